Background: an optimization exercise with open tools, aiming at small area. Do not read the settings as production practice. Function was checked by simulation only, so behaviour that the tests miss may differ from the original. Order is by start time. A run may have started before the one above it ended, and the first run may already hold edits. The series may have gaps, and a smaller design here may also do less where the tests do not look. Power and IR drop assume default switching activity.

**run.sh**
```bash
#!/bin/bash
# synth_recipe.tcl (not shown) runs the flow's synth.tcl, then flattens the netlist and writes it again
# the make line also repeats each setting of config.mk as NAME=value (left out here)
make -C /OpenROAD-flow-scripts/flow DESIGN_CONFIG=/design/flow/config.mk WORK_HOME=/design/flow/orfs CLKGATE_MAP_FILE= SYNTH_SCRIPT=/design/flow/synth_recipe.tcl finish
```
**config.mk**
```make
export PLATFORM = sky130hd
export DESIGN_NAME = PICO_MAIN
export DESIGN_NICKNAME = PICO_MAIN
export VERILOG_FILES = /design/flow/design.v
export SDC_FILE = /design/flow/constraint.sdc
export NUM_CORES = 4
export LEC_CHECK = 0
export CAP_MARGIN = 20
export CORE_MARGIN = 2
export CORE_UTILIZATION = 40
export SLEW_MARGIN = 20
```
**constraint.sdc**
```tcl
create_clock -name core_clock -period 10.0 [get_ports {clock}]
set_input_delay 2.0000 -clock core_clock [delete_from_list [all_inputs] [get_ports {clock}]]
set_output_delay 2.0000 -clock core_clock [all_outputs]
set_load 0.01 [all_outputs]
```
**design.v**
```verilog
`timescale 1ns / 1ps
module Frequency_Signal_Detection(
    input JB7, JB8, JB9, clock, reset,
    output [1:0] forward_signal, left_signal, right_signal,
    output LED9, LED12, LED13
    );
    reg LED9_temp, LED12_temp, LED13_temp;
    reg [31:0] counter, delay1, delay2, delay3;
    reg [16:0] forward_counter;
    reg [16:0] left_counter;
    reg [16:0] right_counter;
    reg last_forward, last_left, last_right, latch1, latch2, latch3;
    reg [5:0] signal_temp, last_signal, return_signal, previous_signal;
    parameter   friendly_freq_high = 33,
                friendly_freq_low = 8,
                enemy_freq_high = 90,
                enemy_freq_low = 34,
                clock_max = 5000;      
    always@(posedge clock) begin
        if (reset) begin
            counter <= 0;
            last_forward <= 0;
            last_left <= 0;
            last_right <= 0;
            forward_counter <= 0;
            left_counter <= 0;
            right_counter <= 0;
            signal_temp <= 0;
            previous_signal <= 0;
            last_signal <= 0;
            delay1 <= 0;
            delay2 <= 0;
            delay3 <= 0;
            latch1 <= 0;
            latch2 <= 0;
            latch3 <= 0;
            LED9_temp <= 0;
            LED12_temp <= 0;
            LED13_temp <= 0;
            return_signal <= 0;
        end
        else if (counter == 0) begin      
            counter <= clock_max;    
            if(last_signal[1:0] == 2'b00) begin
                LED13_temp <= 1;
                LED12_temp <= 0;
                LED9_temp <= 0; end
            else if(last_signal[1:0] == 2'b01) begin
                LED9_temp <= 1;
                LED13_temp <= 0;
                LED12_temp <= 0; end
            else if(last_signal[1:0] == 2'b10) begin
                LED12_temp <= 1;
                LED9_temp <= 0;
                LED13_temp <= 0; end
            forward_counter <= 0;    
            left_counter <= 0;       
            right_counter <= 0;      
            last_signal[1:0] <= signal_temp[1:0];
            last_signal[3:2] <= signal_temp[3:2];
            last_signal[5:4] <= signal_temp[5:4];
            previous_signal[1:0] <= last_signal[1:0];
            previous_signal[3:2] <= last_signal[3:2];
            previous_signal[5:4] <= last_signal[5:4];
            if(last_signal[1:0] != 2'b00 && delay1 < 2)
                delay1 <= delay1 + 1;     
            else if(last_signal[1:0] == 2'b00 || previous_signal[3:2] != last_signal[3:2]) begin
                delay1 <= 0;
                latch1 <= 0;
            end
            else if(delay1 >= 2)
                latch1 <= 1;
            if(last_signal[3:2] != 2'b00 && delay2 < 2)
                delay2 <= delay2 + 1;     
            else if(last_signal[3:2] == 2'b00 || previous_signal[3:2] != last_signal[3:2]) begin
                delay2 <= 0;    
                latch2 <= 0;
            end
            else if(delay2 >= 2)
                latch2 <= 1;
            if(last_signal[5:4] != 2'b00 && delay3 < 2)
                delay3 <= delay3 + 1;     
            else if(last_signal[5:4] == 2'b00 || previous_signal[5:4] != last_signal[5:4]) begin
                delay3 <= 0;    
                latch3 <= 0;
            end
            else if(delay3 >= 2)
                latch3 <= 1;
            if(latch1 == 1)
                return_signal[1:0] <= last_signal[1:0];
            else if(latch1 == 0)
                return_signal[1:0] <= 2'b00;
            if(latch2 == 1)
                return_signal[3:2] <= last_signal[3:2];
            else if(latch2 == 0)
                return_signal[3:2] <= 2'b00; 
            if(latch3 == 1)
                return_signal[5:4] <= last_signal[5:4];
            else if(latch3 == 0)
                return_signal[5:4] <= 2'b00;
        end
        else begin
            counter <= counter - 1;  
            if (JB7 != last_forward && last_forward == 0)
                forward_counter <= forward_counter + 1;
            if (JB8 != last_left && last_left == 0)
                left_counter <= left_counter + 1;
            if (JB9 != last_right && last_right == 0)
                right_counter <= right_counter + 1;
            last_forward <= JB7;
            last_left <= JB8;
            last_right <= JB9;
            if (((forward_counter <= friendly_freq_high) && (forward_counter >= friendly_freq_low))) begin
                signal_temp[1:0] <= 2'b01;  
                end
            else if ((forward_counter <= enemy_freq_high && forward_counter >= enemy_freq_low)) begin
                signal_temp[1:0] <= 2'b10;  
                end
            else begin
                signal_temp[1:0] <= 2'b00;  
                end
            if ((left_counter <= friendly_freq_high && left_counter >= friendly_freq_low)) begin   
                signal_temp[5:4] <= 2'b01;
                end
            else if ((left_counter >= enemy_freq_low && left_counter <= enemy_freq_high)) begin
                signal_temp[5:4] <= 2'b10;
                end
            else if ((left_counter < friendly_freq_low || left_counter > enemy_freq_high)) begin
                signal_temp[5:4] <= 2'b00;
                end
        if ((right_counter <= friendly_freq_high && right_counter >= friendly_freq_low)) begin
            signal_temp[3:2] <= 2'b01;
            end
        else if ((right_counter <= enemy_freq_high && right_counter >= enemy_freq_low)) begin
            signal_temp[3:2] <= 2'b10;
            end
        else begin
            signal_temp[3:2] <= 2'b00;
            end
        end
    end
    assign LED9 = LED9_temp;
    assign LED12 = LED12_temp;
    assign LED13 = LED13_temp;
    assign forward_signal[1:0] = return_signal[1:0];
    assign right_signal[1:0] = return_signal[3:2];
    assign left_signal[1:0] = return_signal[5:4];
endmodule
`timescale 1ns / 1ps
module servo_controller(
    input clock, reset,
    input [1:0] forward_signal, left_signal, right_signal,
    output aim_servo, fire_servo, aiming
);
    reg [21:0] counter;
    reg [23:0] fire_counter;
    reg [30:0] delay;
    reg aiming_reg, firing_reg, fired, aiming_temp;
    reg [4:0] how_many_times_has_this_fool_fired, fool_next;
    reg [17:0] aim_control;
    reg [17:0] fire_control;
    reg [17:0] release_next;     
    parameter   aim_left = 5,       
                aim_right = 200,       
                aim_forward = 100,    
                release_rband = 48;  
    always @(posedge clock) begin
      if (reset) begin
        counter <= 0;
        aiming_temp <= 0;
        aiming_reg <= 0;
        firing_reg <= 0;
        fired <= 0;
        fire_counter <= 0;
        release_next <= 0;
        aim_control <= 0;
        fire_control <= 0;
        how_many_times_has_this_fool_fired <= 0;
        fool_next <= 1;
        delay <= 0;
      end
      else begin
        counter <= counter  + 1;
        if (counter == 'd1999)  
            counter <= 0;
        if(counter < ('d70 + aim_control))
            aiming_reg <= 1;
        else
            aiming_reg <= 0;
        if(counter < ('d70 + release_next))
            firing_reg <= 1;
        else
            firing_reg <= 0;
        if (fire_counter > 'd100 && !fired) begin
            delay <= 'd0;
            fire_counter <= 'd0;
            fired <= 1;      
            if(how_many_times_has_this_fool_fired < 'd2 && !fired) begin
                how_many_times_has_this_fool_fired <= how_many_times_has_this_fool_fired + 1;
                release_next <= 36;  
            end
            else if(how_many_times_has_this_fool_fired < 'd4 && how_many_times_has_this_fool_fired >= 'd2 && !fired) begin
                how_many_times_has_this_fool_fired <= how_many_times_has_this_fool_fired + 1;
                release_next <= 70;  
            end
            else if(how_many_times_has_this_fool_fired < 'd6 && how_many_times_has_this_fool_fired >= 'd4 && !fired) begin
                how_many_times_has_this_fool_fired <= how_many_times_has_this_fool_fired + 1;
                release_next <= 120;  
            end 
            else if(how_many_times_has_this_fool_fired >= 'd6 && !fired) begin
                if(how_many_times_has_this_fool_fired == 'd6)
                    how_many_times_has_this_fool_fired <= 'd7;
                else if(how_many_times_has_this_fool_fired == 'd7)
                    how_many_times_has_this_fool_fired <= 0;
                release_next <= 0;
            end
        end 
        if (forward_signal == 2'b10  && !fired && aim_control != aim_forward && delay > 'd400000) begin                  
            fire_control <= release_next;                            
            fire_counter <= fire_counter + 1; end
        else if (left_signal == 2'b10 && !fired && delay > 'd100000) begin           
            aim_control <= aim_left;                                 
            aiming_temp <= 1; end                                    
        else if (right_signal == 2'b10 && !fired && delay > 'd100000) begin          
            aim_control <= aim_right;                                
            aiming_temp <= 1; end                                    
        else if ((forward_signal || left_signal || right_signal) && fired)  
            aiming_temp <= 0;                                        
        else begin       
            if(delay < 'd2000000)
                delay <= delay + 1;
            fired <= 0;  
            aiming_temp <= 0;    
            aim_control <= aim_forward;
            end
      end
    end
 assign aiming = aiming_temp;
 assign aim_servo = aiming_reg;
 assign fire_servo = firing_reg;
endmodule
`timescale 1ns / 1ps
module Pico_PWM(
    input clock,
    input reset, btnC,
    input SW0,SW1,SW2,SW3, compA, compB, JB1, aiming,
    output enableA, enableB
);
    reg temp_PWM;
    reg [20:0] counter;
    reg [20:0] speed;
    reg [32:0] bufferCounter_clock, surge_clock;
    reg [5:0] bufferCounter;
    reg compBuffer, stop;
    always@(posedge clock) begin  
    if (reset) begin
        counter <= 0;
        temp_PWM <= 0;
        compBuffer <= 0;
        bufferCounter <= 4;
        bufferCounter_clock <= 0;
        stop <= 0;
        surge_clock <= 0;
    end
    else begin
    if (btnC) begin
    stop <= 0;
    compBuffer <= 0;
    end
        if(stop == 0) begin
            if (!compA || !compB)
            surge_clock <= surge_clock + 1;
            end
        else begin
        surge_clock <= 0;
        end
        if (surge_clock >= 8000)
        stop <= 1;
       else if ((!compA || !compB) && stop) begin      
            if (bufferCounter == 4 && !compBuffer) begin       
            compBuffer <= 1;              
            bufferCounter <= 0;           
            bufferCounter_clock <= 0;     
            end
            else if (bufferCounter != 4) begin        
                bufferCounter_clock <= bufferCounter_clock + 1;      
                if (bufferCounter_clock >= 4) begin        
                    bufferCounter_clock <= 0;                    
                    bufferCounter <= bufferCounter + 1;          
                end
            end
           else if(bufferCounter == 4 && compBuffer) begin       
                bufferCounter_clock <= 0;        
                bufferCounter <= 0;          
                compBuffer <= 0;         
            end
        end
         if (!compBuffer && !aiming) begin      
            if(reset)
                counter <= 0;
            else if (counter >= 1567)     
                counter <= 0;
            else
                counter <= counter + 1;
            if(counter < speed)
                temp_PWM <= 1;
            if (counter > speed)
                temp_PWM <= 0;  
        end
        else if (aiming)
            temp_PWM <= 0;
    end
    end
    always @ (*) begin
        case({SW2,SW0,SW3,SW1})
            4'b0100: speed = 21'd417;  
            4'b0001: speed = 21'd833;  
            4'b1000: speed = 21'd1250;  
            4'b0010: speed = 21'd1567;  
            default : speed= 21'd0;
        endcase
    end
    assign enableA = temp_PWM;
    assign enableB = temp_PWM;
endmodule
`timescale 1ns / 1ps
module Pico_project_switches(
input SW0,SW1,SW2,SW3,SW4,SW5,SW6,SW7,SW15,compA, compB, JB1, JB2,
output reg end_reset,
    output LED0,LED1,LED2,LED3,LED4,LED5,LED6,LED7,LED8, LED14
    );
    always @ (*) begin
                end_reset = SW15;
			end
	assign LED0 = SW0;
    assign LED1 = SW1;
    assign LED2 = SW2;
    assign LED3 = SW3;
    assign LED4 = SW4;
    assign LED5 = SW5;
    assign LED6 = SW6;
    assign LED7 = SW7;
endmodule
`timescale 1ns / 1ps
module Pico_project_MotorDriver(
    input reset,
	input compA, compB, JB1, JB2, JB3, clock,
	output reg [3:0] direction, M, L, R, L2, R2,
    output JA1, JA2, JA3, JA4
    );
        localparam stop = 4'b0000;
		localparam forward = 4'b0001;
		localparam backward = 4'b0010;
		localparam right = 4'b0100;
		localparam left = 4'b1000;
		localparam stop_control = 4'b0000;
		localparam forward_control = 4'b1001; 
		localparam backward_control = 4'b0110;
		localparam right_control = 4'b0101;
		localparam left_control = 4'b1010;
        always @ (posedge clock) begin
            if(reset) begin
                M <= 1;
                L <= 0;
                R <= 0;
                R2 <= 0;
                L2 <= 0;
                direction <= stop_control;
                end
            else if(compA == 0 || compB == 0) begin
                direction <= stop_control;
                end
            else begin
            if ((JB1 && JB2 && JB3) || (!JB1 && !JB2 && !JB3) || (JB1 && !JB2 && !JB3))begin  
            if (R == 1)
            direction <= right_control;
            if (L == 1)
            direction <= left_control;            
            end
            if((!JB1 && JB2 && JB3) || (((!JB1 && !JB2 && JB3) || (!JB1 && JB2 && !JB3)) && (R2 == 0 || L2 == 0)))
            direction <= forward_control;
            if (!JB1 && !JB2 && JB3) begin  
            M <= 0;
            L <= 1;
            R <= 0;
            R2 <= 0;
            L2 <= 0;
            end
            if ((JB1 && !JB2 && JB3)) begin   
            direction <= left_control;
            L2 <= 1;
            end
            if (!JB1 && JB2 && !JB3) begin  
            M <= 0;
            L <= 0;
            R <= 1;
            R2 <= 0;
            L2 <= 0;
            end
            if ((JB1 && JB2 && !JB3)) begin  
            direction <= right_control;
            R2 <= 1;
            end
		  end
        end
	assign JA1 = direction[0];
	assign JA2 = direction[1];
	assign JA3 = direction[2];
	assign JA4 = direction[3];
endmodule
`timescale 1ns / 1ps
module Pico_7seg(
    input clock, reset,
    input SW0,SW1,SW2,SW3,SW4,SW5,SW6,SW7,SW15, compA, compB, btnR,
    output a, b, c, d, e, f, g, dp,
    output [3:0] an,
    input [1:0] forward_signal, left_signal, right_signal
);
    localparam N = 8;    
    reg [3:0] in0, in1, in2, in3;
    reg [N-1:0]countn;
    wire [1:0] resetn = 2'b00;   
    reg [6:0]sseg;
    reg [3:0]an_temp;
    reg [6:0] sseg_temp;
    reg stop1;
    reg [31:0] surge_clock1;
    always@(posedge clock) begin
        if (reset || resetn)             
            countn <= 0;
        else
            countn <= countn + 1; 
    end
always@(posedge clock) begin     
      if (reset) begin
        in0 <= 0;
        in1 <= 0;
        in2 <= 0;
        in3 <= 0;
        stop1 <= 0;
        surge_clock1 <= 0;
      end
      else begin
        if (btnR)
        stop1 <= 0;
        if(stop1 == 0) begin
            if (!compA || !compB)
            surge_clock1 <= surge_clock1 + 1;
            end
        else begin
        surge_clock1 <= 0;
        end
        if (surge_clock1 >= 8000)
        stop1 <= 1;
        if ((compA == 0 || compB == 0) && stop1 == 1)begin
            in0 <= 13;
            in1 <= 13;
            in2 <= 14;
            in3 <= 0;
        end
        if ((forward_signal[1:0] == 2'b01 || left_signal[1:0] == 2'b01 || right_signal[1:0] == 2'b01) && !stop1) begin
            in0 <= 11;
            in1 <= 11;
            in2 <= 11;
            in3 <= 11;
        end
        else if ((forward_signal[1:0] == 2'b10 || left_signal[1:0] == 2'b10 || right_signal[1:0] == 2'b10) && !stop1) begin
            in0 <= 14;
            in1 <= 14;
            in2 <= 14;
            in3 <= 14;
        end
       else if (compA == 1 && compB == 1 && !stop1) begin
        if(SW0)
        begin
            in1 <= 5;
            in2 <= 2;
            in3 <= 15;
        end 
        else if(SW1)
        begin
            in1 <= 0;
            in2 <= 5;
            in3 <= 15;
        end 
        else if(SW2)
        begin
            in1 <= 5;
            in2 <= 7;
            in3 <= 15;
        end 
        else if(SW3)
        begin
            in1 <= 0;
            in2 <= 0;
            in3 <= 1;
        end 
        else 
        begin
            in1 <= 0;
            in2 <= 0;
            in3 <= 0;
        end
    end
        else if(compA == 1 && compB == 1 && !stop1) begin
            if(SW4)begin                             
                in0 <= 11;
            end
            if(SW5)begin                             
                in0 <= 10;
            end    
            if(SW6)begin                             
                in0 <= 13;
            end   
            if(SW7)begin                             
                in0 <= 12;
            end  
            if(~SW4 && ~SW5 && ~SW6 && ~SW7)begin    
                in0 <= 15;
            end
       end
      end
    end
always @ (*)begin        
    case(countn[N-1:N-2])  
        2'b00 :   
        begin
            sseg = in0;
            an_temp = 4'b1110;
        end
        2'b01:   
        begin
            sseg = in1;
            an_temp = 4'b1101;
        end
        2'b10:   
        begin
            sseg = in2;
            an_temp = 4'b1011;
        end
        2'b11:   
        begin
            sseg = in3;
            an_temp = 4'b0111;
        end
    endcase
    end
    assign an = an_temp;     
always @ (*)begin        
    case(sseg)
        4'd0 : sseg_temp = 7'b1000000;  
        4'd1 : sseg_temp = 7'b1111001;  
        4'd2 : sseg_temp = 7'b0100100;  
        4'd3 : sseg_temp = 7'b0110000;  
        4'd4 : sseg_temp = 7'b0011001;  
        4'd5 : sseg_temp = 7'b0010010;  
        4'd6 : sseg_temp = 7'b0000010;  
        4'd7 : sseg_temp = 7'b1111000;  
        4'd8 : sseg_temp = 7'b0000000;  
        4'd9 : sseg_temp = 7'b0010000;  
        4'd10 : sseg_temp = 7'b0000011; 
        4'd11 : sseg_temp = 7'b0001110; 
        4'd12 : sseg_temp = 7'b1000111; 
        4'd13 : sseg_temp = 7'b0101111; 
        4'd14 : sseg_temp = 7'b1000110; 
        default : sseg_temp = 7'b0111111;  
    endcase
    end
    assign {g, f, e, d, c, b, a} = sseg_temp; 
    assign dp = 1'b1; 
endmodule
`timescale 1ns / 1ps
module PICO_MAIN(
input clock,
input reset,
input SW1,SW2,SW3,SW4,SW5,SW6,SW7, SW0,
input compA, compB, btnC, btnR, JB1, JB2, JB3, JB7, JB8, JB9,
	output enableA,enableB,
    output JA1,JA2,JA3,JA4,
    output a, b, c, d, e, f, g, dp,
    output [3:0] an,
    output LED0,LED1,LED2,LED3,LED4,LED5,LED6,LED7,LED9,LED12,LED13,aim_servo,fire_servo
    );
    wire [2:0] speed;
    wire [3:0] direction;
    wire [1:0] forward_signal;
    wire [1:0] left_signal;
    wire [1:0] right_signal;
    wire aiming;
	wire end_reset;
	wire SW15 = 1'b0;   
	servo_controller U2(
	   .reset(reset),
	   .aim_servo(aim_servo), .fire_servo(fire_servo), .clock(clock),
	   .forward_signal(forward_signal[1:0]), .left_signal(left_signal[1:0]), .right_signal(right_signal[1:0]), 
	   .aiming(aiming)
	);
	Frequency_Signal_Detection U1(
        .reset(reset), .JB7(JB7), .JB8(JB8), .JB9(JB9), .clock(clock),
        .forward_signal(forward_signal[1:0]), .left_signal(left_signal[1:0]), .right_signal(right_signal[1:0]),
        .LED9(LED9), .LED12(LED12), .LED13(LED13)
    );
	Pico_PWM PWM1(
		.clock(clock),.reset(reset),
		.aiming(aiming),
		.SW0(SW0),.SW1(SW1), .SW2(SW2), .SW3(SW3),
		.compA(compA), .compB(compB),
		.enableA(enableA), .enableB(enableB), .btnC(btnC), .JB1(JB1)
	);
	Pico_project_switches InputControl1(
		.SW0(SW0), .SW1(SW1), .SW2(SW2), .SW3(SW3),
        .SW4(SW4), .SW5(SW5), .SW6(SW6), .SW7(SW7),.SW15(SW15),
		.LED0(LED0),.LED1(LED1),.LED2(LED2),
		.LED3(LED3),.LED4(LED4),.LED5(LED5),
		.LED6(LED6),.LED7(LED7), .compA(compA), .compB(compB), .JB1(JB1), .JB2(JB2),
		.end_reset(end_reset)
	);
	Pico_project_MotorDriver MotorDriver1(
        .reset(reset), .clock(clock),
        .compA(compA), .compB(compB),
		.direction(direction[3:0]),
        .JA1(JA1), .JA2(JA2),
        .JA3(JA3), .JA4(JA4), .JB1(JB1), .JB2(JB2), .JB3(JB3)
    );
    Pico_7seg display1(
    .clock(clock),.reset(reset),.SW0(SW0), .SW1(SW1), .SW2(SW2), .SW3(SW3), .compA(compA), .compB(compB),
    .SW4(SW4), .SW5(SW5), .SW6(SW6), .SW7(SW7),.SW15(SW15),
    .a(a), .b(b), .c(c), .d(d), .e(e), .f(f), .g(g), .dp(dp), .an(an), .btnR(btnR),
    .forward_signal(forward_signal[1:0]), .left_signal(left_signal[1:0]), .right_signal(right_signal[1:0])
    );
endmodule
```
==> impl_results.rst, run 1 <==
.. list-table::
   :header-rows: 1

   * - Metric
     - Value
   * - Run status
     - timing/DRC/antenna clean
   * - Number of global-route vias before repair
     - 16700
   * - Post-layout min period
     - approximately 5.3 ns
   * - Worst clock skew
     - about 0.027 ns
   * - Chip width
     - 236 um
   * - Starting DRT DRC Count
     - 897
   * - Total setup buffers inserted after CTS
     - 0
   * - Post-CTS Hold Buffers
     - 0
   * - Fraction of met1 tracks used by global routing
     - 21.1%
   * - Fraction of the mapped netlist area in compound gates
     - 11.8%
   * - Most frequent cell on the critical path
     - clkdlybuf4s50_1
   * - Clock edge transition at the registers on the reported setup and hold paths
     - 0.06 ns
   * - Std-Cell Rows
     - 84
   * - Synthesized Nets
     - 2650
   * - PortBufs
     - a little over 40
   * - Critical path launch point type
     - input pin
   * - Share of synthesized area spent on multiplexers
     - 0.940%
   * - Routability-driven placement congestion ratio
     - just over 0.8
   * - Final Max Tran Viols
     - 0
   * - Number of detailed-routing iterations run before antenna repair
     - 5
   * - CP Data Required Time
     - approximately 8 ns
   * - Most crowded layer after global routing
     - met2
   * - Post-synthesis area per instance
     - 8.36 sq um
   * - Parity-gate share of the synthesized area counting xor and xnor cells
     - between 8 and 9%
   * - Critical Path Fanout Max
     - 11
   * - Cell at the slowest stage of the critical path
     - clkdlybuf4s50_1
   * - Post-CTS resize count
     - 0
   * - Critical path class
     - in -> out
   * - Overall via count from detail_route
     - about 17000
   * - Achievable clock frequency
     - 0.189 GHz
   * - DP Wirelength
     - 31000 um
   * - I/O pin total
     - 51
   * - Number of buffers inserted during clock tree synthesis
     - 50
   * - Proportion of register bits with asynchronous set or reset after synthesis
     - 0%
   * - Share of total power consumed by net switching
     - about 27%
   * - Routed WL per cell
     - 13.9 um
   * - Area of all placed cells without fillers
     - around 0.024 sq mm
   * - Flop and latch count out of synthesis
     - between 400 and 500
   * - Number of nets in the layout
     - 2640
   * - Final number of hold-violating endpoints
     - 0
   * - VDD IR-drop max
     - 173 uV
   * - H-tree depth
     - 2
   * - Deepest clock path buffer count
     - 3
   * - Yosys warning total
     - 6
   * - Post-DR vias/cell
     - 5.32
   * - Switching Power
     - 1.26 mW
   * - Worst Reg2Reg Path Length in Cells
     - 9
   * - Source-to-sink clock delay at the later pin of the worst-skew pair
     - 0.60 ns
   * - Internal power of the cells
     - 3.33 mW
   * - Critical path buffers and inverters
     - 2
   * - Pwr/cell area
     - about 190 mW/mm^2
   * - Netlist cell types
     - 85
   * - Pleak
     - 8.85 nW
   * - Critical path depth
     - 2
   * - Effective utilization at floorplan
     - a little over 40%
   * - Count of max-cap constraint violations
     - 0
   * - Flip-flop cell with the highest count after synthesis
     - dfxtp_1
   * - Type of the most critical hold path
     - reg -> reg
   * - Total routing usage reported by global routing
     - 16.2%
   * - Largest registers
     - PWM1.bufferCounter_clock x33, PWM1.surge_clock x33
   * - Worst path arrival time
     - 3.30 ns
   * - Count of endpoints failing setup in the final report
     - 0
   * - Ratio of cells with drive above 1 in the final layout
     - 5.47%
   * - Arithmetic-cell share of the synthesized area counting full adders, half adders and majority gates
     - around 3.8%
   * - Worst slew margin relative to its limit
     - 33.2%
   * - Grt met2 use
     - 27.3%
   * - Antenna violations before repair
     - 1
   * - RSZ-0062 raised after global routing
     - false
   * - Number of flops mapped to enable cells by yosys
     - 0
   * - Die height
     - 236 um
   * - Placed cells
     - 3190
   * - Final worst-path cycle share
     - 53.0%
   * - CTS tree
     - built
   * - Placement-stage cell area
     - 0.0223 sq mm
   * - Kind of end point of the critical path
     - primary output
   * - Instance count along the most critical hold path
     - 1
   * - Cell-by-cell trace of the critical path
     - clkdlybuf4s50_1 -> clkdlybuf4s50_1
   * - Number of instances in the synthesized netlist
     - 2565
   * - Wire length of the first global-routing pass
     - 78400 um
   * - Met3 Use GR
     - under 10%
   * - Setup tns final
     - 0 ns
   * - Gate family responsible for the most delay along the worst path
     - buffers and inverters
   * - Netlist area before placement
     - 0.0214 sq mm
   * - Clk root buf
     - clkbuf_16
   * - Logic gate share of total power
     - around 14%
   * - Area growth, synth to finish
     - 11.9%
   * - Total DRC errors in the routed layout
     - 0
   * - Register share of total power
     - 44.2%
   * - Layout fillers
     - between 5000 and 6000
   * - Maximum number of pins on one net before global-route repair
     - 79
   * - Portion of the post-synthesis area used by sequential elements
     - a little over two fifths
   * - Count of placed standard cells in the final layout, fillers left out
     - 3285
   * - Area of the core
     - 0.0528 sq mm
   * - Total wire length after detailed routing
     - between 40000 and 50000 um
   * - Final core occ
     - 45.5%
   * - Largest stage delay on the critical path
     - 0.69 ns
   * - Post-detailed-route count of antenna-violating nets
     - 0
   * - Inserted Diodes
     - 0
   * - Clock Power Share
     - 41.4%
   * - Synth Area in Simple Gates
     - around 28%
   * - Combinational family with the most area after synthesis
     - simple AND/OR/NAND/NOR gates
   * - Number of sinks on the clock net
     - 465
   * - Global-route congestion overflow total
     - 0
   * - Transition time at the pin with the least slew margin
     - between 1 and 1.5 ns
   * - Die outline area
     - 0.0555 sq mm
Yosys cell counts (all sizes together), types with 17 or more instances:
library cell    n  area (sq um)
a211oi         19           143
a21oi         151           759
a31oi          32           200
a41oi          18           158
and2           33           209
and3           60           375
and4           23           201
buf            42           255
clkbuf         71           267
dfxtp         465          9310
ha             65           813
inv            64           240
nand2         244           923
nand2b         18           113
nand3         120           601
nand4          57           363
nor2          436          1640
nor2b          25           156
nor3           69           360
nor4           80           537
o21ai          73           365
or2            17           106
or3            22           138
xnor2          71           622
xor2          126          1100
cell type report:
class | count | area, sq um | share of cell area (%)
sequential | 465 | 9310 | 38.8
timing repair buffer | 51 | 487 | 2.03
clock buffer | 75 | 1500 | 6.24
multi-input combinational | 1923 | 11400 | 47.4
tap | 688 | 861 | 3.59
inverter | 64 | 240 | 1.00
clock inverter | 19 | 221 | 0.923
metrics by stage:
stage / power (mW) / worst slack, ns / hold slack (ns)
6_report: 4.59 / 4.70 / 0.449
5_1_grt: 4.84 / 4.53 / 0.459
2_1_floorplan: 2.59 / 5.88 / 0.413
3_3_place_gp: 2.71 / 4.72 / 0.428
3_5_place_dp: 2.73 / 4.70 / 0.437
4_1_cts: 4.66 / 4.70 / 0.449
worst reg2reg max path: cells and delay by family, from the launching register on:
kind | cells | cell delay, ns
buffers and inverters | 1 | 0.06
adders and majority gates | 1 | 0.17
DFF | 1 | 0.33
and+or+nand+nor | 7 | 2.61
path summary, 6_finish.rpt:
check                startpoint            endpoint  slack, ns
max                         SW0                LED0       4.70
min          display1.countn[0]  display1.countn[0]       0.45
max reg2reg       U1.counter[0]       U1.delay3[14]       6.68
min reg2reg  display1.countn[0]  display1.countn[0]       0.45
metal layers:
layer / wire length (um) / part of all wire [%] / vias up
met4: 1020 / 2.2 / 0
met5: 0 / 0 / -
met3: 1760 / 3.8 / 72
met2: 21000 / 46 / 251
met1: 21900 / 48 / 8161
li1: - / - / 8978
cell usage in the layout (no fill, tap or decap), types with 31 or more instances in the layout:
cell type	netlist	routed
a31oi_1	32	32
nor4_1	77	76
nand2_1	243	243
nor2_1	435	435
a21oi_1	150	150
xnor2_1	71	71
nand3_1	120	120
clkbuf_16	0	51
xor2_1	126	126
nand4_1	56	56
inv_1	64	64
nor3_1	66	66
dfxtp_1	465	465
and2_1	31	31
and3_1	60	60
o21ai_0	70	70
ha_1	65	65
clkdlybuf4s50_1	0	40
kinds of logic after synthesis:
kind of cell | Yosys count
XOR/XNOR | 197
flip-flops | 465
multiplexers | 16
AND/OR/NAND/NOR | 1248
adder cells (fa/ha/maj) | 65
buffers and inverters | 177
other | 1
AO/OA/AOI/OAI | 396
power groups by stage:
stage          clock network (mW)  registers, mW  logic, mW
2_1_floorplan                   0           2.05      0.545
3_3_place_gp                    0           2.06      0.647
3_5_place_dp                    0           2.07      0.663
4_1_cts                      1.96           2.03      0.668
5_1_grt                      2.04           2.04      0.753
6_report                     1.90           2.03      0.662
==> run 2: changes to the inputs <==
==> design.v (replaced) <==
`timescale 1ns / 1ps
module PICO_MAIN(
input clock,
input reset,
input SW1,SW2,SW3,SW4,SW5,SW6,SW7, SW0,
input compA, compB, btnC, btnR, JB1, JB2, JB3, JB7, JB8, JB9,
	output enableA,enableB,
    output JA1,JA2,JA3,JA4,
    output a, b, c, d, e, f, g, dp,
    output [3:0] an,
    output LED0,LED1,LED2,LED3,LED4,LED5,LED6,LED7,LED9,LED12,LED13,aim_servo,fire_servo
    );
    wire over = !compA || !compB;
    reg [12:0] wcnt;
    reg [6:0] cntF, cntL, cntR;
    reg lastF, lastL, lastR;
    reg [1:0] sigF, sigL, sigR;          
    reg chgL, chgR;                      
    reg [1:0] stF, stL, stR;             
    reg [1:0] retF, retL, retR;          
    reg LED9_r, LED12_r, LED13_r;
    wire wz = (wcnt == 13'd0);
    wire w1 = (wcnt == 13'd1);
    function [1:0] cls(input [6:0] n);
        cls = (n >= 7'd8 && n <= 7'd33) ? 2'b01 :
              (n >= 7'd34 && n <= 7'd90) ? 2'b10 : 2'b00;
    endfunction
    function [1:0] conf(input [1:0] st, input [1:0] sig, input chg);
        if (sig != 2'b00 && !st[1])
            conf = st + 2'd1;
        else if (sig == 2'b00 || chg)
            conf = 2'd0;
        else
            conf = 2'd3;
    endfunction
    wire [1:0] nF = cls(cntF);
    wire [1:0] nL = cls(cntL);
    wire [1:0] nR = cls(cntR);
    always @(posedge clock) begin
        if (reset) begin
            wcnt <= 0;
            cntF <= 0; cntL <= 0; cntR <= 0;
            lastF <= 0; lastL <= 0; lastR <= 0;
            sigF <= 0; sigL <= 0; sigR <= 0;
            chgL <= 0; chgR <= 0;
            stF <= 0; stL <= 0; stR <= 0;
            retF <= 0; retL <= 0; retR <= 0;
            LED9_r <= 0; LED12_r <= 0; LED13_r <= 0;
        end else if (wz) begin
            wcnt <= 13'd5000;
            cntF <= 0; cntL <= 0; cntR <= 0;
            if (sigF == 2'b00) begin
                LED13_r <= 1; LED12_r <= 0; LED9_r <= 0;
            end else if (sigF == 2'b01) begin
                LED9_r <= 1; LED13_r <= 0; LED12_r <= 0;
            end else if (sigF == 2'b10) begin
                LED12_r <= 1; LED9_r <= 0; LED13_r <= 0;
            end
            sigF <= nF; sigL <= nL; sigR <= nR;
            chgL <= (nL != sigL);
            chgR <= (nR != sigR);
            stF <= conf(stF, sigF, chgR);
            stL <= conf(stL, sigL, chgL);
            stR <= conf(stR, sigR, chgR);
            retF <= (stF == 2'd3) ? sigF : 2'b00;
            retL <= (stL == 2'd3) ? sigL : 2'b00;
            retR <= (stR == 2'd3) ? sigR : 2'b00;
        end else begin
            wcnt <= wcnt - 13'd1;
            if (!w1) begin
                if (JB7 && !lastF && !(&cntF)) cntF <= cntF + 7'd1;
                if (JB8 && !lastL && !(&cntL)) cntL <= cntL + 7'd1;
                if (JB9 && !lastR && !(&cntR)) cntR <= cntR + 7'd1;
            end
            lastF <= JB7; lastL <= JB8; lastR <= JB9;
        end
    end
    assign LED9 = LED9_r;
    assign LED12 = LED12_r;
    assign LED13 = LED13_r;
    reg [7:0] countn;
    reg [6:0] shi;
    always @(posedge clock) begin
        if (reset) begin
            countn <= 0;
            shi <= 0;
        end else begin
            countn <= countn + 8'd1;
            if (&countn[3:0])
                shi <= (shi == 7'd124) ? 7'd0 : shi + 7'd1;
        end
    end
    wire [10:0] scnt = {shi, countn[3:0]};
    reg [6:0] fire_counter;              
    reg [20:0] delay;                    
    reg aiming_reg, firing_reg, fired, aiming_temp;
    reg [2:0] shots;
    reg [1:0] aim;                       
    reg [10:0] aim_lim, fire_lim;
    always @(*) begin
        case (aim)
            2'd0: aim_lim = 11'd70;
            2'd1: aim_lim = 11'd75;
            2'd2: aim_lim = 11'd270;
            default: aim_lim = 11'd170;
        endcase
        case (shots)
            3'd1, 3'd2: fire_lim = 11'd106;
            3'd3, 3'd4: fire_lim = 11'd140;
            3'd5, 3'd6: fire_lim = 11'd190;
            default: fire_lim = 11'd70;
        endcase
    end
    always @(posedge clock) begin
        if (reset) begin
            aiming_temp <= 0;
            aiming_reg <= 0;
            firing_reg <= 0;
            fired <= 0;
            fire_counter <= 0;
            aim <= 0;
            shots <= 0;
            delay <= 0;
        end else begin
            aiming_reg <= scnt < aim_lim;
            firing_reg <= scnt < fire_lim;
            if (fire_counter > 7'd100 && !fired) begin
                delay <= 0;
                fire_counter <= 0;
                fired <= 1;
                shots <= shots + 3'd1;
            end
            if (retF == 2'b10 && !fired && aim != 2'd3 && delay > 21'd400000)
                fire_counter <= fire_counter + 7'd1;
            else if (retL == 2'b10 && !fired && delay > 21'd100000) begin
                aim <= 2'd1;
                aiming_temp <= 1;
            end
            else if (retR == 2'b10 && !fired && delay > 21'd100000) begin
                aim <= 2'd2;
                aiming_temp <= 1;
            end
            else if ((retF != 0 || retL != 0 || retR != 0) && fired)
                aiming_temp <= 0;
            else begin
                if (delay < 21'd2000000)
                    delay <= delay + 21'd1;
                fired <= 0;
                aiming_temp <= 0;
                aim <= 2'd3;
            end
        end
    end
    assign aim_servo = aiming_reg;
    assign fire_servo = firing_reg;
    reg temp_PWM;
    reg [10:0] pcnt;
    reg [12:0] surge;
    reg [4:0] bcnt;
    reg compBuffer, stop;
    reg [10:0] speed;
    always @(*) begin
        case ({SW2,SW0,SW3,SW1})
            4'b0100: speed = 11'd417;
            4'b0001: speed = 11'd833;
            4'b1000: speed = 11'd1250;
            4'b0010: speed = 11'd1567;
            default: speed = 11'd0;
        endcase
    end
    always @(posedge clock) begin
        if (reset) begin
            pcnt <= 0;
            temp_PWM <= 0;
            compBuffer <= 0;
            bcnt <= 5'd20;
            stop <= 0;
            surge <= 0;
        end else begin
            if (btnC) begin
                stop <= 0;
                compBuffer <= 0;
            end
            if (stop == 0) begin
                if (over)
                    surge <= surge + 13'd1;
            end else
                surge <= 0;
            if (surge >= 13'd8000)
                stop <= 1;
            else if (over && stop) begin
                if (bcnt == 5'd20) begin
                    bcnt <= 0;
                    compBuffer <= !compBuffer;
                end else
                    bcnt <= bcnt + 5'd1;
            end
            if (!compBuffer && !aiming_temp) begin
                if (pcnt >= 11'd1567)
                    pcnt <= 0;
                else
                    pcnt <= pcnt + 11'd1;
                if (pcnt < speed)
                    temp_PWM <= 1;
                if (pcnt > speed)
                    temp_PWM <= 0;
            end else if (aiming_temp)
                temp_PWM <= 0;
        end
    end
    assign enableA = temp_PWM;
    assign enableB = temp_PWM;
    reg [1:0] dir;
    reg L, R, L2, R2;
    localparam D_STOP = 2'b00, D_FWD = 2'b11, D_RIGHT = 2'b01, D_LEFT = 2'b10;
    always @(posedge clock) begin
        if (reset) begin
            L <= 0; R <= 0; R2 <= 0; L2 <= 0;
            dir <= D_STOP;
        end else if (over) begin
            dir <= D_STOP;
        end else begin
            if ((JB1 && JB2 && JB3) || (!JB1 && !JB2 && !JB3) || (JB1 && !JB2 && !JB3)) begin
                if (R) dir <= D_RIGHT;
                if (L) dir <= D_LEFT;
            end
            if ((!JB1 && JB2 && JB3) || (((!JB1 && !JB2 && JB3) || (!JB1 && JB2 && !JB3)) && (R2 == 0 || L2 == 0)))
                dir <= D_FWD;
            if (!JB1 && !JB2 && JB3) begin
                L <= 1; R <= 0; R2 <= 0; L2 <= 0;
            end
            if (JB1 && !JB2 && JB3) begin
                dir <= D_LEFT; L2 <= 1;
            end
            if (!JB1 && JB2 && !JB3) begin
                L <= 0; R <= 1; R2 <= 0; L2 <= 0;
            end
            if (JB1 && JB2 && !JB3) begin
                dir <= D_RIGHT; R2 <= 1;
            end
        end
    end
    assign JA1 = dir[0];
    assign JA2 = dir[1] & !dir[0];
    assign JA3 = dir[0] & !dir[1];
    assign JA4 = dir[1];
    reg [1:0] d0;
    reg [2:0] d13;
    reg stop1;
    reg [12:0] surge1;
    always @(posedge clock) begin
        if (reset) begin
            d0 <= 0;
            d13 <= 0;
            stop1 <= 0;
            surge1 <= 0;
        end else begin
            if (btnR)
                stop1 <= 0;
            if (stop1 == 0) begin
                if (over)
                    surge1 <= surge1 + 13'd1;
            end else
                surge1 <= 0;
            if (surge1 >= 13'd8000)
                stop1 <= 1;
            if (over && stop1) begin
                d0 <= 2'd1; d13 <= 3'd1;
            end
            if ((retF == 2'b01 || retL == 2'b01 || retR == 2'b01) && !stop1) begin
                d0 <= 2'd2; d13 <= 3'd2;
            end else if ((retF == 2'b10 || retL == 2'b10 || retR == 2'b10) && !stop1) begin
                d0 <= 2'd3; d13 <= 3'd3;
            end else if (!over && !stop1) begin
                if (SW0) d13 <= 3'd4;
                else if (SW1) d13 <= 3'd5;
                else if (SW2) d13 <= 3'd6;
                else if (SW3) d13 <= 3'd7;
                else d13 <= 3'd0;
            end
        end
    end
    reg [3:0] digit;
    reg [3:0] an_temp;
    always @(*) begin
        case (countn[7:6])
            2'b00: begin
                an_temp = 4'b1110;
                case (d0)
                    2'd0: digit = 4'd0;
                    2'd1: digit = 4'd13;
                    2'd2: digit = 4'd11;
                    default: digit = 4'd14;
                endcase
            end
            2'b01: begin
                an_temp = 4'b1101;
                case (d13)
                    3'd1: digit = 4'd13;
                    3'd2: digit = 4'd11;
                    3'd3: digit = 4'd14;
                    3'd4: digit = 4'd5;
                    3'd6: digit = 4'd5;
                    default: digit = 4'd0;
                endcase
            end
            2'b10: begin
                an_temp = 4'b1011;
                case (d13)
                    3'd1: digit = 4'd14;
                    3'd2: digit = 4'd11;
                    3'd3: digit = 4'd14;
                    3'd4: digit = 4'd2;
                    3'd5: digit = 4'd5;
                    3'd6: digit = 4'd7;
                    default: digit = 4'd0;
                endcase
            end
            default: begin
                an_temp = 4'b0111;
                case (d13)
                    3'd2: digit = 4'd11;
                    3'd3: digit = 4'd14;
                    3'd4, 3'd5, 3'd6: digit = 4'd15;
                    3'd7: digit = 4'd1;
                    default: digit = 4'd0;
                endcase
            end
        endcase
    end
    reg [6:0] sseg_temp;
    always @(*) begin
        case (digit)
            4'd0 : sseg_temp = 7'b1000000;
            4'd1 : sseg_temp = 7'b1111001;
            4'd2 : sseg_temp = 7'b0100100;
            4'd5 : sseg_temp = 7'b0010010;
            4'd7 : sseg_temp = 7'b1111000;
            4'd11: sseg_temp = 7'b0001110;
            4'd13: sseg_temp = 7'b0101111;
            4'd14: sseg_temp = 7'b1000110;
            default: sseg_temp = 7'b0111111;
        endcase
    end
    assign an = an_temp;
    assign {g, f, e, d, c, b, a} = sseg_temp;
    assign dp = 1'b1;
    assign LED0 = SW0;
    assign LED1 = SW1;
    assign LED2 = SW2;
    assign LED3 = SW3;
    assign LED4 = SW4;
    assign LED5 = SW5;
    assign LED6 = SW6;
    assign LED7 = SW7;
endmodule
==> run 2 against run 1 <==
Net effect: still clean; via count decreased by 54%; hold slack improved by 0.00098 ns; power decreased by 61%; wire length decreased by 56%; flip-flop and latch count decreased by 296; global-route usage decreased by 0.34 points; first-iteration DRC count decreased by 32%; combinational power decreased by 51%; clock-buffer cell count decreased by 57; synthesized area decreased by 55%; register-to-register slack got worse by 0.35 ns; clock power decreased by 63%; highest routed layer unchanged.
==> impl_results.rst, run 2 <==
.. list-table::
   :header-rows: 1

   * - Metric
     - Value
   * - Total setup buffers inserted after CTS
     - 0 (unchanged)
   * - Post-synthesis area per instance
     - 8.06 sq um (-3.5%)
   * - Worst clock skew
     - 0.00948 ns (-0.0175 ns)
   * - Area taken by flip-flops and latches
     - 0.00338 sq mm (-64%)
   * - Std-Cell Rows
     - 56 (-33%)
   * - Source-to-sink clock delay at the later pin of the worst-skew pair
     - 0.43 ns (-0.17 ns)
   * - Clk root buf
     - clkbuf_16
   * - Setup tns final
     - 0 ns (unchanged)
   * - Area of the core
     - 0.0236 sq mm (-55%)
   * - Post-CTS Hold Buffers
     - 0 (unchanged)
   * - Final worst-path cycle share
     - 53.7% (+0.69 points)
   * - Clock Power Share
     - 38.7% (-2.7 points)
   * - Count of placed standard cells in the final layout, fillers left out
     - 1526 (-54%)
   * - Area share of the largest cell type after synthesis
     - 35.1% (-8.4 points)
   * - Worst path arrival time
     - 3.37 ns (+0.07 ns)
   * - Netlist cell types
     - 77 (-9.4%)
   * - Transition time at the pin with the least slew margin
     - 1.04 ns (+0.0356 ns)
   * - Count of endpoints failing setup in the final report
     - 0 (unchanged)
   * - I/O pin total
     - 51 (unchanged)
   * - Portion of the post-synthesis area used by sequential elements
     - 35.1% (-8.4 points)
   * - Wire length of the first global-routing pass
     - 34900 um (-55%)
   * - Overall via count from detail_route
     - 8062 (-54%)
   * - Cell-by-cell trace of the critical path
     - or4b_2 -> a21oi_1 -> nor3_1 -> nand2b_1 -> inv_1 -> ha_1 -> mux2_2 -> nand2_1 -> o21ai_0 -> clkdlybuf4s50_1
   * - Final Max Tran Viols
     - 0 (unchanged)
   * - Pleak
     - 4.01 nW (-55%)
   * - Routed WL per cell
     - 13.1 um (-5.7%)
   * - Pwr/cell area
     - 167 mW/mm^2 (-13%)
   * - Count of max-cap constraint violations
     - 0 (unchanged)
   * - Hold wc startpoint
     - lastR
   * - Proportion of register bits with asynchronous set or reset after synthesis
     - 0% (unchanged)
   * - Switching Power
     - 0.541 mW (-57%)
   * - Number of flops mapped to enable cells by yosys
     - 0 (unchanged)
   * - PortBufs
     - 41 (unchanged)
   * - Total wire length after detailed routing
     - 20000 um (-56%)
   * - Ratio of cells with drive above 1 in the final layout
     - 5.97% (+0.50 points)
   * - Area growth, synth to finish
     - 11.8%
   * - Number of buffers inserted during clock tree synthesis
     - 17 (-66%)
   * - Area taken by multi-input logic gates
     - 0.00570 sq mm (-50%)
   * - Placed cells
     - 1494 (-53%)
   * - Post-DR vias/cell
     - 5.28 (-0.61%)
   * - Top reg by flops
     - delay
   * - Cell at the slowest stage of the critical path
     - or4b_2
   * - Clock edge transition at the registers on the reported setup and hold paths
     - 0.07 ns (about the same)
   * - Yosys warning total
     - 1 (-5)
   * - Internal power of the cells
     - 1.26 mW (-62%)
   * - Top cells by count, synth
     - dfxtp_1, nor2_1, nand2_1
   * - Final number of hold-violating endpoints
     - 0 (unchanged)
   * - Cell type with the largest total area after synthesis
     - dfxtp_1
   * - Max FFs per register
     - 21
   * - Total routing usage reported by global routing
     - 15.9% (-0.34 points)
   * - Type of the most critical hold path
     - reg -> reg
   * - RSZ-0062 raised after global routing
     - false
   * - Flop and latch count out of synthesis
     - 169 (-64%)
   * - Critical path class
     - reg -> out
   * - Number of detailed-routing iterations run before antenna repair
     - 5 (unchanged)
   * - Critical path launch point type
     - flip-flop
   * - Run status
     - timing/DRC/antenna clean
   * - Effective utilization at floorplan
     - 40.9% (+0.24 points)
   * - Number of instances in the synthesized netlist
     - 1197 (-53%)
   * - CTS tree
     - built
   * - RR Startpoint
     - delay[0]
   * - Die height
     - 159 um (-32%)
   * - Inserted Diodes
     - 0 (unchanged)
   * - Worst Reg2Reg Path Length in Cells
     - 8 (-1)
   * - Logic gate share of total power
     - 17.9% (+3.5 points)
   * - H-tree depth
     - 4 (+2)
   * - Die outline area
     - 0.0254 sq mm (-54%)
   * - Post-CTS resize count
     - 0 (unchanged)
   * - Instance count along the most critical hold path
     - 2 (+1)
   * - Maximum number of pins on one net before global-route repair
     - 55 (-30%)
   * - Starting DRT DRC Count
     - 611 (-32%)
   * - Post-detailed-route count of antenna-violating nets
     - 0 (unchanged)
   * - Cell types occupying the most area after synthesis
     - dfxtp_1, ha_1, nor2_1
   * - Commonest non-fill, non-tap cell in the layout
     - dfxtp_1
   * - Layout fillers
     - 2355 (-54%)
   * - CP Data Required Time
     - 8.00 ns (about the same)
   * - Number of nets in the layout
     - 1280 (-52%)
   * - VDD IR-drop max
     - 113 uV (-35%)
   * - Worst slew margin relative to its limit
     - 30.8% (-2.4 points)
   * - Antenna violations before repair
     - 0 (-1)
   * - Synthesized Nets
     - 1283 (-52%)
   * - Share of total power consumed by net switching
     - 30.0% (+2.6 points)
   * - Total DRC errors in the routed layout
     - 0 (unchanged)
   * - Number of global-route vias before repair
     - 7378 (-56%)
   * - Deepest clock path buffer count
     - 2 (-1)
   * - Routability-driven placement congestion ratio
     - 0.788 (-3.8%)
   * - Reg-to-Reg End
     - delay[8]
   * - Achievable clock frequency
     - 0.186 GHz (-1.3%)
   * - Netlist area before placement
     - 0.00965 sq mm (-55%)
   * - Cell with the most instances after synthesis
     - dfxtp_1
   * - Global-route congestion overflow total
     - 0 (unchanged)
   * - Commonest cells after routing, fill and taps aside
     - dfxtp_1, nor2_1, nand2_1, a21oi_1, ha_1
   * - Flip-flop cell with the highest count after synthesis
     - dfxtp_1
   * - Number of sinks on the clock net
     - 169 (-64%)
   * - Flop-to-flop setup slack
     - 6.33 ns (-0.35 ns)
   * - Critical Path Fanout Max
     - 15 (+4)
   * - Kind of end point of the critical path
     - primary output
   * - Register share of total power
     - 43.4% (-0.8 points)
   * - DP Wirelength
     - 13700 um (-56%)
   * - Post-layout min period
     - 5.37 ns (+0.0694 ns)
   * - Chip width
     - 159 um (-32%)
   * - Hold-critical path endpoint
     - lastR
   * - Largest stage delay on the critical path
     - 0.62 ns (-0.07 ns)
run 2: changes by cell type after synthesis, sizes merged, moves of 31 or more:
cell,previous run,this run
clkbuf,71,39
xnor2,71,25
nor2,436,146
a21oi,151,78
dfxtp,465,169
nand2,244,108
xor2,126,47
and3,60,22
nor3,69,38
nor4,80,8
nand3,120,34
run 2: kinds of logic after synthesis:
| family | synth area share [%] |
|---|---|
| compound gates | 16.9 |
| xor+xnor | 6.53 |
| fa+ha+maj | 8.56 |
| buf+inv | 5.91 |
| flops | 35.1 |
| mux | 1.54 |
| other cells | 0.0389 |
| simple gates | 25.4 |
run 2: worst max-delay path, delay by kind of cell (launching register included):
kind / cells / cell delay, ns
adder cells (fa/ha/maj): 1 / 0.24
AO/OA/AOI/OAI: 2 / 0.23
flip-flops: 1 / 0.61
multiplexers: 1 / 0.27
AND/OR/NAND/NOR: 4 / 0.95
buffers and inverters: 2 / 0.63
run 2: worst max path at each step:
stage,start,endpoint,slack (ns)
final,countn[7],g,4.63
after global routing,countn[7],g,4.43
after CTS,countn[6],a,4.52
after detailed placement,SW0,LED0,4.71
after global placement,SW2,LED2,4.74
after floorplan,SW0,LED0,5.88
run 2: power groups by stage:
stage / Combinational [mW] / Sequential [mW] / Clock (mW)
2_1_floorplan: 0.251 / 0.786 / 0
3_3_place_gp: 0.319 / 0.797 / 0
3_5_place_dp: 0.325 / 0.799 / 0
4_1_cts: 0.327 / 0.783 / 0.720
5_1_grt: 0.371 / 0.792 / 0.743
6_report: 0.322 / 0.783 / 0.698
run 2: layout make-up:
class,count,share of cell area (%)
Multi-Input combinational cell,897,52.9
Sequential cell,169,31.4
Timing Repair Buffer,46,4.11
Clock buffer,18,4.07
Tap cell,319,3.70
Inverter,63,2.19
Clock inverter,14,1.72
run 2: through the flow:
stage | setup slack (ns) | utilization, % | instance area [sq um] | hold slack [ns] | power, mW
6_report | 4.63 | 45.7 | 10800 | 0.450 | 1.80
2_1_floorplan | 5.88 | - | 9650 | 0.422 | 1.04
5_1_grt | 4.43 | 45.7 | 10800 | 0.471 | 1.91
4_1_cts | 4.52 | 45.7 | 10800 | 0.451 | 1.83
3_5_place_dp | 4.71 | 43.0 | 10200 | 0.441 | 1.12
3_3_place_gp | 4.74 | 43.0 | 10200 | 0.437 | 1.12
run 2: layer usage:
layer  GRT usage (%)  up-vias  routed length [um]
li1                -     4208                   -
met1            21.8     3733               10400
met2            26.3      105                9010
met3            2.55       16                 517
met4            3.76        0                 138
met5               0        -                   0
==> run 3: changes to the inputs <==
==> flow/run.sh (new file) <==
#!/bin/bash
bash standard.sh > standard.log 2>&1
==> standard.sh (new file) <==
#!/bin/bash
# synth_recipe.tcl (not shown) runs the flow's synth.tcl, then flattens the netlist and writes it again
# the make line also repeats each setting of config.mk as NAME=value (left out here)
make -C /OpenROAD-flow-scripts/flow DESIGN_CONFIG=/design/flow/config.mk WORK_HOME=/design/flow/orfs CLKGATE_MAP_FILE= SYNTH_SCRIPT=/design/flow/synth_recipe.tcl "${@:-finish}"
removed: run.sh
==> run 3 against run 2 <==
Net effect: power did not move; first-iteration DRC count did not move; combinational power about the same; critical path type unchanged; fmax stayed put; core utilization unchanged; synthesized cell count did not move; largest cell class unchanged; critical path depth did not move; non-clock buffer count did not move; global-route usage stayed put; hold slack did not move; setup slack unchanged.
==> impl_results.rst, run 3 <==
.. list-table::
   :header-rows: 1

   * - Metric
     - Value
   * - Routability-driven placement congestion ratio
     - 0.788 (unchanged)
   * - Number of instances in the synthesized netlist
     - 1197 (unchanged)
   * - Post-DR vias/cell
     - 5.28 (unchanged)
   * - Count of max-cap constraint violations
     - 0 (unchanged)
   * - Placed cells
     - 1494 (unchanged)
   * - Pwr Total
     - 1.80 mW (unchanged)
   * - Antenna violations before repair
     - 0 (unchanged)
   * - Area share of the largest cell type after synthesis
     - 35.1% (unchanged)
   * - Instance count along the most critical hold path
     - 2 (unchanged)
   * - Flop and latch count out of synthesis
     - 169 (unchanged)
   * - Clk root buf
     - clkbuf_16
   * - Wire length of the first global-routing pass
     - 34900 um (unchanged)
   * - CTS tree
     - built
   * - VDD IR-drop max
     - 113 uV (unchanged)
   * - Count of placed standard cells in the final layout, fillers left out
     - 1526 (unchanged)
   * - Count of endpoints failing setup in the final report
     - 0 (unchanged)
   * - Effective utilization at floorplan
     - 40.9% (unchanged)
   * - Number of flops mapped to enable cells by yosys
     - 0 (unchanged)
   * - Ratio of cells with drive above 1 in the final layout
     - 5.97% (unchanged)
   * - Final worst-path cycle share
     - 53.7% (unchanged)
   * - Area growth, synth to finish
     - 11.8% (unchanged)
   * - Area of the core
     - 0.0236 sq mm (unchanged)
   * - Pwr/cell area
     - 167 mW/mm^2 (unchanged)
   * - Critical Path Fanout Max
     - 15 (unchanged)
   * - Number of nets in the layout
     - 1280 (unchanged)
   * - Post-layout min period
     - 5.37 ns (unchanged)
   * - Overall via count from detail_route
     - 8062 (unchanged)
   * - CP Launch Point
     - countn[7]
   * - Final Max Tran Viols
     - 0 (unchanged)
   * - Worst slew margin relative to its limit
     - 30.8% (unchanged)
   * - Number of global-route vias before repair
     - 7378 (unchanged)
   * - Top cells by count, synth
     - dfxtp_1, nor2_1, nand2_1
   * - Last element of the critical path
     - g
   * - Total setup buffers inserted after CTS
     - 0 (unchanged)
   * - Cell with the most instances after synthesis
     - dfxtp_1
   * - Setup tns final
     - 0 ns (unchanged)
   * - Cell types occupying the most area after synthesis
     - dfxtp_1, ha_1, nor2_1
   * - Starting DRT DRC Count
     - 611 (unchanged)
   * - Transition time at the pin with the least slew margin
     - 1.04 ns (unchanged)
   * - Reg-to-Reg End
     - delay[8]
   * - RSZ-0062 raised after global routing
     - false
   * - Layout fillers
     - 2355 (unchanged)
   * - Die height
     - 159 um (unchanged)
   * - Final core occ
     - 45.7% (unchanged)
   * - Post-CTS Hold Buffers
     - 0 (unchanged)
   * - Flop-to-flop setup slack
     - 6.33 ns (about the same)
   * - Inserted Diodes
     - 0 (unchanged)
   * - Post-CTS resize count
     - 0 (unchanged)
   * - Yosys warning total
     - 1 (unchanged)
   * - Area taken by flip-flops and latches
     - 0.00338 sq mm (unchanged)
   * - Proportion of register bits with asynchronous set or reset after synthesis
     - 0% (unchanged)
   * - Post-synthesis area per instance
     - 8.06 sq um (unchanged)
   * - Final number of hold-violating endpoints
     - 0 (unchanged)
   * - Kind of end point of the critical path
     - primary output
   * - RR Startpoint
     - delay[0]
   * - Chip width
     - 159 um (unchanged)
   * - Post-detailed-route count of antenna-violating nets
     - 0 (unchanged)
   * - Deepest clock path buffer count
     - 2 (unchanged)
   * - Critical path launch point type
     - flip-flop
   * - DP Wirelength
     - 13700 um (unchanged)
   * - Area taken by multi-input logic gates
     - 0.00570 sq mm (unchanged)
   * - Max FFs per register
     - 21 (unchanged)
   * - Worst Reg2Reg Path Length in Cells
     - 8 (unchanged)
   * - Global-route congestion overflow total
     - 0 (unchanged)
   * - Total wire length after detailed routing
     - 20000 um (unchanged)
   * - Total routing usage reported by global routing
     - 15.9% (unchanged)
   * - Clock edge transition at the registers on the reported setup and hold paths
     - 0.07 ns (about the same)
   * - Flip-flop cell with the highest count after synthesis
     - dfxtp_1
   * - Pleak
     - 4.01 nW (unchanged)
   * - Std-Cell Rows
     - 56 (unchanged)
   * - CP Data Required Time
     - 8.00 ns (about the same)
   * - H-tree depth
     - 4 (unchanged)
   * - Number of sinks on the clock net
     - 169 (unchanged)
   * - Die outline area
     - 0.0254 sq mm (unchanged)
   * - Maximum number of pins on one net before global-route repair
     - 55 (unchanged)
   * - Source-to-sink clock delay at the later pin of the worst-skew pair
     - 0.43 ns (about the same)
   * - Cell type with the largest total area after synthesis
     - dfxtp_1
   * - Number of detailed-routing iterations run before antenna repair
     - 5 (unchanged)
   * - Run status
     - timing/DRC/antenna clean
   * - Number of buffers inserted during clock tree synthesis
     - 17 (unchanged)
   * - Worst clock skew
     - 0.00948 ns (unchanged)
   * - Commonest non-fill, non-tap cell in the layout
     - dfxtp_1
   * - Netlist area before placement
     - 0.00965 sq mm (unchanged)
   * - Total DRC errors in the routed layout
     - 0 (unchanged)
   * - Type of the most critical hold path
     - reg -> reg
   * - PnR worst setup slack
     - 4.63 ns (unchanged)
   * - I/O pin total
     - 51 (unchanged)
   * - Synthesized Nets
     - 1283 (unchanged)
   * - Achievable clock frequency
     - 0.186 GHz (unchanged)
   * - Netlist cell types
     - 77 (unchanged)
   * - Critical path class
     - reg -> out
   * - DP Worst Slack
     - 4.71 ns (unchanged)
   * - Worst path arrival time
     - 3.37 ns (about the same)
   * - Commonest cells after routing, fill and taps aside
     - dfxtp_1, nor2_1, nand2_1, a21oi_1, ha_1
   * - Routed WL per cell
     - 13.1 um (unchanged)
   * - Portion of the post-synthesis area used by sequential elements
     - 35.1% (unchanged)
   * - Top reg by flops
     - delay
   * - PortBufs
     - 41 (unchanged)
[run 3: cell counts in the layout (fill, tap and decap cells not counted)]
Identical to the previous run, type by type.
[run 3: how the worst min path moves through the flow]
stage               from         to  slack [ns]
2_1_floorplan  countn[0]  countn[0]        0.42
3_3_place_gp       lastR      lastR        0.44
3_5_place_dp       lastR      lastR        0.44
4_1_cts            lastR      lastR        0.45
5_1_grt            lastR      lastR        0.47
6_report           lastR      lastR        0.45
[run 3: layout make-up]
type | count | area share, %
multi-input combinational | 897 | 52.9
sequential | 169 | 31.4
timing repair buffer | 46 | 4.11
clock buffer | 18 | 4.07
tap | 319 | 3.70
inverter | 63 | 2.19
clock inverter | 14 | 1.72
[run 3: critical path, cell delays in order, from the launching register on]
cell and delay [ns]:
dfxtp_1 0.61, or4b_2 0.62, a21oi_1 0.16, nor3_1 0.09
nand2b_1 0.18, inv_1 0.15, ha_1 0.24, mux2_2 0.27
nand2_1 0.06, o21ai_0 0.07, clkdlybuf4s50_1 0.48
[run 3: power breakdown]
group	switching, mW	total (mW)	internal, mW	leakage, nW
Clock	0.291	0.698	0.408	0.307
Combinational	0.192	0.322	0.131	2.33
Sequential	0.0585	0.783	0.725	1.37
Total	0.541	1.80	1.26	4.01
[run 3: metrics by stage]
stage	cell area [sq um]	hold slack, ns
2_1_floorplan	9650	0.422
6_report	10800	0.450
5_1_grt	10800	0.471
3_3_place_gp	10200	0.437
3_5_place_dp	10200	0.441
4_1_cts	10800	0.451
[run 3: cells by family after synthesis]
group / count (synthesis) / synth area share, %
adders and majority gates: 66 / 8.56
DFF: 169 / 35.1
muxes: 13 / 1.54
AOI/OAI and AO/OA: 248 / 16.9
xor gates and xnor gates: 72 / 6.53
buffers and inverters: 131 / 5.91
and+or+nand+nor: 497 / 25.4
other: 1 / 0.0389
[run 3: routing by layer]
metal	global-route usage (%)	share of wire (%)	up-vias
li1	-	-	4208
met5	0	0	-
met1	21.8	52	3733
met2	26.3	45	105
met4	3.76	0.69	0
met3	2.55	2.6	16
==> run 4: changes to the inputs <==
==> flow/run.sh (replaced) <==
#!/bin/bash
export BUFFER_PORTS_ARGS="-buffer_cell sky130_fd_sc_hd__buf_1"
export CTS_ARGS="-sink_clustering_enable -repair_clock_nets -dont_use_dummy_load -buf_list sky130_fd_sc_hd__clkbuf_8 -sink_clustering_size 30 -sink_clustering_max_diameter 100"
bash standard.sh > standard.log 2>&1
==> run 4 against run 3 <==
Net effect: critical endpoint unchanged; setup slack better by 0.34 ns; critical path type unchanged; highest routed layer unchanged; register-to-register slack better by 0.15 ns; clock-buffer cell count is 1 lower; sequential power hardly changed; synthesized area stayed put; combinational power is 4% lower; largest power group unchanged; die area stayed put; fmax is 6.6% higher; first-iteration DRC count is 14% lower.
==> impl_results.rst, run 4 <==
.. list-table::
   :header-rows: 1

   * - Metric
     - Value
   * - Run status
     - timing/DRC/antenna clean
   * - Fraction of met1 tracks used by global routing
     - 20.9% (-0.85 points)
   * - Pwr Total
     - 1.46 mW (-19%)
   * - Clock edge transition at the registers on the reported setup and hold paths
     - 0.08 ns (about the same)
   * - Number of buffers inserted during clock tree synthesis
     - 17 (unchanged)
   * - Critical path launch point type
     - flip-flop
   * - Total wire length after detailed routing
     - 19600 um (-2.1%)
   * - Area taken by flip-flops and latches
     - 0.00338 sq mm (unchanged)
   * - Cell with the most instances after synthesis
     - dfxtp_1
   * - Count of max-cap constraint violations
     - 0 (unchanged)
   * - Count of endpoints failing setup in the final report
     - 0 (unchanged)
   * - Largest stage delay on the critical path
     - 0.63 ns (about the same)
   * - Die height
     - 159 um (unchanged)
   * - Area of all placed cells without fillers
     - 0.0102 sq mm (-5.9%)
   * - Placement-stage cell area
     - 0.00992 sq mm (-2.4%)
   * - Overall via count from detail_route
     - 8031 (-0.38%)
   * - Wire length of the first global-routing pass
     - 33900 um (-2.9%)
   * - Logic gate share of total power
     - 21.2% (+3.3 points)
   * - Portion of the post-synthesis area used by sequential elements
     - 35.1% (unchanged)
   * - VDD IR-drop max
     - 65.6 uV (-42%)
   * - Total DRC errors in the routed layout
     - 0 (unchanged)
   * - Type of the most critical hold path
     - reg -> reg
   * - Post-DR vias/cell
     - 5.32 (+0.60%)
   * - Instance count along the most critical hold path
     - 1 (-1)
   * - RSZ-0062 raised after global routing
     - false
   * - Commonest cells after routing, fill and taps aside
     - dfxtp_1, nor2_1, nand2_1, a21oi_1, ha_1
   * - Final worst-path cycle share
     - 50.4% (-3.4 points)
   * - Grt met2 use
     - 25.9% (-0.34 points)
   * - Worst clock skew
     - 0.0358 ns (+0.0263 ns)
   * - Most crowded layer after global routing
     - met2
   * - CTS tree
     - built
   * - Inserted Diodes
     - 0 (unchanged)
   * - Setup tns final
     - 0 ns (unchanged)
   * - Number of detailed-routing iterations run before antenna repair
     - 4 (-1)
   * - Area taken by multi-input logic gates
     - 0.00571 sq mm (+0.11%)
   * - Cell types occupying the most area after synthesis
     - dfxtp_1, ha_1, nor2_1
   * - Source-to-sink clock delay at the later pin of the worst-skew pair
     - 0.46 ns (+0.03 ns)
   * - Area share of the largest cell type after synthesis
     - 35.1% (unchanged)
   * - Commonest non-fill, non-tap cell in the layout
     - dfxtp_1
   * - Flop and latch count out of synthesis
     - 169 (unchanged)
   * - Total routing usage reported by global routing
     - 15.6% (-0.30 points)
   * - Number of flops mapped to enable cells by yosys
     - 0 (unchanged)
   * - Clk root buf
     - clkbuf_8
   * - Die outline area
     - 0.0254 sq mm (unchanged)
   * - Area of the core
     - 0.0236 sq mm (unchanged)
   * - Clock Power Share
     - 25.0% (-14 points)
   * - Proportion of register bits with asynchronous set or reset after synthesis
     - 0% (unchanged)
   * - Post-layout min period
     - 5.04 ns (-0.335 ns)
   * - DP Wirelength
     - 13600 um (-0.35%)
   * - Max FFs per register
     - 21 (unchanged)
   * - Starting DRT DRC Count
     - 525 (-14%)
   * - Final Max Tran Viols
     - 0 (unchanged)
   * - Total setup buffers inserted after CTS
     - 0 (unchanged)
   * - Routability-driven placement congestion ratio
     - 0.774 (-1.8%)
   * - Worst Reg2Reg Path Length in Cells
     - 8 (unchanged)
   * - Post-CTS resize count
     - 0 (unchanged)
   * - Worst path arrival time
     - 3.04 ns (-0.33 ns)
   * - Count of placed standard cells in the final layout, fillers left out
     - 1511 (-0.98%)
   * - Kind of end point of the critical path
     - primary output
   * - Chip width
     - 159 um (unchanged)
   * - Flip-flop cell with the highest count after synthesis
     - dfxtp_1
   * - Netlist area before placement
     - 0.00965 sq mm (unchanged)
   * - Antenna violations before repair
     - 0 (unchanged)
   * - Pwr/cell area
     - 143 mW/mm^2 (-14%)
   * - Worst slew margin relative to its limit
     - 33.7% (+2.9 points)
   * - Number of instances in the synthesized netlist
     - 1197 (unchanged)
   * - Std-Cell Rows
     - 56 (unchanged)
   * - Switching Power
     - 0.463 mW (-14%)
   * - Achievable clock frequency
     - 0.198 GHz (+6.6%)
   * - Cell-by-cell trace of the critical path
     - or4b_2 -> a21oi_1 -> nor3_1 -> nand2b_1 -> inv_1 -> ha_1 -> mux2_2 -> nand2_1 -> o21ai_0 -> buf_1
   * - Number of nets in the layout
     - 1280 (unchanged)
   * - Transition time at the pin with the least slew margin
     - 0.994 ns (-0.0437 ns)
   * - Post-CTS Hold Buffers
     - 0 (unchanged)
   * - CP Data Required Time
     - 8.00 ns (about the same)
   * - Area growth, synth to finish
     - 5.24%
   * - I/O pin total
     - 51 (unchanged)
   * - Synthesized Nets
     - 1283 (unchanged)
   * - Deepest clock path buffer count
     - 2 (unchanged)
   * - Cell at the slowest stage of the critical path
     - dfxtp_1
   * - PortBufs
     - 41 (unchanged)
   * - Top reg by flops
     - delay
   * - Post-detailed-route count of antenna-violating nets
     - 0 (unchanged)
   * - Number of sinks on the clock net
     - 169 (unchanged)
   * - Ratio of cells with drive above 1 in the final layout
     - 4.78% (-1.2 points)
   * - H-tree depth
     - 4 (unchanged)
   * - Critical Path Fanout Max
     - 15 (unchanged)
   * - Yosys warning total
     - 1 (unchanged)
   * - Share of total power consumed by net switching
     - 31.8% (+1.9 points)
   * - Effective utilization at floorplan
     - 40.9% (unchanged)
   * - Netlist cell types
     - 77 (unchanged)
   * - Global-route congestion overflow total
     - 0 (unchanged)
   * - Register share of total power
     - 53.8% (+10 points)
   * - Cell type with the largest total area after synthesis
     - dfxtp_1
   * - Layout fillers
     - 2415 (+2.5%)
   * - Number of global-route vias before repair
     - 7316 (-0.84%)
   * - Top cells by count, synth
     - dfxtp_1, nor2_1, nand2_1
   * - Final number of hold-violating endpoints
     - 0 (unchanged)
   * - Pleak
     - 3.72 nW (-7.2%)
   * - Routed WL per cell
     - 13.0 um (-1.2%)
   * - Met3 Use GR
     - 2.92% (+0.36 points)
   * - Maximum number of pins on one net before global-route repair
     - 47 (-15%)
   * - Critical path class
     - reg -> out
   * - Internal power of the cells
     - 0.993 mW (-21%)
   * - Placed cells
     - 1494 (unchanged)
   * - Post-synthesis area per instance
     - 8.06 sq um (unchanged)
[run 4: logic make-up after synthesis]
| family | count (synthesis) | share of synthesized area [%] |
|---|---|---|
| AO/OA/AOI/OAI | 248 | 16.9 |
| buffers and inverters | 131 | 5.91 |
| adder cells (fa/ha/maj) | 66 | 8.56 |
| AND/OR/NAND/NOR | 497 | 25.4 |
| flip-flops | 169 | 35.1 |
| other | 1 | 0.0389 |
| multiplexers | 13 | 1.54 |
| XOR/XNOR | 72 | 6.53 |
[run 4: worst paths after layout]
kind | start | endpoint | slack [ns]
worst max-delay path | countn[7] | g | 4.96
worst min-delay path | countn[0] | countn[0] | 0.46
worst max register to register | delay[0] | delay[2] | 6.48
worst min register to register | countn[0] | countn[0] | 0.46
[run 4: final cells by class]
class / count / area share [%]
clock buffer: 17 / 2.30
inverter: 63 / 2.33
multi-input combinational: 897 / 56.2
sequential: 169 / 33.3
tap: 319 / 3.93
timing repair buffer: 46 / 1.92
[run 4: power by group through the flow]
stage	combinational [mW]	sequential (mW)	clock [mW]
finish	0.309	0.783	0.364
global route	0.361	0.793	0.412
CTS	0.312	0.783	0.384
detailed placement	0.309	0.798	0
global placement	0.307	0.797	0
floorplan	0.251	0.786	0
[run 4: worst max-delay path, delay by kind of cell, from the launching register on]
family | cells | cell delay (ns)
muxes | 1 | 0.26
and+or+nand+nor | 4 | 0.95
DFF | 1 | 0.63
buffers and inverters | 2 | 0.28
AOI/OAI and AO/OA | 2 | 0.24
adders and majority gates | 1 | 0.23
[run 4: metrics by stage]
stage               hold WS, ns  worst slack, ns  util, %
global route              0.487             4.74     43.0
floorplan                 0.422             5.88        -
global placement          0.439             5.49     42.0
finish                    0.459             4.96     43.0
CTS                       0.460             4.94     43.0
detailed placement        0.445             5.46     42.0
[run 4: layer usage]
| metal | part of all wire, % | routed length (um) |
|---|---|---|
| met1 | 51 | 9970 |
| met2 | 46 | 8920 |
| met3 | 2.7 | 525 |
| met4 | 0.88 | 172 |
| met5 | 0 | 0 |
==> run 5: changes to the inputs <==
--- a/design.v
+++ b/design.v
@@ -1,15 +1,8 @@
 `timescale 1ns / 1ps
-module PICO_MAIN(
-input clock,
-input reset,
-input SW1,SW2,SW3,SW4,SW5,SW6,SW7, SW0,
-input compA, compB, btnC, btnR, JB1, JB2, JB3, JB7, JB8, JB9,
-	output enableA,enableB,
-    output JA1,JA2,JA3,JA4,
-    output a, b, c, d, e, f, g, dp,
-    output [3:0] an,
-    output LED0,LED1,LED2,LED3,LED4,LED5,LED6,LED7,LED9,LED12,LED13,aim_servo,fire_servo
-    );
-    wire over = !compA || !compB;
+module Frequency_Signal_Detection(
+    input clock, reset, JB7, JB8, JB9,
+    output reg [1:0] retF, retL, retR,
+    output LED9, LED12, LED13
+);
     reg [12:0] wcnt;
     reg [6:0] cntF, cntL, cntR;
@@ -18,8 +11,7 @@
     reg chgL, chgR;                      
     reg [1:0] stF, stL, stR;             
-    reg [1:0] retF, retL, retR;          
     reg LED9_r, LED12_r, LED13_r;
-    wire wz = (wcnt == 13'd0);
-    wire w1 = (wcnt == 13'd1);
+    wire wz = (wcnt == 13'h0001);
+    wire w1 = (wcnt == 13'h1000);
     function [1:0] cls(input [6:0] n);
         cls = (n >= 7'd8 && n <= 7'd33) ? 2'b01 :
@@ -39,5 +31,5 @@
     always @(posedge clock) begin
         if (reset) begin
-            wcnt <= 0;
+            wcnt <= 13'h0001;
             cntF <= 0; cntL <= 0; cntR <= 0;
             lastF <= 0; lastL <= 0; lastR <= 0;
@@ -48,5 +40,5 @@
             LED9_r <= 0; LED12_r <= 0; LED13_r <= 0;
         end else if (wz) begin
-            wcnt <= 13'd5000;
+            wcnt <= 13'hC70;
             cntF <= 0; cntL <= 0; cntR <= 0;
             if (sigF == 2'b00) begin
@@ -67,5 +59,5 @@
             retR <= (stR == 2'd3) ? sigR : 2'b00;
         end else begin
-            wcnt <= wcnt - 13'd1;
+            wcnt <= {wcnt[11:0], wcnt[12] ^ wcnt[3] ^ wcnt[2] ^ wcnt[0]};
             if (!w1) begin
                 if (JB7 && !lastF && !(&cntF)) cntF <= cntF + 7'd1;
@@ -79,20 +71,16 @@
     assign LED12 = LED12_r;
     assign LED13 = LED13_r;
-    reg [7:0] countn;
-    reg [6:0] shi;
-    always @(posedge clock) begin
-        if (reset) begin
-            countn <= 0;
-            shi <= 0;
-        end else begin
-            countn <= countn + 8'd1;
-            if (&countn[3:0])
-                shi <= (shi == 7'd124) ? 7'd0 : shi + 7'd1;
-        end
-    end
-    wire [10:0] scnt = {shi, countn[3:0]};
+endmodule
+`timescale 1ns / 1ps
+module servo_controller(
+    input clock, reset,
+    input [10:0] scnt,
+    input [1:0] retF, retL, retR,
+    output aim_servo, fire_servo,
+    output reg aiming_temp
+);
     reg [6:0] fire_counter;              
     reg [20:0] delay;                    
-    reg aiming_reg, firing_reg, fired, aiming_temp;
+    reg aiming_reg, firing_reg, fired;
     reg [2:0] shots;
     reg [1:0] aim;                       
@@ -154,4 +142,10 @@
     assign aim_servo = aiming_reg;
     assign fire_servo = firing_reg;
+endmodule
+`timescale 1ns / 1ps
+module Pico_PWM(
+    input clock, reset, btnC, SW0, SW1, SW2, SW3, over, aiming_temp,
+    output enableA, enableB
+);
     reg temp_PWM;
     reg [10:0] pcnt;
@@ -211,4 +205,29 @@
     assign enableA = temp_PWM;
     assign enableB = temp_PWM;
+endmodule
+`timescale 1ns / 1ps
+module Pico_timebase(
+    input clock, reset,
+    output reg [7:0] countn,
+    output [10:0] scnt
+);
+    reg [6:0] shi;
+    always @(posedge clock) begin
+        if (reset) begin
+            countn <= 0;
+            shi <= 0;
+        end else begin
+            countn <= countn + 8'd1;
+            if (&countn[3:0])
+                shi <= (shi == 7'd124) ? 7'd0 : shi + 7'd1;
+        end
+    end
+    assign scnt = {shi, countn[3:0]};
+endmodule
+`timescale 1ns / 1ps
+module Pico_project_MotorDriver(
+    input clock, reset, over, JB1, JB2, JB3,
+    output JA1, JA2, JA3, JA4
+);
     reg [1:0] dir;
     reg L, R, L2, R2;
@@ -245,4 +264,13 @@
     assign JA3 = dir[0] & !dir[1];
     assign JA4 = dir[1];
+endmodule
+`timescale 1ns / 1ps
+module Pico_7seg(
+    input clock, reset, btnR, over, SW0, SW1, SW2, SW3,
+    input [1:0] countn_hi,
+    input [1:0] retF, retL, retR,
+    output a, b, c, d, e, f, g, dp,
+    output [3:0] an
+);
     reg [1:0] d0;
     reg [2:0] d13;
@@ -251,6 +279,6 @@
     always @(posedge clock) begin
         if (reset) begin
-            d0 <= 0;
-            d13 <= 0;
+            d0 <= 2'd0;
+            d13 <= 3'd0;
             stop1 <= 0;
             surge1 <= 0;
@@ -281,64 +309,54 @@
         end
     end
-    reg [3:0] digit;
+    reg [6:0] sseg_temp;
     reg [3:0] an_temp;
     always @(*) begin
-        case (countn[7:6])
-            2'b00: begin
-                an_temp = 4'b1110;
+        case (countn_hi)
+            2'b00: an_temp = 4'b1110;
+            2'b01: an_temp = 4'b1101;
+            2'b10: an_temp = 4'b1011;
+            default: an_temp = 4'b0111;
+        endcase
+        case (countn_hi)
+            2'b00:
                 case (d0)
-                    2'd0: digit = 4'd0;
-                    2'd1: digit = 4'd13;
-                    2'd2: digit = 4'd11;
-                    default: digit = 4'd14;
+                    2'd0: sseg_temp = 7'b1000000;
+                    2'd1: sseg_temp = 7'b0101111;
+                    2'd2: sseg_temp = 7'b0001110;
+                    2'd3: sseg_temp = 7'b1000110;
                 endcase
-            end
-            2'b01: begin
-                an_temp = 4'b1101;
+            2'd1:
                 case (d13)
-                    3'd1: digit = 4'd13;
-                    3'd2: digit = 4'd11;
-                    3'd3: digit = 4'd14;
-                    3'd4: digit = 4'd5;
-                    3'd6: digit = 4'd5;
-                    default: digit = 4'd0;
+                    3'd0: sseg_temp = 7'b1000000;
+                    3'd1: sseg_temp = 7'b0101111;
+                    3'd2: sseg_temp = 7'b0001110;
+                    3'd3: sseg_temp = 7'b1000110;
+                    3'd4: sseg_temp = 7'b0010010;
+                    3'd5: sseg_temp = 7'b1000000;
+                    3'd6: sseg_temp = 7'b0010010;
+                    3'd7: sseg_temp = 7'b1000000;
                 endcase
-            end
-            2'b10: begin
-                an_temp = 4'b1011;
+            2'd2:
                 case (d13)
-                    3'd1: digit = 4'd14;
-                    3'd2: digit = 4'd11;
-                    3'd3: digit = 4'd14;
-                    3'd4: digit = 4'd2;
-                    3'd5: digit = 4'd5;
-                    3'd6: digit = 4'd7;
-                    default: digit = 4'd0;
+                    3'd0: sseg_temp = 7'b1000000;
+                    3'd1: sseg_temp = 7'b1000110;
+                    3'd2: sseg_temp = 7'b0001110;
+                    3'd3: sseg_temp = 7'b1000110;
+                    3'd4: sseg_temp = 7'b0100100;
+                    3'd5: sseg_temp = 7'b0010010;
+                    3'd6: sseg_temp = 7'b1111000;
+                    3'd7: sseg_temp = 7'b1000000;
                 endcase
-            end
-            default: begin
-                an_temp = 4'b0111;
+            2'd3:
                 case (d13)
-                    3'd2: digit = 4'd11;
-                    3'd3: digit = 4'd14;
-                    3'd4, 3'd5, 3'd6: digit = 4'd15;
-                    3'd7: digit = 4'd1;
-                    default: digit = 4'd0;
+                    3'd0: sseg_temp = 7'b1000000;
+                    3'd1: sseg_temp = 7'b1000000;
+                    3'd2: sseg_temp = 7'b0001110;
+                    3'd3: sseg_temp = 7'b1000110;
+                    3'd4: sseg_temp = 7'b0111111;
+                    3'd5: sseg_temp = 7'b0111111;
+                    3'd6: sseg_temp = 7'b0111111;
+                    3'd7: sseg_temp = 7'b1111001;
                 endcase
-            end
-        endcase
-    end
-    reg [6:0] sseg_temp;
-    always @(*) begin
-        case (digit)
-            4'd0 : sseg_temp = 7'b1000000;
-            4'd1 : sseg_temp = 7'b1111001;
-            4'd2 : sseg_temp = 7'b0100100;
-            4'd5 : sseg_temp = 7'b0010010;
-            4'd7 : sseg_temp = 7'b1111000;
-            4'd11: sseg_temp = 7'b0001110;
-            4'd13: sseg_temp = 7'b0101111;
-            4'd14: sseg_temp = 7'b1000110;
-            default: sseg_temp = 7'b0111111;
         endcase
     end
@@ -346,4 +364,34 @@
     assign {g, f, e, d, c, b, a} = sseg_temp;
     assign dp = 1'b1;
+endmodule
+`timescale 1ns / 1ps
+module PICO_MAIN(
+input clock,
+input reset,
+input SW1,SW2,SW3,SW4,SW5,SW6,SW7, SW0,
+input compA, compB, btnC, btnR, JB1, JB2, JB3, JB7, JB8, JB9,
+	output enableA,enableB,
+    output JA1,JA2,JA3,JA4,
+    output a, b, c, d, e, f, g, dp,
+    output [3:0] an,
+    output LED0,LED1,LED2,LED3,LED4,LED5,LED6,LED7,LED9,LED12,LED13,aim_servo,fire_servo
+    );
+    wire over = !compA || !compB;
+    wire [1:0] retF, retL, retR;
+    wire [7:0] countn;
+    wire [10:0] scnt;
+    wire aiming_temp;
+    Frequency_Signal_Detection U1(.clock(clock), .reset(reset), .JB7(JB7), .JB8(JB8), .JB9(JB9),
+        .retF(retF), .retL(retL), .retR(retR), .LED9(LED9), .LED12(LED12), .LED13(LED13));
+    Pico_timebase TB(.clock(clock), .reset(reset), .countn(countn), .scnt(scnt));
+    servo_controller U2(.clock(clock), .reset(reset), .scnt(scnt), .retF(retF), .retL(retL), .retR(retR),
+        .aim_servo(aim_servo), .fire_servo(fire_servo), .aiming_temp(aiming_temp));
+    Pico_PWM PWM1(.clock(clock), .reset(reset), .btnC(btnC), .SW0(SW0), .SW1(SW1), .SW2(SW2), .SW3(SW3),
+        .over(over), .aiming_temp(aiming_temp), .enableA(enableA), .enableB(enableB));
+    Pico_project_MotorDriver MotorDriver1(.clock(clock), .reset(reset), .over(over), .JB1(JB1), .JB2(JB2), .JB3(JB3),
+        .JA1(JA1), .JA2(JA2), .JA3(JA3), .JA4(JA4));
+    Pico_7seg display1(.clock(clock), .reset(reset), .btnR(btnR), .over(over), .SW0(SW0), .SW1(SW1), .SW2(SW2), .SW3(SW3),
+        .countn_hi(countn[7:6]), .retF(retF), .retL(retL), .retR(retR),
+        .a(a), .b(b), .c(c), .d(d), .e(e), .f(f), .g(g), .dp(dp), .an(an));
     assign LED0 = SW0;
     assign LED1 = SW1;
==> run 5 against run 4 <==
Net effect: synthesized cell count is 5.0% lower; power is 1.6% lower; clock skew is 0.0080 ns lower; first-iteration DRC count is 27% lower; sequential share of layout area is 1.7 points higher; final area is 4.7% lower; flip-flop and latch count stayed put; final cell count is 5.8% lower; largest power group unchanged.
==> impl_results.rst, run 5 <==
.. list-table::
   :header-rows: 1

   * - Metric
     - Value
   * - Run status
     - timing/DRC/antenna clean
   * - Gate family responsible for the most delay along the worst path
     - buffers and inverters
   * - Netlist cell types
     - 69 (-10%)
   * - Worst clock skew
     - 0.0278 ns (-0.00802 ns)
   * - PortBufs
     - 41 (unchanged)
   * - Source-to-sink clock delay at the later pin of the worst-skew pair
     - 0.45 ns (about the same)
   * - Transition time at the pin with the least slew margin
     - 0.957 ns (-0.0371 ns)
   * - Post-detailed-route count of antenna-violating nets
     - 0 (unchanged)
   * - Count of max-cap constraint violations
     - 0 (unchanged)
   * - CTS tree
     - built
   * - Synthesized Nets
     - 1219 (-5.0%)
   * - Cell types occupying the most area after synthesis
     - dfxtp_1, ha_1, nor2_1
   * - Placement-stage cell area
     - 0.00943 sq mm (-5.0%)
   * - Die outline area
     - 0.0241 sq mm (-5.0%)
   * - Post-CTS Hold Buffers
     - 0 (unchanged)
   * - Clk root buf
     - clkbuf_8
   * - Setup tns final
     - 0 ns (unchanged)
   * - Number of sinks on the clock net
     - 169 (unchanged)
   * - Number of instances in the synthesized netlist
     - 1137 (-5.0%)
   * - Most frequent cell on the critical path
     - buf_1
   * - Inserted Diodes
     - 0 (unchanged)
   * - Worst Reg2Reg Path Length in Cells
     - 6 (-2)
   * - Final worst-path cycle share
     - 45.5% (-4.9 points)
   * - Critical Path Fanout Max
     - 10 (-5)
   * - RSZ-0062 raised after global routing
     - false
   * - Number of global-route vias before repair
     - 6834 (-6.6%)
   * - Die height
     - 155 um (-2.5%)
   * - Critical path launch point type
     - input pin
   * - Pwr/cell area
     - 148 mW/mm^2 (+3.3%)
   * - Cell-by-cell trace of the critical path
     - buf_1 -> buf_1
   * - Post-layout min period
     - 4.55 ns (-0.485 ns)
   * - VDD IR-drop max
     - 98.2 uV (+50%)
   * - Total routing usage reported by global routing
     - 15.3% (-0.25 points)
   * - Instance count along the most critical hold path
     - 2 (+1)
   * - Worst path arrival time
     - 2.55 ns (-0.49 ns)
   * - Number of buffers inserted during clock tree synthesis
     - 17 (unchanged)
   * - Achievable clock frequency
     - 0.220 GHz (+11%)
   * - Total setup buffers inserted after CTS
     - 0 (unchanged)
   * - Max FFs per register
     - 21 (unchanged)
   * - Flop and latch count out of synthesis
     - 169 (unchanged)
   * - Commonest non-fill, non-tap cell in the layout
     - dfxtp_1
   * - Netlist area before placement
     - 0.00916 sq mm (-5.1%)
   * - Post-CTS resize count
     - 0 (unchanged)
   * - Final number of hold-violating endpoints
     - 0 (unchanged)
   * - Area of all placed cells without fillers
     - 0.00968 sq mm (-4.7%)
   * - Deepest clock path buffer count
     - 2 (unchanged)
   * - Area share of the largest cell type after synthesis
     - 37.0% (+1.9 points)
   * - Cell at the slowest stage of the critical path
     - buf_1
   * - Routed WL per cell
     - 12.8 um (-0.94%)
   * - Largest stage delay on the critical path
     - 0.35 ns (-0.28 ns)
   * - Maximum number of pins on one net before global-route repair
     - 80 (+70%)
   * - Portion of the post-synthesis area used by sequential elements
     - 37.0% (+1.9 points)
   * - Kind of end point of the critical path
     - primary output
   * - Area growth, synth to finish
     - 5.70%
   * - Total DRC errors in the routed layout
     - 0 (unchanged)
   * - Ratio of cells with drive above 1 in the final layout
     - 3.42% (-1.4 points)
   * - CP Data Required Time
     - 8.00 ns (about the same)
   * - Post-synthesis area per instance
     - 8.05 sq um (-0.14%)
   * - Antenna violations before repair
     - 0 (unchanged)
   * - Effective utilization at floorplan
     - 40.6% (-0.32 points)
   * - Commonest cells after routing, fill and taps aside
     - dfxtp_1, nor2_1, nand2_1, a21oi_1, ha_1
   * - Number of detailed-routing iterations run before antenna repair
     - 5 (+1)
   * - Cell type with the largest total area after synthesis
     - dfxtp_1
   * - Chip width
     - 155 um (-2.5%)
   * - Top reg by flops
     - U2.delay
   * - Critical path buffers and inverters
     - 2 (unchanged)
   * - Cell with the most instances after synthesis
     - dfxtp_1
   * - Flip-flop cell with the highest count after synthesis
     - dfxtp_1
   * - I/O pin total
     - 51 (unchanged)
   * - Starting DRT DRC Count
     - 381 (-27%)
   * - Routability-driven placement congestion ratio
     - 0.785 (+1.5%)
   * - Critical path class
     - in -> out
   * - H-tree depth
     - 4 (unchanged)
   * - Global-route congestion overflow total
     - 0 (unchanged)
   * - Std-Cell Rows
     - 55 (-1.8%)
   * - Wire length of the first global-routing pass
     - 31200 um (-7.9%)
   * - Proportion of register bits with asynchronous set or reset after synthesis
     - 0% (unchanged)
   * - Critical path depth
     - 2 (-8)
   * - Pleak
     - 3.62 nW (-2.7%)
   * - Post-DR vias/cell
     - 5.29 (-0.51%)
   * - Yosys warning total
     - 6 (+5)
   * - Overall via count from detail_route
     - 7530 (-6.2%)
   * - Worst-case hold slack
     - 0.455 ns (-0.00408 ns)
   * - Total wire length after detailed routing
     - 18300 um (-6.6%)
   * - Number of flops mapped to enable cells by yosys
     - 0 (unchanged)
   * - Worst slew margin relative to its limit
     - 36.2% (+2.5 points)
   * - Number of nets in the layout
     - 1223 (-4.5%)
   * - Clock edge transition at the registers on the reported setup and hold paths
     - 0.08 ns (about the same)
   * - Top cells by count, synth
     - dfxtp_1, nor2_1, nand2_1
   * - Area of the core
     - 0.0226 sq mm (-4.4%)
   * - Final Max Tran Viols
     - 0 (unchanged)
   * - Type of the most critical hold path
     - reg -> reg
   * - Count of endpoints failing setup in the final report
     - 0 (unchanged)
   * - DP Wirelength
     - 12900 um (-5.1%)
   * - Final core occ
     - 42.9% (-0.14 points)
==> run 5: cell count changes after synthesis, sizes merged, moves of 5 or more <==
cell	delta
nand4	-17
nand2b	-6
nand3	+14
a41oi	-5
xor2	-5
clkbuf	+8
nand3b	+10
or2	-5
inv	-18
o311ai	+10
a21o	-8
o221ai	-12
o2111ai	-6
buf	-14
==> run 5: per-layer routing <==
metal	vias up	share of wire (%)	track usage, %
met5	-	0	0
met4	0	0.97	3.98
met3	12	2.5	2.98
met2	70	48	27.2
met1	3464	49	19.1
li1	3984	-	-
==> run 5: path summary, 6_finish.rpt <==
kind,startpoint,endpoint,slack [ns]
setup / recovery,SW1,LED1,5.45
hold / removal,U1.lastR,U1.lastR,0.46
setup reg to reg,U2.delay[15],U2.delay[17],6.35
hold reg to reg,U1.lastR,U1.lastR,0.46
==> run 5: power by group <==
group	internal (mW)	switching [mW]	total [mW]
clock	0.151	0.209	0.360
sequential	0.729	0.0524	0.781
combinational	0.109	0.183	0.292
total	0.988	0.445	1.43
==> run 5: cell type report <==
cell class	count	area, sq um
inverters	45	169
multi-input cells	861	5330
fillers	2307	12900
flip-flops and latches	169	3380
clock buffers	17	234
repair buffers	47	204
well taps	285	357
==> run 5: per-stage QoR <==
stage	std cells	worst slack, ns	power, mW
3_5_place_dp	1406	5.45	1.09
4_1_cts	1423	5.45	1.45
5_1_grt	1424	5.40	1.53
6_report	1424	5.45	1.43
2_1_floorplan	1137	5.88	1.02
3_3_place_gp	1406	5.48	1.08
==> run 5: worst register-to-register path, stage by stage (launching register included) <==
cell      delay, ns
dfxtp_1        0.37
or4_1          0.55
or4_1          0.46
o211ai_1       0.71
nand4_1        0.82
or3_1          0.59
o21ai_0        0.07
==> run 5: logic make-up (layout without fill, tap and decap cells) <==
| group | count (synthesis) | in the layout | synth area share [%] |
|---|---|---|---|
| AOI/OAI and AO/OA | 228 | 228 | 15.4 |
| xor gates and xnor gates | 66 | 66 | 6.31 |
| adders and majority gates | 62 | 62 | 8.47 |
| buffers and inverters | 107 | 109 | 4.89 |
| DFF | 169 | 169 | 37.0 |
| muxes | 13 | 13 | 1.46 |
| other | 1 | 1 | 0.0410 |
| and+or+nand+nor | 491 | 491 | 26.5 |
==> run 6: changes to the inputs <==
==> flow/run.sh (replaced) <==
#!/bin/bash
# The standard layout (standard.sh), with three changes:
#  - synthesis maps the logic with an area-oriented ABC script (flow/abc_area.script)
#    instead of ORFS's delay-oriented one; everything else in synthesis, including the
#    -nofsm -noshare wrapper, the flattening and the renaming, is synth_recipe.tcl's;
#  - port buffers are the smallest buffer cell;
#  - the clock tree uses clkbuf_8 sink clusters and no dummy loads.
set -euo pipefail
HERE=$(pwd)
sed 's#^  log_cmd abc {\*}$abc_args$#  set abc_args [lreplace $abc_args 1 1 '"$HERE"'/flow/abc_area.script]\n  log_cmd abc {*}$abc_args#' \
    "$FLOW_HOME/scripts/synth.tcl" > "$HERE/synth_area.tcl"
grep -q 'abc_area.script' "$HERE/synth_area.tcl"
sed 's#source $::env(SCRIPTS_DIR)/synth.tcl#source '"$HERE"'/synth_area.tcl#' synth_recipe.tcl > "$HERE/my_synth.tcl"
grep -q 'synth_area.tcl' "$HERE/my_synth.tcl"
sed 's#SYNTH_SCRIPT=[^ ]*#SYNTH_SCRIPT='"$HERE"'/my_synth.tcl#' standard.sh > "$HERE/my_standard.sh"
grep -q 'my_synth.tcl' "$HERE/my_standard.sh"
export BUFFER_PORTS_ARGS="-buffer_cell sky130_fd_sc_hd__buf_1"
export CTS_ARGS="-sink_clustering_enable -repair_clock_nets -dont_use_dummy_load -buf_list sky130_fd_sc_hd__clkbuf_8 -sink_clustering_size 30 -sink_clustering_max_diameter 100"
bash "$HERE/my_standard.sh" > standard.log 2>&1
==> flow/abc_area.script (new file) <==
&get -n
&deepsyn -T 60 -S 7
&put
strash
dch -f
amap
topo
==> run 6 against run 5 <==
Net effect: global-route usage is 0.86 points higher; core utilization grew 0.92 points; clock power hardly changed; synthesized cell count down 11%; still clean; hold slack lost 0.047 ns; synthesized area fell by 12%; combinational power decreased by 16%.
==> impl_results.rst, run 6 <==
.. list-table::
   :header-rows: 1

   * - Metric
     - Value
   * - Pleak
     - 3.13 nW (-14%)
   * - Kind of end point of the critical path
     - primary output
   * - Post-synthesis area per instance
     - 8.01 sq um (-0.49%)
   * - Cell types occupying the most area after synthesis
     - dfxtp_1, ha_1, nor2_1
   * - Antenna violations before repair
     - 0 (unchanged)
   * - Instance count along the most critical hold path
     - 2 (unchanged)
   * - Final worst-path cycle share
     - 45.8% (+0.28 points)
   * - Portion of the post-synthesis area used by sequential elements
     - 41.8% (+4.8 points)
   * - Share of total power consumed by net switching
     - 29.9% (-1.1 points)
   * - Cell at the slowest stage of the critical path
     - dfxtp_1
   * - Pwr Total
     - 1.35 mW (-5.5%)
   * - Ratio of cells with drive above 1 in the final layout
     - 2.07% (-1.4 points)
   * - Source-to-sink clock delay at the later pin of the worst-skew pair
     - 0.44 ns (about the same)
   * - Worst path arrival time
     - 2.58 ns (+0.03 ns)
   * - Number of flops mapped to enable cells by yosys
     - 0 (unchanged)
   * - Area share of the largest cell type after synthesis
     - 41.8% (+4.8 points)
   * - Total DRC errors in the routed layout
     - 0 (unchanged)
   * - Critical Path Fanout Max
     - 6 (-4)
   * - Critical path class
     - reg -> out
   * - Number of instances in the synthesized netlist
     - 1011 (-11%)
   * - Cell type with the largest total area after synthesis
     - dfxtp_1
   * - Area growth, synth to finish
     - 8.33%
   * - Post-detailed-route count of antenna-violating nets
     - 0 (unchanged)
   * - RSZ-0062 raised after global routing
     - false
   * - Critical path buffers and inverters
     - 3 (+1)
   * - I/O pin total
     - 51 (unchanged)
   * - Top reg by flops
     - U2.delay
   * - Std-Cell Rows
     - 52 (-5.5%)
   * - Flip-flop cell with the highest count after synthesis
     - dfxtp_1
   * - Yosys warning total
     - 6 (unchanged)
   * - Synth Area in Simple Gates
     - 20.1% (-6.4 points)
   * - Count of endpoints failing setup in the final report
     - 0 (unchanged)
   * - Commonest cells after routing, fill and taps aside
     - nor2_1, dfxtp_1, clkinv_1, nand2_1, ha_1
   * - Total wire length after detailed routing
     - 16800 um (-8.3%)
   * - Top cells by count, synth
     - nor2_1, dfxtp_1, clkinv_1
   * - Layout fillers
     - 2077 (-10%)
   * - Fraction of the mapped netlist area in compound gates
     - 20.8% (+5.4 points)
   * - Critical path depth
     - 6 (+4)
   * - Global-route congestion overflow total
     - 0 (unchanged)
   * - Chip width
     - 146 um (-5.8%)
   * - Flop and latch count out of synthesis
     - 169 (unchanged)
   * - Register share of total power
     - 55.2% (+0.7 points)
   * - Max FFs per register
     - 21 (unchanged)
   * - DP Wirelength
     - 12400 um (-4.2%)
   * - Wire length of the first global-routing pass
     - 28800 um (-7.8%)
   * - Routability-driven placement congestion ratio
     - 0.855 (+8.8%)
   * - Routed WL per cell
     - 12.6 um (-1.9%)
   * - Clk root buf
     - clkbuf_8
   * - Post-CTS resize count
     - 0 (unchanged)
   * - Clock edge transition at the registers on the reported setup and hold paths
     - 0.09 ns (about the same)
   * - Number of detailed-routing iterations run before antenna repair
     - 5 (unchanged)
   * - Die outline area
     - 0.0214 sq mm (-11%)
   * - Share of synthesized area spent on multiplexers
     - 0% (-1.5 points)
   * - Maximum number of pins on one net before global-route repair
     - 36 (-55%)
   * - Flop-to-flop setup slack
     - 5.55 ns (-0.80 ns)
   * - Effective utilization at floorplan
     - 40.4% (-0.14 points)
   * - Cell with the most instances after synthesis
     - nor2_1
   * - Setup tns final
     - 0 ns (unchanged)
   * - Parity-gate share of the synthesized area counting xor and xnor cells
     - 0% (-6.3 points)
   * - Inserted Diodes
     - 0 (unchanged)
   * - Worst Reg2Reg Path Length in Cells
     - 25 (+19)
   * - Critical path launch point type
     - flip-flop
   * - Cell-by-cell trace of the critical path
     - clkinv_1 -> ha_1 -> a222oi_1 -> clkinv_1 -> a311oi_1 -> buf_1
   * - Post-layout min period
     - 4.58 ns (+0.0285 ns)
   * - Type of the most critical hold path
     - reg -> reg
   * - Die height
     - 146 um (-5.8%)
   * - Final Max Tran Viols
     - 0 (unchanged)
   * - Worst-case hold slack
     - 0.408 ns (-0.0468 ns)
   * - Number of buffers inserted during clock tree synthesis
     - 17 (unchanged)
   * - Netlist cell types
     - 47 (-32%)
   * - Total setup buffers inserted after CTS
     - 0 (unchanged)
   * - CP Data Required Time
     - 8.00 ns (about the same)
   * - Combinational family with the most area after synthesis
     - compound AO/OA/AOI/OAI gates
   * - Final number of hold-violating endpoints
     - 0 (unchanged)
   * - Arithmetic-cell share of the synthesized area counting full adders, half adders and majority gates
     - 9.58% (+1.1 points)
   * - Area of the core
     - 0.0200 sq mm (-11%)
   * - Logic gate share of total power
     - 18.1% (-2.3 points)
   * - Run status
     - timing/DRC/antenna clean
   * - Internal power of the cells
     - 0.949 mW (-3.9%)
   * - Number of global-route vias before repair
     - 6195 (-9.4%)
   * - Pwr/cell area
     - 154 mW/mm^2 (+4.2%)
   * - Post-DR vias/cell
     - 5.13 (-3.0%)
   * - Worst slew margin relative to its limit
     - 49.2% (+13 points)
   * - Clock Power Share
     - 26.8% (+1.7 points)
   * - PortBufs
     - 41 (unchanged)
   * - Total routing usage reported by global routing
     - 16.2% (+0.86 points)
   * - Proportion of register bits with asynchronous set or reset after synthesis
     - 0% (unchanged)
   * - Post-CTS Hold Buffers
     - 0 (unchanged)
   * - Largest stage delay on the critical path
     - 0.45 ns (+0.10 ns)
   * - Starting DRT DRC Count
     - 275 (-28%)
   * - Gate family responsible for the most delay along the worst path
     - compound AO/OA/AOI/OAI gates
   * - Most frequent cell on the critical path
     - clkinv_1
   * - Number of nets in the layout
     - 1145 (-6.4%)
   * - Deepest clock path buffer count
     - 2 (unchanged)
   * - Switching Power
     - 0.405 mW (-9.0%)
   * - Achievable clock frequency
     - 0.218 GHz (-0.62%)
   * - Number of sinks on the clock net
     - 169 (unchanged)
   * - Count of max-cap constraint violations
     - 0 (unchanged)
   * - Overall via count from detail_route
     - 6830 (-9.3%)
   * - Netlist area before placement
     - 0.00810 sq mm (-12%)
   * - CTS tree
     - built
   * - Transition time at the pin with the least slew margin
     - 0.754 ns (-0.202 ns)
   * - Commonest non-fill, non-tap cell in the layout
     - nor2_1
   * - Worst clock skew
     - 0.0241 ns (-0.00370 ns)
   * - Synthesized Nets
     - 1093 (-10%)
   * - H-tree depth
     - 4 (unchanged)
   * - VDD IR-drop max
     - 91.9 uV (-6.4%)
[run 6: changes by cell type after synthesis, moves of 30 or more]
cell	change
a211oi_1	+37
clkbuf_1	-47
inv_1	-44
nor2_1	+30
clkinv_1	+143
nand2_1	-44
xor2_1	-42
[run 6: per-layer routing]
metal	vias up	global-route usage [%]	routed length [um]
li1	3678	-	-
met1	3053	22.7	8710
met2	86	25.4	7350
met3	13	3.47	548
met4	0	4.37	169
met5	-	0	0
[run 6: path summary, 6_finish.rpt]
| kind | from | endpoint |
|---|---|---|
| worst min-delay path | U1.wcnt[6] | U1.wcnt[7] |
| worst max register to register | U2.delay[0] | U2.delay[19] |
| worst max-delay path | display1.d13[1] | g |
| worst min register to register | U1.wcnt[6] | U1.wcnt[7] |
[run 6: area by class of cell]
type                    instances  area (sq um)  area share [%]
clock buffers                  17           234            2.67
well taps                     270           338            3.85
flip-flops and latches        169          3380            38.6
multi-input cells             686          4090            46.7
repair buffers                 45           185            2.11
inverters                     144           541            6.16
[run 6: kinds of logic after synthesis]
kind of cell	after synthesis
buffers and inverters	156
other	1
adder cells (fa/ha/maj)	62
AO/OA/AOI/OAI	254
flip-flops	169
AND/OR/NAND/NOR	369
[run 6: worst register-to-register path, cell delays in order (launching register included)]
cell       delay (ns)
dfxtp_1          0.32
clkinv_1         0.07
ha_1             0.15
nand4_1          0.13
nor2_1           0.11
nor3_1           0.05
o211ai_1         0.16
a31oi_1          0.13
o2111ai_1        0.43
o21ai_0          0.23
nor2_1           0.22
o41ai_1          0.18
nor2_1           0.16
nand3_1          0.12
nor2_1           0.13
nand2_1          0.10
nor3_1           0.29
nand3_1          0.17
nor2_1           0.16
clkinv_1         0.10
nor3_1           0.27
and3_1           0.25
nand2_1          0.10
nor2_1           0.13
o21ai_0          0.09
a21oi_1          0.11
[run 6: power by group through the flow]
stage / Combinational (mW) / Clock [mW] / Sequential [mW]
global route: 0.281 / 0.408 / 0.753
CTS: 0.248 / 0.382 / 0.747
global placement: 0.246 / 0 / 0.762
floorplan: 0.180 / 0 / 0.758
finish: 0.245 / 0.363 / 0.747
detailed placement: 0.246 / 0 / 0.762
[run 6: per-stage QoR]
step                      utilization (%)  area (sq um)  std cells  worst slack (ns)
final                                43.8          8770       1331              5.42
after global routing                 43.8          8770       1331              4.88
after detailed placement             42.6          8540       1314              5.21
after floorplan                         -          8100       1011              5.69
after global placement               42.6          8540       1314              5.31
after CTS                            43.8          8770       1331              5.39
==> run 7: changes to the inputs <==
--- a/design.v
+++ b/design.v
@@ -113,5 +113,5 @@
             aiming_reg <= scnt < aim_lim;
             firing_reg <= scnt < fire_lim;
-            if (fire_counter > 7'd100 && !fired) begin
+            if (fire_counter[6] && fire_counter[5] && fire_counter[2] && (fire_counter[1] || fire_counter[0]) && !fired) begin    
                 delay <= 0;
                 fire_counter <= 0;
@@ -181,8 +181,8 @@
             end else
                 surge <= 0;
-            if (surge >= 13'd8000)
+            if (&surge[12:8] && surge[6])      
                 stop <= 1;
             else if (over && stop) begin
-                if (bcnt == 5'd20) begin
+                if (bcnt[4] && bcnt[2]) begin       
                     bcnt <= 0;
                     compBuffer <= !compBuffer;
@@ -191,5 +191,5 @@
             end
             if (!compBuffer && !aiming_temp) begin
-                if (pcnt >= 11'd1567)
+                if (pcnt[10] && pcnt[9] && &pcnt[4:0])      
                     pcnt <= 0;
                 else
@@ -220,5 +220,5 @@
             countn <= countn + 8'd1;
             if (&countn[3:0])
-                shi <= (shi == 7'd124) ? 7'd0 : shi + 7'd1;
+                shi <= (&shi[6:2]) ? 7'd0 : shi + 7'd1;
         end
     end
@@ -291,5 +291,5 @@
             end else
                 surge1 <= 0;
-            if (surge1 >= 13'd8000)
+            if (&surge1[12:8] && surge1[6])      
                 stop1 <= 1;
             if (over && stop1) begin
==> run 7 against run 6 <==
Net effect: still clean on timing, DRC and antenna; synthesized area shrank 0.53%; flip-flop and latch count stayed put; die area shrank 0.51%; power down 2.8%; combinational power shrank 14%; clock skew grew 0.0055 ns; critical path depth grew 23; synthesized cell count shrank 0.59%; fmax decreased by 4.9%; clock power decreased by 1%; largest power group unchanged.
==> impl_results.rst, run 7 <==
.. list-table::
   :header-rows: 1

   * - Metric
     - Value
   * - Pwr/cell area
     - 151 mW/mm^2 (-2.2%)
   * - Max FFs per register
     - 21 (unchanged)
   * - Combinational family with the most area after synthesis
     - compound AO/OA/AOI/OAI gates
   * - Portion of the post-synthesis area used by sequential elements
     - 42.0% (+0.22 points)
   * - WL met2
     - 7120 um (-3.0%)
   * - Achievable clock frequency
     - 0.208 GHz (-4.9%)
   * - Cell types occupying the most area after synthesis
     - dfxtp_1, ha_1, nor2_1
   * - Starting DRT DRC Count
     - 346 (+26%)
   * - Placed cells
     - 1303 (-0.84%)
   * - Overall via count from detail_route
     - 6733 (-1.4%)
   * - Routability-driven placement congestion ratio
     - 0.838 (-2.0%)
   * - Flop and latch count out of synthesis
     - 169 (unchanged)
   * - Commonest non-fill, non-tap cell in the layout
     - dfxtp_1
   * - Worst path arrival time
     - 5.20 ns (+2.62 ns)
   * - Number of flops mapped to enable cells by yosys
     - 0 (unchanged)
   * - Worst slew margin relative to its limit
     - 48.7% (-0.53 points)
   * - Netlist area before placement
     - 0.00806 sq mm (-0.53%)
   * - Global-route congestion overflow total
     - 0 (unchanged)
   * - Count of endpoints failing setup in the final report
     - 0 (unchanged)
   * - Flip-flop cell with the highest count after synthesis
     - dfxtp_1
   * - Wire length of the first global-routing pass
     - 27900 um (-3.3%)
   * - Netlist cell types
     - 46 (-2.1%)
   * - H-tree depth
     - 4 (unchanged)
   * - Die outline area
     - 0.0213 sq mm (-0.51%)
   * - Gate family responsible for the most delay along the worst path
     - simple AND/OR/NAND/NOR gates
   * - DP Wirelength
     - 11900 um (-3.8%)
   * - Inserted Diodes
     - 0 (unchanged)
   * - Synth Area in Simple Gates
     - 19.7% (-0.36 points)
   * - Top reg by flops
     - U2.delay
   * - Deepest clock path buffer count
     - 2 (unchanged)
   * - Setup tns final
     - 0 ns (unchanged)
   * - Source-to-sink clock delay at the later pin of the worst-skew pair
     - 0.45 ns (about the same)
   * - Commonest cells after routing, fill and taps aside
     - dfxtp_1, nor2_1, clkinv_1, ha_1, nand2_1
   * - Critical path launch point type
     - flip-flop
   * - Post-DR vias/cell
     - 5.10 (-0.60%)
   * - Pleak
     - 3.08 nW (-1.6%)
   * - Fraction of the mapped netlist area in compound gates
     - 20.9% (+0.094 points)
   * - DP Worst Slack
     - 4.88 ns (-0.327 ns)
   * - Length of routed wiring on met1
     - 8390 um (-3.6%)
   * - RSZ-0062 raised after global routing
     - false
   * - Number of sinks on the clock net
     - 169 (unchanged)
   * - Total wire length after detailed routing
     - 16100 um (-3.7%)
   * - Ratio of cells with drive above 1 in the final layout
     - 1.99% (-0.083 points)
   * - Cell type with the largest total area after synthesis
     - dfxtp_1
   * - Final Max Tran Viols
     - 0 (unchanged)
   * - Number of instances in the synthesized netlist
     - 1005 (-0.59%)
   * - Most frequent cell on the critical path
     - nor2_1
   * - CP Data Required Time
     - 10.38 ns (+2.38 ns)
   * - Number of buffers inserted during clock tree synthesis
     - 17 (unchanged)
   * - Clk root buf
     - clkbuf_8
   * - Total routing usage reported by global routing
     - 15.5% (-0.68 points)
   * - Synthesized Nets
     - 1084 (-0.82%)
   * - Proportion of register bits with asynchronous set or reset after synthesis
     - 0% (unchanged)
   * - Type of the most critical hold path
     - reg -> reg
   * - Number of nets in the layout
     - 1136 (-0.79%)
   * - Routed WL per cell
     - 12.2 um (-2.9%)
   * - VDD IR-drop max
     - 92.2 uV (+0.32%)
   * - Total setup buffers inserted after CTS
     - 0 (unchanged)
   * - Kind of end point of the critical path
     - flip-flop
   * - PnR worst setup slack
     - 5.18 ns (-0.235 ns)
   * - Top cells by count, synth
     - dfxtp_1, nor2_1, clkinv_1
   * - PortBufs
     - 41 (unchanged)
   * - Std-Cell Rows
     - 51 (-1.9%)
   * - Critical Path Fanout Max
     - 6 (unchanged)
   * - Final number of hold-violating endpoints
     - 0 (unchanged)
   * - Worst-case hold slack
     - 0.427 ns (+0.0182 ns)
   * - Post-synthesis area per instance
     - 8.02 sq um (about the same)
   * - Critical path buffers and inverters
     - 3 (unchanged)
   * - Clock edge transition at the registers on the reported setup and hold paths
     - 0.09 ns (about the same)
   * - Area growth, synth to finish
     - 8.25% (about the same)
   * - Post-CTS Hold Buffers
     - 0 (unchanged)
   * - Number of detailed-routing iterations run before antenna repair
     - 4 (-1)
   * - I/O pin total
     - 51 (unchanged)
   * - Transition time at the pin with the least slew margin
     - 0.768 ns (+0.0137 ns)
   * - Die height
     - 146 um (-0.26%)
   * - Area share of the largest cell type after synthesis
     - 42.0% (+0.22 points)
   * - Post-layout min period
     - 4.82 ns (+0.235 ns)
   * - Post-detailed-route count of antenna-violating nets
     - 0 (unchanged)
   * - Total DRC errors in the routed layout
     - 0 (unchanged)
   * - Post-CTS resize count
     - 0 (unchanged)
   * - Worst clock skew
     - 0.0296 ns (+0.00552 ns)
   * - Arithmetic-cell share of the synthesized area counting full adders, half adders and majority gates
     - 9.16% (-0.42 points)
   * - Cell with the most instances after synthesis
     - dfxtp_1
   * - Amount of wire on met3 after detailed routing
     - 465 um (-15%)
   * - Antenna violations before repair
     - 0 (unchanged)
   * - Critical path class
     - reg -> reg
   * - Largest stage delay on the critical path
     - 0.45 ns (about the same)
   * - CTS tree
     - built
   * - Yosys warning total
     - 6 (unchanged)
   * - Number of global-route vias before repair
     - 6240 (+0.73%)
   * - Run status
     - timing/DRC/antenna clean
   * - Effective utilization at floorplan
     - 41.1% (+0.71 points)
   * - Area of the core
     - 0.0196 sq mm (-2.2%)
   * - Parity-gate share of the synthesized area counting xor and xnor cells
     - 0% (unchanged)
   * - Final worst-path cycle share
     - 48.2% (+2.3 points)
   * - Chip width
     - 146 um (-0.26%)
   * - Uppermost layer routed
     - met4
   * - Count of max-cap constraint violations
     - 0 (unchanged)
   * - Maximum number of pins on one net before global-route repair
     - 40 (+11%)
   * - Share of synthesized area spent on multiplexers
     - 0% (unchanged)
   * - Cell at the slowest stage of the critical path
     - o2111ai_1
   * - Count of placed standard cells in the final layout, fillers left out
     - 1320 (-0.83%)
-- run 7: changes by cell type after synthesis, sizes merged, moves of 4 or more --
cell	previous run	this run
o22ai	23	31
nand2b	0	4
nor2b	8	15
clkinv	144	154
nor4	11	6
a21oi	56	49
o21ai	46	56
nand3	20	24
nand2	66	58
a211oi	49	41
nor2	172	157
-- run 7: final timing paths --
kind               startpoint            to  slack [ns]  cells past startpoint
hold / removal     U1.wcnt[7]    U1.wcnt[8]        0.43                      2
setup / recovery  U2.delay[0]  U2.delay[20]        5.18                     29
setup reg to reg  U2.delay[0]  U2.delay[20]        5.18                     29
hold reg to reg    U1.wcnt[7]    U1.wcnt[8]        0.43                      2
-- run 7: cell type report --
cell class	count	area, sq um
inverters	154	578
well taps	265	332
repair buffers	44	178
multi-input cells	671	4020
flip-flops and latches	169	3380
clock buffers	17	234
fillers	1990	10900
-- run 7: kinds of logic after synthesis --
kind of cell,Yosys count
adder cells (fa/ha/maj),59
AO/OA/AOI/OAI,257
other,1
AND/OR/NAND/NOR,354
flip-flops,169
buffers and inverters,165
-- run 7: worst reg2reg max path, delay by kind of cell (launching register included) --
kind	cells	cell delay [ns]
DFF	1	0.32
buffers and inverters	3	0.25
and+or+nand+nor	18	2.44
adders and majority gates	1	0.16
AOI/OAI and AO/OA	7	1.58
-- run 7: where the power goes --
group          switching, mW  internal [mW]
registers             0.0297          0.716
logic                  0.138         0.0726
clock network          0.209          0.150
-- run 7: per-stage QoR --
step / power, mW / cell area, sq um / utilization [%]
final: 1.32 / 8720 / 44.5
after global routing: 1.40 / 8720 / 44.5
after CTS: 1.34 / 8720 / 44.5
after detailed placement: 0.975 / 8490 / 43.3
after global placement: 0.971 / 8490 / 43.3
after floorplan: 0.913 / 8060 / -
-- run 7: per-layer routing --
layer	track usage, %	up-vias
met5	0	-
met4	4.46	0
met3	3.67	14
met2	25.2	67
met1	20.6	3015
li1	-	3637
==> run 8: changes to the inputs <==
--- a/flow/run.sh
+++ b/flow/run.sh
@@ -2,5 +2,6 @@
 # The standard layout (standard.sh), with three changes:
 #  - synthesis maps the logic with an area-oriented ABC script (flow/abc_area.script)
-#    instead of ORFS's delay-oriented one; everything else in synthesis, including the
+#    instead of ORFS's delay-oriented one, and leaves adders to ABC instead of
+#    mapping them to half-adder cells first; everything else in synthesis, including the
 #    -nofsm -noshare wrapper, the flattening and the renaming, is synth_recipe.tcl's;
 #  - port buffers are the smallest buffer cell;
@@ -9,6 +10,9 @@
 HERE=$(pwd)
 sed 's#^  log_cmd abc {\*}$abc_args$#  set abc_args [lreplace $abc_args 1 1 '"$HERE"'/flow/abc_area.script]\n  log_cmd abc {*}$abc_args#' \
-    "$FLOW_HOME/scripts/synth.tcl" > "$HERE/synth_area.tcl"
+    "$FLOW_HOME/scripts/synth.tcl" > "$HERE/synth_area.tcl.tmp"
+# no half-adder cells: leave adders to ABC with the rest of the logic
+sed 's#^  \[dont_use_adder_kinds\] ne "none"$#  0#' "$HERE/synth_area.tcl.tmp" > "$HERE/synth_area.tcl"
 grep -q 'abc_area.script' "$HERE/synth_area.tcl"
+grep -q '^  0$' "$HERE/synth_area.tcl"
 sed 's#source $::env(SCRIPTS_DIR)/synth.tcl#source '"$HERE"'/synth_area.tcl#' synth_recipe.tcl > "$HERE/my_synth.tcl"
 grep -q 'synth_area.tcl' "$HERE/my_synth.tcl"
==> run 8 against run 7 <==
Net effect: power fell by 3.0%; critical path depth rose by 5; final cell count fell by 11%; critical endpoint is now U2.delay[19]; clock-buffer cell count did not move; highest routed layer unchanged; core utilization fell by 0.16 points; combinational power fell by 15%; final area fell by 12%; largest power group unchanged; die area fell by 13%; non-clock buffer count rose by 2; fmax fell by 15%; synthesized area fell by 13%.
==> impl_results.rst, run 8 <==
.. list-table::
   :header-rows: 1

   * - Metric
     - Value
   * - Number of flops mapped to enable cells by yosys
     - 0 (unchanged)
   * - Proportion of register bits with asynchronous set or reset after synthesis
     - 0% (unchanged)
   * - Post-detailed-route count of antenna-violating nets
     - 0 (unchanged)
   * - Effective utilization at floorplan
     - 40.7% (-0.45 points)
   * - Cell with the most instances after synthesis
     - dfxtp_1
   * - Synth Area in Simple Gates
     - 23.9% (+4.1 points)
   * - Layout fillers
     - 1734 (-13%)
   * - Count of endpoints failing setup in the final report
     - 0 (unchanged)
   * - Achievable clock frequency
     - 0.177 GHz (-15%)
   * - Global-route congestion overflow total
     - 0 (unchanged)
   * - Cell at the slowest stage of the critical path
     - dfxtp_1
   * - Deepest clock path buffer count
     - 2 (unchanged)
   * - Critical path class
     - reg -> reg
   * - Pleak
     - 2.50 nW (-19%)
   * - Flip-flop cell with the highest count after synthesis
     - dfxtp_1
   * - Gate family responsible for the most delay along the worst path
     - simple AND/OR/NAND/NOR gates
   * - Arithmetic-cell share of the synthesized area counting full adders, half adders and majority gates
     - 0% (-9.2 points)
   * - Chip width
     - 136 um (-6.5%)
   * - Post-layout min period
     - 5.65 ns (+0.833 ns)
   * - Post-CTS resize count
     - 0 (unchanged)
   * - Yosys warning total
     - 6 (unchanged)
   * - Clk root buf
     - clkbuf_8
   * - Portion of the post-synthesis area used by sequential elements
     - 48.2% (+6.3 points)
   * - Type of the most critical hold path
     - reg -> reg
   * - Instance count along the most critical hold path
     - 2 (unchanged)
   * - Die height
     - 136 um (-6.5%)
   * - CP Data Required Time
     - 10.37 ns (about the same)
   * - Cell type with the largest total area after synthesis
     - dfxtp_1
   * - Hold-critical path endpoint
     - U1.wcnt[7]
   * - Worst Reg2Reg Path Length in Cells
     - 34 (+17%)
   * - Total setup buffers inserted after CTS
     - 0 (unchanged)
   * - Final worst-path cycle share
     - 56.5% (+8.3 points)
   * - Area growth, synth to finish
     - 9.03%
   * - Routed WL per cell
     - 11.6 um (-5.0%)
   * - Flop and latch count out of synthesis
     - 169 (unchanged)
   * - Number of sinks on the clock net
     - 169 (unchanged)
   * - Netlist cell types
     - 45 (-2.2%)
   * - I/O pin total
     - 51 (unchanged)
   * - Wire length of the first global-routing pass
     - 23600 um (-15%)
   * - Number of nets in the layout
     - 974 (-14%)
   * - Number of instances in the synthesized netlist
     - 899 (-11%)
   * - Parity-gate share of the synthesized area counting xor and xnor cells
     - 0% (unchanged)
   * - Overall via count from detail_route
     - 6027 (-10%)
   * - Post-synthesis area per instance
     - 7.80 sq um (-2.7%)
   * - Top cells by count, synth
     - dfxtp_1, nor2_1, clkinv_1
   * - Number of buffers inserted during clock tree synthesis
     - 17 (unchanged)
   * - Commonest non-fill, non-tap cell in the layout
     - dfxtp_1
   * - Maximum number of pins on one net before global-route repair
     - 41 (+2.5%)
   * - Critical Path Fanout Max
     - 4 (-2)
   * - Worst clock skew
     - 0.0202 ns (-0.00944 ns)
   * - Combinational family with the most area after synthesis
     - simple AND/OR/NAND/NOR gates
   * - PortBufs
     - 41 (unchanged)
   * - Synthesized Nets
     - 919 (-15%)
   * - Std-Cell Rows
     - 48 (-5.9%)
   * - Kind of end point of the critical path
     - flip-flop
   * - Netlist area before placement
     - 0.00701 sq mm (-13%)
   * - RSZ-0062 raised after global routing
     - false
   * - Total DRC errors in the routed layout
     - 0 (unchanged)
   * - Largest stage delay on the critical path
     - 0.33 ns (-0.12 ns)
   * - Pwr/cell area
     - 167 mW/mm^2 (+11%)
   * - Antenna violations before repair
     - 0 (unchanged)
   * - Worst path arrival time
     - 6.02 ns (+0.82 ns)
   * - Number of global-route vias before repair
     - 5419 (-13%)
   * - Max FFs per register
     - 21 (unchanged)
   * - PnR worst setup slack
     - 4.35 ns (-0.833 ns)
   * - Area share of the largest cell type after synthesis
     - 48.2% (+6.3 points)
   * - Hold wc startpoint
     - U1.wcnt[6]
   * - Starting DRT DRC Count
     - 258 (-25%)
   * - Critical path launch point type
     - flip-flop
   * - Source-to-sink clock delay at the later pin of the worst-skew pair
     - 0.46 ns (about the same)
   * - Fraction of the mapped netlist area in compound gates
     - 19.7% (-1.2 points)
   * - Top reg by flops
     - U2.delay
   * - CTS tree
     - built
   * - Post-CTS Hold Buffers
     - 0 (unchanged)
   * - Flop-to-flop setup slack
     - 4.35 ns (-0.83 ns)
   * - Post-DR vias/cell
     - 5.12 (+0.39%)
   * - Critical path depth
     - 34 (+17%)
   * - Final number of hold-violating endpoints
     - 0 (unchanged)
   * - Number of detailed-routing iterations run before antenna repair
     - 4 (unchanged)
   * - Most frequent cell on the critical path
     - nor2_1
   * - Critical path buffers and inverters
     - 3 (unchanged)
   * - Run status
     - timing/DRC/antenna clean
   * - RR Startpoint
     - U2.delay[8]
   * - DP Wirelength
     - 10000 um (-16%)
   * - Setup tns final
     - 0 ns (unchanged)
   * - Routability-driven placement congestion ratio
     - 0.795 (-5.1%)
   * - H-tree depth
     - 4 (unchanged)
   * - Cell types occupying the most area after synthesis
     - dfxtp_1, nor2_1, clkinv_1
   * - Worst slew margin relative to its limit
     - 45.8% (-2.9 points)
   * - VDD IR-drop max
     - 153 uV (+66%)
   * - Inserted Diodes
     - 0 (unchanged)
   * - Clock edge transition at the registers on the reported setup and hold paths
     - 0.07 ns (-0.02 ns)
   * - DP Worst Slack
     - 4.50 ns (-0.377 ns)
   * - Reg-to-Reg End
     - U2.delay[19]
   * - Die outline area
     - 0.0186 sq mm (-13%)
   * - Commonest cells after routing, fill and taps aside
     - dfxtp_1, nor2_1, clkinv_1, nor3_1, nand2_1
   * - Area of the core
     - 0.0172 sq mm (-12%)
   * - Count of max-cap constraint violations
     - 0 (unchanged)
   * - Ratio of cells with drive above 1 in the final layout
     - 2.42% (+0.43 points)
   * - Total routing usage reported by global routing
     - 15.6% (+0.050 points)
   * - Final Max Tran Viols
     - 0 (unchanged)
   * - Share of synthesized area spent on multiplexers
     - 0% (unchanged)
   * - Total wire length after detailed routing
     - 13700 um (-15%)
   * - Transition time at the pin with the least slew margin
     - 0.807 ns (+0.0387 ns)
[run 8: changes by cell type in the layout (fill, tap and decap cells not counted), moves of 8 or more]
cell / delta
clkinv_1: -22
nand3_1: -9
o21a_1: -9
and3_1: -9
ha_1: -59
a211oi_1: -11
and2_0: +8
nor3_1: +21
nor2_1: +10
[run 8: how the worst max path moves through the flow]
stage | startpoint | endpoint | slack [ns]
after floorplan | U2.delay[8] | U2.delay[19] | 5.18
after global placement | U2.delay[8] | U2.delay[19] | 4.58
after detailed placement | U2.delay[8] | U2.delay[19] | 4.50
after CTS | U2.delay[8] | U2.delay[19] | 4.45
after global routing | U2.delay[8] | U2.delay[19] | 3.52
final | U2.delay[8] | U2.delay[19] | 4.35
[run 8: logic make-up (layout without fill, tap and decap cells)]
group                  after synthesis  after routing
DFF                                169            169
other                                1              1
buffers and inverters              142            195
and+or+nand+nor                    374            374
AOI/OAI and AO/OA                  213            213
[run 8: power breakdown]
group          switching, mW  internal (mW)  total (mW)
Clock                  0.205          0.150       0.355
Combinational          0.120         0.0593       0.179
Sequential            0.0250          0.718       0.742
[run 8: cell type report]
class	count	area [sq um]	share of cell area, %
inverters	132	495	6.48
flip-flops and latches	169	3380	44.2
clock buffers	17	234	3.06
multi-input cells	588	3060	40.0
repair buffers	46	193	2.52
well taps	225	282	3.68
[run 8: per-stage QoR]
| stage | util [%] | cells | total power, mW | hold slack (ns) | area (sq um) |
|---|---|---|---|---|---|
| after floorplan | - | 899 | 0.882 | 0.403 | 7010 |
| after global routing | 44.4 | 1177 | 1.35 | 0.448 | 7650 |
| after global placement | 43.0 | 1160 | 0.940 | 0.412 | 7410 |
| after detailed placement | 43.0 | 1160 | 0.939 | 0.414 | 7410 |
| after CTS | 44.4 | 1177 | 1.29 | 0.434 | 7650 |
| final | 44.4 | 1177 | 1.28 | 0.430 | 7650 |
[run 8: worst min-delay path: stages, from the launching register on]
cell      delay [ns]
dfxtp_1         0.31
clkinv_1        0.05
nor2_1          0.04
[run 8: layer usage]
metal,routed length [um],global-route usage (%),vias up
met1,6920,20.0,2689
met5,0,0,-
met4,154,4.86,0
met2,6130,25.8,94
met3,471,3.77,12
li1,-,-,3232
==> run 9: changes to the inputs <==
--- a/design.v
+++ b/design.v
@@ -2,5 +2,5 @@
 module Frequency_Signal_Detection(
     input clock, reset, JB7, JB8, JB9,
-    output reg [1:0] retF, retL, retR,
+    output [1:0] retF, retL, retR,
     output LED9, LED12, LED13
 );
@@ -10,11 +10,11 @@
     reg [1:0] sigF, sigL, sigR;          
     reg chgL, chgR;                      
-    reg [1:0] stF, stL, stR;             
+    reg [2:0] jF, jL, jR;
     reg LED9_r, LED12_r, LED13_r;
     wire wz = (wcnt == 13'h0001);
     wire w1 = (wcnt == 13'h1000);
     function [1:0] cls(input [6:0] n);
-        cls = (n >= 7'd8 && n <= 7'd33) ? 2'b01 :
-              (n >= 7'd34 && n <= 7'd90) ? 2'b10 : 2'b00;
+        cls = (!n[6] && n[5] && (n[4] || n[3] || (n[2] && n[1]))) ? 2'b01 :
+              (n[6] && !(n[5] && n[4] && n[3] && n[0])) ? 2'b10 : 2'b00;
     endfunction
     function [1:0] conf(input [1:0] st, input [1:0] sig, input chg);
@@ -26,4 +26,23 @@
             conf = 2'd3;
     endfunction
+    function [1:0] jst(input [2:0] j);
+        jst = (j[1:0] == 2'b11) ? {j[2], !j[2]} : {j[2], j[2]};
+    endfunction
+    function [1:0] jret(input [2:0] j);
+        jret = (j[1:0] == 2'b11) ? 2'b00 : j[1:0];
+    endfunction
+    function [2:0] jnext(input [2:0] j, input [1:0] sig, input chg);
+        reg [1:0] st, ret;
+        begin
+            st = conf(jst(j), sig, chg);
+            ret = (jst(j) == 2'd3) ? sig : 2'b00;
+            if (ret != 2'b00) jnext = {st[1], ret};
+            else if (st == 2'd1 || st == 2'd2) jnext = {st[1], 2'b11};
+            else jnext = {st[1], 2'b00};
+        end
+    endfunction
+    assign retF = jret(jF);
+    assign retL = jret(jL);
+    assign retR = jret(jR);
     wire [1:0] nF = cls(cntF);
     wire [1:0] nL = cls(cntL);
@@ -32,14 +51,13 @@
         if (reset) begin
             wcnt <= 13'h0001;
-            cntF <= 0; cntL <= 0; cntR <= 0;
+            cntF <= 7'd30; cntL <= 7'd30; cntR <= 7'd30;
             lastF <= 0; lastL <= 0; lastR <= 0;
             sigF <= 0; sigL <= 0; sigR <= 0;
             chgL <= 0; chgR <= 0;
-            stF <= 0; stL <= 0; stR <= 0;
-            retF <= 0; retL <= 0; retR <= 0;
+            jF <= 0; jL <= 0; jR <= 0;
             LED9_r <= 0; LED12_r <= 0; LED13_r <= 0;
         end else if (wz) begin
             wcnt <= 13'hC70;
-            cntF <= 0; cntL <= 0; cntR <= 0;
+            cntF <= 7'd30; cntL <= 7'd30; cntR <= 7'd30;
             if (sigF == 2'b00) begin
                 LED13_r <= 1; LED12_r <= 0; LED9_r <= 0;
@@ -52,16 +70,13 @@
             chgL <= (nL != sigL);
             chgR <= (nR != sigR);
-            stF <= conf(stF, sigF, chgR);
-            stL <= conf(stL, sigL, chgL);
-            stR <= conf(stR, sigR, chgR);
-            retF <= (stF == 2'd3) ? sigF : 2'b00;
-            retL <= (stL == 2'd3) ? sigL : 2'b00;
-            retR <= (stR == 2'd3) ? sigR : 2'b00;
+            jF <= jnext(jF, sigF, chgR);
+            jL <= jnext(jL, sigL, chgL);
+            jR <= jnext(jR, sigR, chgR);
         end else begin
             wcnt <= {wcnt[11:0], wcnt[12] ^ wcnt[3] ^ wcnt[2] ^ wcnt[0]};
             if (!w1) begin
-                if (JB7 && !lastF && !(&cntF)) cntF <= cntF + 7'd1;
-                if (JB8 && !lastL && !(&cntL)) cntL <= cntL + 7'd1;
-                if (JB9 && !lastR && !(&cntR)) cntR <= cntR + 7'd1;
+                if (JB7 && !lastF && !(cntF[6] && cntF[5] && cntF[4] && cntF[3] && cntF[0])) cntF <= cntF + 7'd1;
+                if (JB8 && !lastL && !(cntL[6] && cntL[5] && cntL[4] && cntL[3] && cntL[0])) cntL <= cntL + 7'd1;
+                if (JB9 && !lastR && !(cntR[6] && cntR[5] && cntR[4] && cntR[3] && cntR[0])) cntR <= cntR + 7'd1;
             end
             lastF <= JB7; lastL <= JB8; lastR <= JB9;
@@ -81,5 +96,10 @@
 );
     reg [6:0] fire_counter;              
-    reg [20:0] delay;                    
+    reg [4:0] dhi;                       
+    reg [16:0] dlo;                      
+    wire dlo_top = dlo[16] && dlo[15] && dlo[10] && dlo[9] && dlo[7] && dlo[5];    
+    wire d_gt100k = |dhi;
+    wire d_gt400k = dhi[4] || dhi[3] || dhi[2];
+    wire d_max = dhi[4] && dhi[1] && dhi[0] && dlo_top;                          
     reg aiming_reg, firing_reg, fired;
     reg [2:0] shots;
@@ -109,21 +129,23 @@
             aim <= 0;
             shots <= 0;
-            delay <= 0;
+            dhi <= 0;
+            dlo <= 0;
         end else begin
             aiming_reg <= scnt < aim_lim;
             firing_reg <= scnt < fire_lim;
             if (fire_counter[6] && fire_counter[5] && fire_counter[2] && (fire_counter[1] || fire_counter[0]) && !fired) begin    
-                delay <= 0;
+                dhi <= 0;
+                dlo <= 0;
                 fire_counter <= 0;
                 fired <= 1;
                 shots <= shots + 3'd1;
             end
-            if (retF == 2'b10 && !fired && aim != 2'd3 && delay > 21'd400000)
+            if (retF == 2'b10 && !fired && aim != 2'd3 && d_gt400k)
                 fire_counter <= fire_counter + 7'd1;
-            else if (retL == 2'b10 && !fired && delay > 21'd100000) begin
+            else if (retL == 2'b10 && !fired && d_gt100k) begin
                 aim <= 2'd1;
                 aiming_temp <= 1;
             end
-            else if (retR == 2'b10 && !fired && delay > 21'd100000) begin
+            else if (retR == 2'b10 && !fired && d_gt100k) begin
                 aim <= 2'd2;
                 aiming_temp <= 1;
@@ -132,6 +154,11 @@
                 aiming_temp <= 0;
             else begin
-                if (delay < 21'd2000000)
-                    delay <= delay + 21'd1;
+                if (!d_max) begin
+                    if (dlo_top) begin
+                        dlo <= 17'd1;
+                        dhi <= dhi + 5'd1;
+                    end else
+                        dlo <= dlo + 17'd1;
+                end
                 fired <= 0;
                 aiming_temp <= 0;
==> run 9 against run 8 <==
Net effect: fmax is 29% higher; clock skew grew 0.0057 ns; die area fell by 2.9%; combinational power increased by 17%; setup slack improved by 1.3 ns; flip-flop and latch count is 2 lower; hold slack worse by 0.021 ns; sequential share of layout area rose by 0.82 points; critical path depth fell by 32; clock-buffer cell count is the same; power increased by 3.2%; critical endpoint is now LED1; largest power group unchanged.
==> impl_results.rst, run 9 <==
.. list-table::
   :header-rows: 1

   * - Metric
     - Value
   * - Cell with the most instances after synthesis
     - nor2_1
   * - Starting DRT DRC Count
     - 316 (+22%)
   * - Run status
     - timing/DRC/antenna clean
   * - Die height
     - 134 um (-1.4%)
   * - Cell types occupying the most area after synthesis
     - dfxtp_1, nor2_1, clkinv_1
   * - Pleak
     - 2.56 nW (+2.5%)
   * - Share of total power consumed by net switching
     - 28.6% (+1.2 points)
   * - Die outline area
     - 0.0181 sq mm (-2.9%)
   * - Global-route congestion overflow total
     - 0 (unchanged)
   * - Most frequent cell on the critical path
     - buf_1
   * - Deepest clock path buffer count
     - 2 (unchanged)
   * - Pwr Total
     - 1.32 mW (+3.2%)
   * - H-tree depth
     - 4 (unchanged)
   * - Antenna violations before repair
     - 0 (unchanged)
   * - Yosys warning total
     - 6 (unchanged)
   * - Area of the core
     - 0.0166 sq mm (-3.8%)
   * - Number of sinks on the clock net
     - 167 (-1.2%)
   * - Proportion of register bits with asynchronous set or reset after synthesis
     - 0% (unchanged)
   * - Post-layout min period
     - 4.39 ns (-1.26 ns)
   * - Post-CTS resize count
     - 0 (unchanged)
   * - Number of flops mapped to enable cells by yosys
     - 0 (unchanged)
   * - Reg-to-Reg End
     - U2.dlo[16]
   * - Critical Path Fanout Max
     - 6 (+2)
   * - Largest stage delay on the critical path
     - 0.21 ns (-0.12 ns)
   * - Source-to-sink clock delay at the later pin of the worst-skew pair
     - 0.45 ns (about the same)
   * - Critical path buffers and inverters
     - 2 (-1)
   * - Critical path class
     - in -> out
   * - Number of buffers inserted during clock tree synthesis
     - 17 (unchanged)
   * - Effective utilization at floorplan
     - 41.0% (+0.36 points)
   * - Overall via count from detail_route
     - 5660 (-6.1%)
   * - Routability-driven placement congestion ratio
     - 0.783 (-1.5%)
   * - Count of endpoints failing setup in the final report
     - 0 (unchanged)
   * - Internal power of the cells
     - 0.941 mW (+1.5%)
   * - Inserted Diodes
     - 0 (unchanged)
   * - Top reg by flops
     - U2.dlo
   * - Commonest non-fill, non-tap cell in the layout
     - nor2_1
   * - Achievable clock frequency
     - 0.228 GHz (+29%)
   * - Chip width
     - 134 um (-1.4%)
   * - Post-CTS Hold Buffers
     - 0 (unchanged)
   * - Kind of end point of the critical path
     - primary output
   * - Cell-by-cell trace of the critical path
     - buf_1 -> buf_1
   * - CP Data Required Time
     - 8.00 ns (-2.37 ns)
   * - Netlist cell types
     - 47 (+4.4%)
   * - Logic gate share of total power
     - 16.0% (+2.0 points)
   * - Pwr/cell area
     - 178 mW/mm^2 (+6.4%)
   * - Clock Power Share
     - 26.7% (-1.1 points)
   * - Wire length of the first global-routing pass
     - 22500 um (-4.6%)
   * - Flip-flop cell with the highest count after synthesis
     - dfxtp_1
   * - Post-detailed-route count of antenna-violating nets
     - 0 (unchanged)
   * - Maximum number of pins on one net before global-route repair
     - 41 (unchanged)
   * - Cell at the slowest stage of the critical path
     - buf_1
   * - Post-synthesis area per instance
     - 7.77 sq um (-0.40%)
   * - Final worst-path cycle share
     - 43.9% (-13 points)
   * - Area share of the largest cell type after synthesis
     - 49.1% (+0.88 points)
   * - Number of instances in the synthesized netlist
     - 876 (-2.6%)
   * - Register share of total power
     - 57.3% (-0.9 points)
   * - Setup tns final
     - 0 ns (unchanged)
   * - Clock edge transition at the registers on the reported setup and hold paths
     - 0.09 ns (+0.02 ns)
   * - Total routing usage reported by global routing
     - 15.1% (-0.51 points)
   * - Max FFs per register
     - 17 (-19%)
   * - Number of nets in the layout
     - 949 (-2.6%)
   * - Flop-to-flop setup slack
     - 5.92 ns (+1.57 ns)
   * - Worst clock skew
     - 0.0259 ns (+0.00571 ns)
   * - Total setup buffers inserted after CTS
     - 0 (unchanged)
   * - Switching Power
     - 0.377 mW (+7.7%)
   * - Number of detailed-routing iterations run before antenna repair
     - 4 (unchanged)
   * - VDD IR-drop max
     - 118 uV (-23%)
   * - Worst Reg2Reg Path Length in Cells
     - 21 (-38%)
   * - Layout fillers
     - 1724 (-0.58%)
   * - Std-Cell Rows
     - 47 (-2.1%)
   * - CTS tree
     - built
   * - Netlist area before placement
     - 0.00681 sq mm (-2.9%)
   * - Final number of hold-violating endpoints
     - 0 (unchanged)
   * - Synthesized Nets
     - 896 (-2.5%)
   * - Worst path arrival time
     - 2.39 ns (-3.63 ns)
   * - Gate family responsible for the most delay along the worst path
     - buffers and inverters
   * - Area growth, synth to finish
     - 8.99% (about the same)
   * - Cell type with the largest total area after synthesis
     - dfxtp_1
   * - PortBufs
     - 41 (unchanged)
   * - RSZ-0062 raised after global routing
     - false
   * - Flop and latch count out of synthesis
     - 167 (-1.2%)
   * - Area taken by multi-input logic gates
     - 0.00298 sq mm (-2.6%)
   * - Top cells by count, synth
     - nor2_1, dfxtp_1, clkinv_1
   * - Type of the most critical hold path
     - reg -> reg
   * - Count of max-cap constraint violations
     - 0 (unchanged)
   * - Ratio of cells with drive above 1 in the final layout
     - 2.27% (-0.15 points)
   * - Portion of the post-synthesis area used by sequential elements
     - 49.1% (+0.88 points)
   * - Instance count along the most critical hold path
     - 2 (unchanged)
   * - Total DRC errors in the routed layout
     - 0 (unchanged)
   * - RR Startpoint
     - U1.jF[1]
   * - Worst slew margin relative to its limit
     - 32.9% (-13 points)
   * - Hold wc startpoint
     - U1.wcnt[6]
   * - Final Max Tran Viols
     - 0 (unchanged)
   * - Critical path launch point type
     - input pin
   * - Final core occ
     - 44.7% (+0.37 points)
   * - Total wire length after detailed routing
     - 12900 um (-5.4%)
   * - DP Wirelength
     - 9260 um (-7.7%)
   * - Area taken by flip-flops and latches
     - 0.00334 sq mm (-1.2%)
   * - Transition time at the pin with the least slew margin
     - 0.982 ns (+0.175 ns)
   * - Number of global-route vias before repair
     - 5143 (-5.1%)
   * - I/O pin total
     - 51 (unchanged)
   * - Post-DR vias/cell
     - 4.93 (-3.6%)
   * - Routed WL per cell
     - 11.3 um (-3.0%)
   * - Hold-critical path endpoint
     - U1.wcnt[7]
   * - Commonest cells after routing, fill and taps aside
     - nor2_1, dfxtp_1, clkinv_1, o21ai_0, nor3_1
   * - Clk root buf
     - clkbuf_8
run 9: changes by cell type after synthesis, sizes merged, moves of 3 or more:
| cell | before | now |
|---|---|---|
| o21ai | 51 | 74 |
| nor2 | 167 | 189 |
| o221a | 0 | 3 |
| a211oi | 30 | 23 |
| and2 | 10 | 16 |
| and3 | 10 | 21 |
| o22ai | 27 | 7 |
| a21oi | 43 | 30 |
| clkinv | 132 | 109 |
| o211a | 6 | 2 |
| nor3b | 4 | 1 |
| nand3 | 15 | 8 |
| or2 | 6 | 2 |
run 9: through the flow:
stage	hold slack (ns)	setup WS, ns	cells	cell area [sq um]
detailed placement	0.413	5.61	1130	7180
finish	0.409	5.61	1147	7420
global placement	0.411	5.64	1130	7180
global route	0.424	5.43	1147	7420
floorplan	0.403	5.88	876	6810
CTS	0.408	5.62	1147	7420
run 9: worst max path at each step:
stage                                 to  cells past startpoint         start
after floorplan                     LED0                      1           SW0
after global placement              LED1                      2           SW1
after detailed placement  PWM1.surge[12]                     12         compB
after CTS                           LED1                      2           SW1
after global routing                   g                      9  TB.countn[6]
final                               LED1                      2           SW1
run 9: cell families after synthesis:
family	Yosys count	share of synthesized area, %
AO/OA/AOI/OAI	188	17.4
XOR/XNOR	1	0.129
buffers and inverters	119	7.11
flip-flops	167	49.1
other	1	0.0551
AND/OR/NAND/NOR	400	26.2
run 9: cell type report:
type | instances | area share (%)
inverter | 109 | 5.52
clock buffer | 17 | 3.15
timing repair buffer | 44 | 2.40
multi-input combinational | 590 | 40.2
sequential | 167 | 45.1
tap | 220 | 3.71
run 9: power by group through the flow:
stage                     sequential [mW]  clock, mW  combinational (mW)
after floorplan                     0.765          0               0.154
after global placement              0.770          0               0.211
after detailed placement            0.770          0               0.212
after CTS                           0.755      0.368               0.213
after global routing                0.764      0.396               0.246
final                               0.755      0.352               0.210
run 9: per-layer routing:
| layer | share of wire (%) | global-route usage, % | routed length [um] |
|---|---|---|---|
| met1 | 52 | 19.2 | 6670 |
| met2 | 45 | 24.9 | 5760 |
| met3 | 3.3 | 4.27 | 433 |
| met4 | 0.55 | 4.21 | 71 |
| met5 | 0 | 0 | 0 |

## static timing again, ports no longer ideal
In the flow no input, the clock included, has a driving cell. The finished layouts below were timed again as built, in two steps. Step 1 assumes that a clkbuf_16 drives the clock port and a buf_2 every other input. Step 2 also shifts input and output timing later by t, the mid clock arrival at the registers, as if the neighbouring blocks saw the same clock. a / b / c = ideal / step 1 / step 2; a / b = the first two.
run | t, ns | slack for setup (ns) | worst setup path at the end | latest minus earliest clock arrival (ns) | worst slew at a driven data input, ns
run 1 | 0.637 | 4.696 / 4.671 / 4.671 | input to output | 0.027 / 0.027 | 0.10
run 2 | 0.466 | 4.626 / 4.583 / 4.676 | input to output | 0.010 / 0.010 | 0.07
run 3 | 0.466 | 4.626 / 4.583 / 4.676 | input to output | 0.010 / 0.010 | 0.07
run 4 | 0.485 | 4.961 / 4.921 / 5.406 | register to output | 0.041 / 0.041 | 0.07
run 5 | 0.469 | 5.447 / 5.421 / 5.421 | input to output | 0.035 / 0.034 | 0.06
run 6 | 0.476 | 5.418 / 5.376 / 5.105 | input to register | 0.030 / 0.030 | 0.06
run 7 | 0.482 | 5.183 / 5.183 / 4.854 | input to register | 0.030 / 0.030 | 0.06
run 8 | 0.482 | 4.351 / 4.351 / 4.351 | register to register | 0.026 / 0.027 | 0.06
run 9 | 0.471 | 5.609 / 5.586 / 5.577 | input to register | 0.028 / 0.028 | 0.06
After both steps every run listed still meets setup and hold. For run 7, which loses most, drivers alone change the setup slack by 0.000 ns; drivers and shift together by -0.329 ns.
